This design comes from an exercise in tuning for small area and a short achievable clock period on the open sky130 flow, not from production work.
The RTL was checked by simulation tests, not by an equivalence proof against the original design.
Order is by start time. A run may have started before the one above it ended, and the first run may already hold edits.
The series may have gaps, and a smaller design here may also do less where the tests do not look.
Power figures rest on the tool's default switching activity, not on a simulated workload.

<file path="flow/run.sh">
#!/bin/bash
# synth_recipe.tcl (not shown) runs the flow's synth.tcl, then flattens the netlist and writes it again
# the make line also repeats each setting of config.mk as NAME=value (left out here)
make -C /OpenROAD-flow-scripts/flow DESIGN_CONFIG=/design/flow/config.mk WORK_HOME=/design/flow/orfs CLKGATE_MAP_FILE= SYNTH_SCRIPT=/design/flow/synth_recipe.tcl finish
</file>
<file path="flow/config.mk">
export PLATFORM = sky130hd
export DESIGN_NAME = UART
export DESIGN_NICKNAME = UART
export VERILOG_FILES = /design/flow/design.v
export SDC_FILE = /design/flow/constraint.sdc
export NUM_CORES = 4
export LEC_CHECK = 0
export CAP_MARGIN = 20
export CORE_MARGIN = 2
export CORE_UTILIZATION = 40
export SLEW_MARGIN = 20
</file>
<file path="flow/constraint.sdc">
create_clock -name core_clock -period 5.0 [get_ports {clk}]
set_input_delay 1.0000 -clock core_clock [delete_from_list [all_inputs] [get_ports {clk}]]
set_output_delay 1.0000 -clock core_clock [all_outputs]
set_load 0.01 [all_outputs]
</file>
<file path="flow/design.v">
package UART_csr_pkg;
parameter  int unsigned NUM_UART_CSR        = 3;
parameter  int unsigned UART_CSR_DATA_WIDTH = 32;
localparam int unsigned UART_CSR_ADDR_WIDTH = $clog2(NUM_UART_CSR);
typedef logic [UART_CSR_ADDR_WIDTH-1:0] uart_csr_addr_t;
typedef logic [UART_CSR_DATA_WIDTH-1:0] uart_csr_data_t;
typedef enum logic {UART_NO_PARITY = 1'b0,   UART_PARITY = 1'b1}     uart_set_parity_e;
typedef enum logic {UART_EVEN_PARITY = 1'b0, UART_ODD_PARITY = 1'b1} uart_parity_e;
typedef enum logic {UART_NO_ERROR = 1'b0,    UART_ERROR = 1'b1}      uart_error_e;
typedef enum logic {UART_FREE = 1'b0,        UART_BUSY = 1'b1}       uart_busy_e;
parameter int unsigned UART_BAUD_RATE_CSR_DONT_CARE_BITS = 0;
parameter int unsigned UART_CONTROL_0_CSR_DONT_CARE_BITS = UART_CSR_DATA_WIDTH - 6;
parameter int unsigned UART_STATUS_0_CSR_DONT_CARE_BITS  = UART_CSR_DATA_WIDTH - 3;
typedef struct packed {
    uart_csr_data_t baud_rate;
} uart_baud_rate_csr_t;
typedef struct packed {
    logic [UART_CONTROL_0_CSR_DONT_CARE_BITS-1:0] dont_care;
    logic [3:0]                                   data_bits;
    uart_parity_e                                 odd_parity;
    uart_set_parity_e                             parity_bit;
} uart_control_0_csr_t;
typedef struct packed {
    logic[UART_STATUS_0_CSR_DONT_CARE_BITS-1:0] dont_care;
    uart_error_e                                data_bits_error;
    uart_error_e                                parity_error;
    uart_busy_e                                 busy;
} uart_status_0_csr_t;
parameter uart_csr_addr_t UART_BAUD_RATE_CSR_ADDR = 'h0;
parameter uart_csr_addr_t UART_CONTROL_0_CSR_ADDR = 'h1;
parameter uart_csr_addr_t UART_STATUS_0_CSR_ADDR  = 'h2;
parameter uart_csr_data_t UART_BAUD_RATE_CSR_RST = 'd5208;       
parameter uart_csr_data_t UART_CONTROL_0_CSR_RST = {{UART_CONTROL_0_CSR_DONT_CARE_BITS{1'b0}}, 4'd8, UART_ODD_PARITY, UART_PARITY}; 
parameter uart_csr_data_t UART_STATUS_0_CSR_RST = {{UART_STATUS_0_CSR_DONT_CARE_BITS{1'b0}}, UART_NO_ERROR, UART_NO_ERROR, UART_FREE};
endpackage
package UART_pkg;
parameter logic UART_START_BIT = 1'b0;
parameter logic UART_STOP_BIT  = 1'b1; 
typedef logic[7:0] uart_data_t;
endpackage
package UART_tx_pkg;
typedef enum logic[1:0] {
    IDLE_S      = 2'd0,
    WAIT_BIT_S  = 2'd1, 
    SHIFT_BIT_S = 2'd2
} tx_state;
endpackage      
package UART_rx_pkg;
typedef enum logic[1:0] {
    IDLE_S      = 2'd0,
    WAIT_BIT_S  = 2'd1, 
    SHIFT_BIT_S = 2'd2,
    DONE_S      = 2'd3
} rx_state;
endpackage      
module shift_register#(
    parameter bit              SHIFT_LEFT  = 1'b1,
    parameter int unsigned     WIDTH       = 8,
    parameter logic[WIDTH-1:0] RST_VAL     = {WIDTH{1'b0}}
)(
    input  logic            clk,
    input  logic            rst_n,
    input  logic[WIDTH-1:0] data_in_p,
    input  logic            data_in_s,
    input  logic            load,
    input  logic            shift,
    output logic[WIDTH-1:0] data_out_p,
    output logic            data_out_s
);
localparam bit SHIFT_RIGHT = ~SHIFT_LEFT;
logic [WIDTH-1:0] shift_reg;
logic [WIDTH-1:0] next_shift_reg;
assign data_out_p = shift_reg;
generate
    if (SHIFT_LEFT) begin : gen_shift_register_left 
        assign next_shift_reg = {shift_reg[WIDTH-2:0], data_in_s};    
        assign data_out_s     = shift_reg[WIDTH-1];
    end else begin : gen_shift_register_right 
        assign next_shift_reg = {data_in_s, shift_reg[WIDTH-1:1]};   
        assign data_out_s     = shift_reg[0];
    end 
endgenerate
always_ff @(posedge clk or negedge rst_n) begin
    if (~rst_n) begin
        shift_reg <= RST_VAL;
    end else begin
        if (load) begin
            shift_reg <= data_in_p;
        end else if (shift) begin
            shift_reg <= next_shift_reg;
        end
    end
end
endmodule   
module timer#(
    parameter bit HALF_PULSE     = 0,
    parameter int unsigned WIDTH = 32
)(
    input  logic            clk,
    input  logic            rst_n,
    input  logic            clr_n,           
    input  logic[WIDTH-1:0] count,
    input  logic            en,
    output logic            half_trigger,    
    output logic            trigger
);
logic[WIDTH-1:0] cntr;
logic[WIDTH-1:0] next_cntr;
assign next_cntr = cntr + 1'b1;
assign trigger = (next_cntr == count);
generate
    if (HALF_PULSE) begin: gen_half_trigger
        assign half_trigger = (next_cntr == (count>>1));
    end else begin: gen_no_half_trigger
        assign half_trigger = 1'b0;
    end
endgenerate
always_ff @(posedge clk or negedge rst_n) begin
    if (~rst_n) begin
        cntr <= {WIDTH{1'b0}};
    end else if (~clr_n) begin
        cntr <= {WIDTH{1'b0}};
    end else if (en) begin
        if (trigger) begin
            cntr <= {WIDTH{1'b0}};
        end else begin
            cntr <= next_cntr;
        end
    end
end
endmodule
module UART_csr (
    input  logic           clk,
    input  logic           rst_n,
    input  UART_csr_pkg::uart_csr_addr_t wr_addr,
    input  UART_csr_pkg::uart_csr_data_t wr_data,
    input  logic           wen,
    input  UART_csr_pkg::uart_csr_addr_t rd_addr,
    output UART_csr_pkg::uart_csr_data_t rd_data,
    input  logic           ren,
    output UART_csr_pkg::uart_baud_rate_csr_t csr_baud_rate,
    output UART_csr_pkg::uart_control_0_csr_t csr_control_0,
    output UART_csr_pkg::uart_status_0_csr_t  csr_status_0,
    input logic           parity_error,
    input UART_csr_pkg::uart_busy_e     busy
);
UART_csr_pkg::uart_baud_rate_csr_t uart_baud_rate_csr;
UART_csr_pkg::uart_control_0_csr_t uart_control_0_csr;
UART_csr_pkg::uart_status_0_csr_t  uart_status_0_csr;
logic write_uart_baud_rate_csr;
logic write_uart_control_0_csr;
logic read_uart_status_0_csr;
logic data_bit_error;
assign csr_baud_rate = uart_baud_rate_csr;
assign csr_control_0 = uart_control_0_csr;
assign csr_status_0  = uart_status_0_csr;
assign write_uart_baud_rate_csr = wen && (wr_addr == UART_csr_pkg::UART_BAUD_RATE_CSR_ADDR);
assign write_uart_control_0_csr = wen && (wr_addr == UART_csr_pkg::UART_CONTROL_0_CSR_ADDR);
assign read_uart_status_0_csr  = ren && (rd_addr == UART_csr_pkg::UART_STATUS_0_CSR_ADDR);
always_ff @(posedge clk or negedge rst_n) begin
    if (~rst_n) begin
        uart_baud_rate_csr <= UART_csr_pkg::UART_BAUD_RATE_CSR_RST;
    end else if (write_uart_baud_rate_csr) begin
        uart_baud_rate_csr <= wr_data;
    end
end
always_ff @(posedge clk or negedge rst_n) begin
    if (~rst_n) begin
        uart_control_0_csr <= UART_csr_pkg::UART_CONTROL_0_CSR_RST;
    end else if (write_uart_control_0_csr) begin
        uart_control_0_csr <= wr_data;
    end
end
assign data_bit_error = (uart_control_0_csr.data_bits < 5) || (uart_control_0_csr.data_bits > 8);
always_ff @(posedge clk or negedge rst_n) begin
    if (~rst_n) begin
        uart_status_0_csr <= UART_csr_pkg::UART_STATUS_0_CSR_RST;
    end else if (read_uart_status_0_csr) begin       
        uart_status_0_csr.data_bits_error <= UART_csr_pkg::UART_NO_ERROR;
        uart_status_0_csr.parity_error    <= UART_csr_pkg::UART_NO_ERROR;
    end else begin
        if (data_bit_error) begin
            uart_status_0_csr.data_bits_error <= UART_csr_pkg::UART_ERROR;
        end
        if (parity_error) begin
            uart_status_0_csr.parity_error    <= UART_csr_pkg::UART_ERROR;
        end
        uart_status_0_csr.busy                <= busy;
    end
end
always_ff @(posedge clk or negedge rst_n) begin
    if (~rst_n) begin
        rd_data <= {UART_csr_pkg::UART_CSR_DATA_WIDTH{1'b0}};
    end else if (ren) begin
        case (rd_addr)
            UART_csr_pkg::UART_BAUD_RATE_CSR_ADDR: begin
                rd_data <= uart_baud_rate_csr;
            end
            UART_csr_pkg::UART_CONTROL_0_CSR_ADDR: begin
                rd_data <= uart_control_0_csr;
            end
            UART_csr_pkg::UART_STATUS_0_CSR_ADDR: begin
                rd_data <= uart_status_0_csr;
            end
            default: begin
                rd_data <= {UART_csr_pkg::UART_CSR_DATA_WIDTH{1'b0}};
            end
        endcase
    end
end
endmodule
module UART_tx_fsm (
    input  logic        clk,
    input  logic        rst_n,
    input  logic        send,
    input  logic        wait_bit_done,
    output logic        tx_data_ready,
    output UART_csr_pkg::uart_busy_e  busy,
    output logic        start_bits,
    output logic        shift_bits,
    output logic        wait_bit_en,
    output logic        wait_bit_rst_n,
    input UART_csr_pkg::uart_baud_rate_csr_t csr_baud_rate,
    input UART_csr_pkg::uart_control_0_csr_t csr_control_0
);
UART_tx_pkg::tx_state state, next_state;
logic[3:0] bits_sent;
logic all_bits_sent;        
logic bits_sent_en;         
logic bits_sent_rst_n;     
logic use_parity_bit;      
always_ff @(posedge clk or negedge rst_n) begin
    if (~rst_n) begin
        state <= UART_tx_pkg::IDLE_S;    
    end else begin
        state <= next_state;
    end    
end
always_comb begin
    case(state)
        UART_tx_pkg::IDLE_S: begin
            next_state = (send) ? UART_tx_pkg::WAIT_BIT_S : UART_tx_pkg::IDLE_S;
        end
        UART_tx_pkg::WAIT_BIT_S: begin
            if (wait_bit_done) begin
                if (~all_bits_sent) begin
                    next_state = UART_tx_pkg::SHIFT_BIT_S;        
                end else begin
                    next_state = UART_tx_pkg::IDLE_S;
                end
            end else begin
                next_state = UART_tx_pkg::WAIT_BIT_S;             
            end
        end
        UART_tx_pkg::SHIFT_BIT_S: begin
            next_state = UART_tx_pkg::WAIT_BIT_S;
        end
        default: begin
            next_state = UART_tx_pkg::IDLE_S;
        end
    endcase
end
always_comb begin
    case(state)
        UART_tx_pkg::IDLE_S: begin
            bits_sent_rst_n   = 1'b0;
            bits_sent_en      = 1'b0;
            tx_data_ready     = 1'b1;
            busy              = UART_csr_pkg::UART_FREE;
            shift_bits        = 1'b0;
            wait_bit_en       = 1'b0;
            wait_bit_rst_n    = 1'b0;
            start_bits        = send;
        end
        UART_tx_pkg::WAIT_BIT_S: begin
            bits_sent_rst_n   = 1'b1;
            bits_sent_en      = 1'b0;
            tx_data_ready     = 1'b0;
            busy              = UART_csr_pkg::UART_BUSY;
            shift_bits        = 1'b0;
            wait_bit_en       = 1'b1;
            wait_bit_rst_n    = 1'b1;
            start_bits        = 1'b0;
        end
        UART_tx_pkg::SHIFT_BIT_S: begin
            bits_sent_rst_n   = 1'b1;
            bits_sent_en      = 1'b1;
            tx_data_ready     = 1'b0;
            busy              = UART_csr_pkg::UART_BUSY;
            shift_bits        = 1'b1;
            wait_bit_en       = 1'b0;
            wait_bit_rst_n    = 1'b0;
            start_bits        = 1'b0;
        end
        default: begin
            bits_sent_rst_n   = 1'b0;
            bits_sent_en      = 1'b0;
            tx_data_ready     = 1'b0;
            busy              = UART_csr_pkg::UART_BUSY;
            shift_bits        = 1'b0;
            wait_bit_en       = 1'b0;
            wait_bit_rst_n    = 1'b0;
            start_bits        = 1'b0;
        end
    endcase
end
always_ff @(posedge clk or negedge rst_n) begin
    if (~rst_n) begin
        bits_sent <= 4'd0;
    end else if (~bits_sent_rst_n) begin
        bits_sent <= 4'd0;
    end else if (bits_sent_en) begin
        bits_sent <= bits_sent + 1'b1;
    end
end
assign use_parity_bit = (csr_control_0.parity_bit == UART_csr_pkg::UART_PARITY);
assign all_bits_sent  = (bits_sent == (csr_control_0.data_bits + use_parity_bit + 1'b1));  
endmodule
module UART_tx_datapath (
    input  logic        clk,
    input  logic        rst_n,
    input  logic        start_bits,
    input  logic        shift_bits,
    input  logic        wait_bit_en,
    input  logic        wait_bit_rst_n,
    input  UART_pkg::uart_data_t  tx_data,
    output logic        wait_bit_done,
    output logic        tx,
    input UART_csr_pkg::uart_baud_rate_csr_t csr_baud_rate,
    input UART_csr_pkg::uart_control_0_csr_t csr_control_0
);
logic[10:0] load_shift_reg_data;
logic parity_bit;
logic parity_bit_stop;
logic odd_parity;
logic even_parity;
shift_register#(
    .SHIFT_LEFT(1'b0),
    .WIDTH(11),           
    .RST_VAL(11'b111_1111_1111)
) shft_reg(
    .clk(clk),
    .rst_n(rst_n),
    .data_in_p(load_shift_reg_data),
    .data_in_s(1'b1),
    .load(start_bits),
    .shift(shift_bits),
    .data_out_s(tx)
);
timer#(
    .HALF_PULSE(1'b0),
    .WIDTH(32)
) wait_bit_timer(
    .clk(clk),
    .rst_n(rst_n),
    .clr_n(wait_bit_rst_n),
    .count(csr_baud_rate),
    .en(wait_bit_en),
    .trigger(wait_bit_done)
);
assign odd_parity = ~even_parity;
assign parity_bit = (csr_control_0.odd_parity) ? odd_parity : even_parity;
assign parity_bit_stop = (csr_control_0.parity_bit) ? parity_bit : UART_pkg::UART_STOP_BIT;
always_comb begin
    case (csr_control_0.data_bits)
        4'd5: begin
            even_parity          = ^tx_data[4:0];
            load_shift_reg_data = {3'b111, UART_pkg::UART_STOP_BIT, parity_bit_stop, tx_data[4:0], UART_pkg::UART_START_BIT};
        end
        4'd6: begin
            even_parity          = ^tx_data[5:0];
            load_shift_reg_data = {2'b1, UART_pkg::UART_STOP_BIT, parity_bit_stop, tx_data[5:0], UART_pkg::UART_START_BIT};
        end
        4'd7: begin
            even_parity          = ^tx_data[6:0];
            load_shift_reg_data = {1'b1, UART_pkg::UART_STOP_BIT, parity_bit_stop, tx_data[6:0], UART_pkg::UART_START_BIT};
        end
        4'd8: begin
            even_parity          = ^tx_data[7:0];
            load_shift_reg_data = {UART_pkg::UART_STOP_BIT, parity_bit_stop, tx_data[7:0], UART_pkg::UART_START_BIT};
        end
        default: begin
            even_parity = 1'b0;
			load_shift_reg_data = 11'b111_1111_1111;
        end
    endcase
end
endmodule
module UART_tx (
    input  logic        clk,
    input  logic        rst_n,
    input  UART_pkg::uart_data_t  tx_data,
    input  logic        send,
    output logic        tx_data_ready,
    output logic        tx,
    input UART_csr_pkg::uart_baud_rate_csr_t csr_baud_rate,
    input UART_csr_pkg::uart_control_0_csr_t csr_control_0,
    output UART_csr_pkg::uart_busy_e  busy
);
logic wait_bit_done;
logic start_bits;
logic shift_bits;
logic wait_bit_en;
logic wait_bit_rst_n;
UART_tx_fsm fsm(
    .clk(clk),
    .rst_n(rst_n),
    .send(send),
    .wait_bit_done(wait_bit_done),
    .tx_data_ready(tx_data_ready),
    .busy(busy),
    .start_bits(start_bits),
    .shift_bits(shift_bits),
    .wait_bit_en(wait_bit_en),
    .wait_bit_rst_n(wait_bit_rst_n),
    .csr_baud_rate(csr_baud_rate),
    .csr_control_0(csr_control_0)
);
UART_tx_datapath datapath(
    .clk(clk),
    .rst_n(rst_n),
    .start_bits(start_bits),
    .shift_bits(shift_bits),
    .wait_bit_en(wait_bit_en),
    .wait_bit_rst_n(wait_bit_rst_n),
    .tx_data(tx_data),
    .wait_bit_done(wait_bit_done),
    .tx(tx),
    .csr_baud_rate(csr_baud_rate),
    .csr_control_0(csr_control_0)
);
endmodule
module UART_rx_fsm (
    input  logic clk,
    input  logic rst_n,
    input  logic rx,
    input  logic wait_bit_done,
    output logic shift_bits,
    output logic wait_bit_en,
    output logic wait_bit_rst_n,
    output logic done,
    input UART_csr_pkg::uart_baud_rate_csr_t csr_baud_rate,
    input UART_csr_pkg::uart_control_0_csr_t csr_control_0
);
UART_rx_pkg::rx_state state, next_state;
logic[3:0] bits_sent;
logic all_bits_sent;        
logic bits_sent_en;         
logic bits_sent_rst_n;     
logic use_parity_bit;      
logic valid_shift;         
always_ff @(posedge clk or negedge rst_n) begin
    if (~rst_n) begin
        state <= UART_rx_pkg::IDLE_S;
    end else begin
        state <= next_state;
    end
end
always_comb begin
    case (state)
        UART_rx_pkg::IDLE_S: begin
            next_state = (~rx) ? UART_rx_pkg::WAIT_BIT_S : UART_rx_pkg::IDLE_S;    
        end
        UART_rx_pkg::WAIT_BIT_S: begin
            if (wait_bit_done) begin
                if (~all_bits_sent) begin
                    next_state = UART_rx_pkg::SHIFT_BIT_S;        
                end else begin
                    next_state = UART_rx_pkg::DONE_S;         
                end
            end else begin
                next_state = UART_rx_pkg::WAIT_BIT_S;             
            end
        end
        UART_rx_pkg::SHIFT_BIT_S: begin
            next_state = UART_rx_pkg::WAIT_BIT_S;
        end
        UART_rx_pkg::DONE_S: begin
            next_state = (~rx) ? UART_rx_pkg::WAIT_BIT_S : UART_rx_pkg::IDLE_S;
        end
        default: begin
            next_state = UART_rx_pkg::IDLE_S;
        end
    endcase
end
always_comb begin
    case(state)
        UART_rx_pkg::IDLE_S: begin
            bits_sent_rst_n   = 1'b0;
            bits_sent_en      = 1'b0;
            shift_bits        = 1'b0;
            wait_bit_en       = 1'b0;
            wait_bit_rst_n    = 1'b0;
            done              = 1'b0;
        end
        UART_rx_pkg::WAIT_BIT_S: begin
            bits_sent_rst_n   = 1'b1;
            bits_sent_en      = 1'b0;
            shift_bits        = 1'b0;
            wait_bit_en       = 1'b1;
            wait_bit_rst_n    = 1'b1;
            done              = 1'b0;
        end
        UART_rx_pkg::SHIFT_BIT_S: begin
            bits_sent_rst_n   = 1'b1;
            bits_sent_en      = 1'b1;
            shift_bits        = valid_shift;
            wait_bit_en       = 1'b0;
            wait_bit_rst_n    = 1'b0;
            done              = 1'b0;
        end
        UART_rx_pkg::DONE_S: begin
            bits_sent_rst_n   = 1'b0;
            bits_sent_en      = 1'b0;
            shift_bits        = 1'b0;
            wait_bit_en       = 1'b0;
            wait_bit_rst_n    = 1'b0;
            done              = 1'b1;
        end
        default: begin
            bits_sent_rst_n   = 1'b0;
            bits_sent_en      = 1'b0;
            shift_bits        = 1'b0;
            wait_bit_en       = 1'b0;
            wait_bit_rst_n    = 1'b0;
            done              = 1'b0;
        end
    endcase
end
always_ff @(posedge clk or negedge rst_n) begin
    if (~rst_n) begin
        bits_sent <= 4'd0;
    end else if (~bits_sent_rst_n) begin
        bits_sent <= 4'd0;
    end else if (bits_sent_en) begin
        bits_sent <= bits_sent + 1'b1;
    end
end
assign use_parity_bit = (csr_control_0.parity_bit == UART_csr_pkg::UART_PARITY);
assign all_bits_sent  = (bits_sent == (csr_control_0.data_bits + use_parity_bit + 1'b1));  
assign valid_shift = (bits_sent <= (csr_control_0.data_bits + use_parity_bit));
endmodule
module UART_rx_datapath (
    input  logic        clk,
    input  logic        rst_n,
    input  logic        rx,
    input  logic        shift_bits,
    input  logic        wait_bit_en,
    input  logic        wait_bit_rst_n,
    input  logic        done,
    input  logic        rx_data_ready,
    output logic        wait_bit_done,
    output UART_pkg::uart_data_t  rx_data,
    output logic        parity_error,
    output logic        rx_data_valid,
    input UART_csr_pkg::uart_baud_rate_csr_t csr_baud_rate,
    input UART_csr_pkg::uart_control_0_csr_t csr_control_0
);
logic sample_rx;
logic [8:0] shift_reg;
logic [7:0] shift_reg_no_parity;
logic rx_sampled;
logic odd_parity;
logic even_parity;
logic parity;
logic check_parity;
logic check_odd;
always_ff @(posedge clk or negedge rst_n) begin
    if (~rst_n) begin
        rx_sampled <= 1'b0;
    end
    else if (sample_rx) begin
        rx_sampled <= rx;    
    end    
end
timer#(
    .HALF_PULSE(1'b1),
    .WIDTH(32)
)wait_bit_timer(
    .clk(clk),
    .rst_n(rst_n),
    .clr_n(wait_bit_rst_n),
    .count(csr_baud_rate),
    .en(wait_bit_en),
    .half_trigger(sample_rx),
    .trigger(wait_bit_done)
);
shift_register#(
    .SHIFT_LEFT(1'b0),
    .WIDTH(9)           
) shft_reg(
    .clk(clk),
    .rst_n(rst_n),
    .data_in_p(9'd0),
    .data_in_s(rx_sampled),
    .load(1'b0),
    .shift(shift_bits),
    .data_out_p(shift_reg)
);
assign shift_reg_no_parity = (csr_control_0.parity_bit) ? shift_reg[7:0] : shift_reg[8:1];
always_ff @(posedge clk or negedge rst_n) begin
    if (~rst_n) begin
        parity       <= 1'b0;
        check_parity <= 1'b0;
        check_odd    <= 1'b0;
        rx_data      <= 8'd0;
    end else if (done) begin
        parity       <= shift_reg[8];
        check_parity <= csr_control_0.parity_bit;
        check_odd    <= csr_control_0.odd_parity;
        case(csr_control_0.data_bits)
            4'd5: begin
                rx_data    <= {3'd0, shift_reg_no_parity[7:3]};
            end
            4'd6: begin
                rx_data    <= {2'd0, shift_reg_no_parity[7:2]};
            end
            4'd7: begin
                rx_data    <= {1'd0, shift_reg_no_parity[7:1]};
            end
            4'd8: begin
                rx_data    <= {shift_reg_no_parity[7:0]};
            end
        endcase
    end 
end
assign even_parity  = ^rx_data;
assign odd_parity  = ~even_parity;
always_comb begin
    if (check_parity) begin
        parity_error = (check_odd) ? (parity != odd_parity) : (parity != even_parity);
    end else begin
	     parity_error = 1'b0;
	 end
end
always_ff @(posedge clk or negedge rst_n) begin
    if (~rst_n) begin
        rx_data_valid <= 1'b0;
    end else if (done) begin
        rx_data_valid <= 1'b1;
    end else if (rx_data_ready) begin
        rx_data_valid <= 1'b0;
    end
end
endmodule
module UART_rx (
    input  logic        clk,
    input  logic        rst_n,
    input  logic        rx_data_ready,
    output UART_pkg::uart_data_t  rx_data,
    output logic        rx_data_valid,
    input  logic        rx,
    output logic        parity_error,
    input UART_csr_pkg::uart_baud_rate_csr_t csr_baud_rate,
    input UART_csr_pkg::uart_control_0_csr_t csr_control_0
);
logic wait_bit_done;
logic start_bits;
logic shift_bits;
logic wait_bit_en;
logic wait_bit_rst_n;
logic done;
UART_rx_fsm fsm(
    .clk(clk),
    .rst_n(rst_n),
    .rx(rx),
    .wait_bit_done(wait_bit_done),
    .shift_bits(shift_bits),
    .wait_bit_en(wait_bit_en),
    .wait_bit_rst_n(wait_bit_rst_n),
    .done(done),
    .csr_baud_rate(csr_baud_rate),
    .csr_control_0(csr_control_0)
);
UART_rx_datapath datapath(
    .clk(clk),
    .rst_n(rst_n),
    .rx(rx),
    .shift_bits(shift_bits),
    .wait_bit_en(wait_bit_en),
    .wait_bit_rst_n(wait_bit_rst_n),
    .done(done),
    .rx_data_ready(rx_data_ready),
    .wait_bit_done(wait_bit_done),
    .rx_data(rx_data),
    .parity_error(parity_error),
    .rx_data_valid(rx_data_valid),
    .csr_baud_rate(csr_baud_rate),
    .csr_control_0(csr_control_0)
);
endmodule
module UART (
    input  logic           clk,
    input  logic           rst_n,
    input  UART_csr_pkg::uart_csr_addr_t csr_wr_addr,
    input  UART_csr_pkg::uart_csr_data_t csr_wr_data,
    input  logic           csr_wen,
    input  UART_csr_pkg::uart_csr_addr_t csr_rd_addr,
    input  logic           csr_ren,
    output UART_csr_pkg::uart_csr_data_t csr_rd_data,
    input  UART_pkg::uart_data_t     tx_data,
    input  logic           tx_send,
    output logic           tx_data_ready,
    output UART_pkg::uart_data_t     rx_data,
    output logic           rx_flag,            
    input  logic           rx_flag_clr,        
    output logic           tx,
    input  logic           rx,
    output logic           parity_error
);
    UART_csr_pkg::uart_baud_rate_csr_t csr_baud_rate;
    UART_csr_pkg::uart_control_0_csr_t csr_control_0;
    UART_csr_pkg::uart_status_0_csr_t  csr_status_0;
    UART_csr_pkg::uart_busy_e uart_busy_f;
    logic uart_parity_error_f;
    assign parity_error = csr_status_0.parity_error;
    UART_csr csr(
        .clk(clk),
        .rst_n(rst_n),
        .wr_addr(csr_wr_addr),
        .wr_data(csr_wr_data),
        .wen(csr_wen),
        .rd_addr(csr_rd_addr),
        .rd_data(csr_rd_data),
        .ren(csr_ren),
        .csr_baud_rate(csr_baud_rate),
        .csr_control_0(csr_control_0),
        .csr_status_0(csr_status_0),
        .parity_error(uart_parity_error_f),
        .busy(uart_busy_f)
    );
    UART_tx tx0(
        .clk(clk),
        .rst_n(rst_n),
        .tx_data(tx_data),
        .send(tx_send),
        .tx_data_ready(tx_data_ready),
        .tx(tx),
        .csr_baud_rate(csr_baud_rate),
        .csr_control_0(csr_control_0),
        .busy(uart_busy_f)
    );
    UART_rx rx0(
        .clk(clk),
        .rst_n(rst_n),
        .rx_data(rx_data),
        .rx_data_valid(rx_flag),
        .rx_data_ready(rx_flag_clr),
        .rx(rx),
        .csr_baud_rate(csr_baud_rate),
        .csr_control_0(csr_control_0),
        .parity_error(uart_parity_error_f)
    );
endmodule
</file>
==> summary.md, run 1 <==
| Metric | Value |
|---|---|
| IO buf count | 94 |
| Fmax | 0.255 GHz |
| Largest family of logic cells by synthesized area | simple AND/OR/NAND/NOR gates |
| Compound-cell area share of the yosys netlist | 11.2% |
| Total routing usage reported by global routing | 22.5% |
| Final period utilization | 78.6% |
| Cell type with the highest aggregate area in the netlist | dfrtp_1 |
| Clock buffer depth | 3 |
| Post-Route Hold Slack | 481 ps |
| Switching power | 1.57 mW |
| Net Count, Synth | 1323 |
| Cts-stage hold buffer count | 0 |
| Wire per inst | 21.5 um |
| Count of buffers added by post-CTS timing repair for setup | 0 |
| Initial DRC count | 746 |
| Share of the synthesized area in the top cell type | 37.9% |
| Part of the power in the clock network | 37.1% |
| Clock H-tree levels | 1 |
| Mapped Cells | 1252 |
| Peak supply drop | 0.000265 V |
| Final total negative setup slack | 0 ps |
| Combinational share of power | 20.9% |
| Remaining routing DRC violations | 0 |
| Final clock skew | 15.1 ps |
| Number of endpoints with negative hold slack in the final report | 0 |
| Area share of and/or/nand/nor cells after synthesis | 16.9% |
| Final estimated routing congestion in global placement | 0.934 |
| Outcome | complete, no violations |
| Clock-pin slew reported for the worst setup and hold paths after clock tree synthesis | 60 ps |
| Final Max Slew Viols | 0 |
| Die Span Y | 181 um |
| Global route overflow | 0 |
| Via count normalized by instance count | 5.71 |
| Starting density of the core | 40.7% |
| R2R depth | 11 |
| Average cell area after synthesis | 9.97 sq um |
| Fraction of the mapped netlist area in adder cells | 2.01% |
| Multiplexer fraction of the synthesized cell area | 11.1% |
| Area of the placeable core | 30700 sq um |
| Number of cell rows | 64 |
| Via count | 9803 |
| Number of distinct library cells after synthesis | 81 |
| Wire length of the first global-routing pass | 57.7 mm |
| WHS Endpoint | rx0.datapath.rx_data_valid |
| EDFF count, synth | 0 |
| Kind of critical path | register to register |
| Via count of the first global-routing pass | 9617 |
| Pin count of the biggest net entering global routing | 113 |
| Parity-gate share of the synthesized area counting xor and xnor cells | 12.0% |
| Commonest register cell after synthesis | dfrtp_1 |
| Count of antenna-violating nets left after detailed routing | 0 |
| Clock tree from TritonCTS | yes |
| Number of gates resized after cts | 0 |
| Number of sinks handled by clock tree synthesis | 208 |
| Share of layout cells above drive strength 1 | 13.5% |
| Length of the first detailed-routing pass in iterations | 5 |
| Setup slack of the worst register-to-register path | 1070 ps |
| Number of buffers inserted during clock tree synthesis | 25 |
| Clock latency reported for the late side of the worst-skew pair | 540 ps |
| Start of the worst register-to-register path | rx0.datapath.wait_bit_timer.cntr[0] |
| Internal Dissipation | 3.61 mW |
| Final antenna diode count | 0 |
| Overall power after layout | 5.18 mW |
| X dimension of the die | 181 um |
| Time the final worst path needs with I/O delays and setup | 3930 ps |
| Crit path DAT | 4320 ps |
| Total length of routed wires | 36.9 mm |
| Hold_sp | rx0.datapath.rx_data_valid |
| Async S/R FF share, synth | 100% |
| Worst Setup End Kind | register |
| Half-perimeter wire length after placement | 27.2 mm |
| DIE AREA | 32600 sq um |
| RSZ-0062 raised after global routing | no |
| Sequential area share after synthesis | 41.9% |
| Synthesis-to-finish area growth | 17.0% |
| Worst endpoint required time | 5390 ps |
| Number of register bits inferred by synthesis | 208 |
| Kind of launch point of the worst setup path | register |
| Switching part of the total power | 30.3% |
| # setup viols final | 0 |
| Normalized max-slew margin | 34.6% |
| Power density over cell area | 355 nW/um^2 |
| Critical path peak fanout | 18 |
| Clock root buffer | clkbuf_16 |
| Mapped Area | 12500 sq um |
| P_leak | 6.04 nW |
| Worst min-delay path class | register to register |
| Reg-to-reg endpoint | rx0.datapath.wait_bit_timer.cntr[17] |
| Net count of the finished layout | 1374 |
| YS warnings | 9 |
| Worst hold path depth | 1 |
| Top-level I/O count | 95 |
| Transition time at the pin with the least slew margin | 980 ps |
| Ranking of synthesized cells by area | dfrtp_1 38%, mux2_2 6.4%, xnor2_1 6.4% |
| Sequential cell fraction of total power | 42.0% |
| Antenna violations before repair | 0 |
| Max-Cap Viols | 0 |
-- layer usage --
metal	vias up	part of all wire [%]	wire (um)	track usage, %
met5	-	0	0	0
met2	286	45	16600	34.4
met3	67	4.9	1820	2.95
li1	4600	-	-	-
met4	0	3.2	1180	7.58
met1	4850	47	17300	32.7
-- final cells by class --
cell class,count,area (sq um)
Inverter,63,236
Clock buffer,39,758
Timing Repair Buffer,114,1100
Multi-Input combinational cell,891,6660
Fill cell,2881,16100
Tap cell,396,495
Clock inverter,7,116
Sequential cell,208,5230
-- placed cells by master (no fill, tap or decap), types with 7 or more instances in the layout --
master,instances
a21oi_1,37
a31oi_1,7
and2_1,9
and3_1,19
and4_1,13
buf_4,19
clkbuf_16,25
clkbuf_8,9
clkdlybuf4s50_1,92
dfrtp_1,189
dfstp_2,19
ha_1,20
inv_1,63
mux2_2,71
mux2i_1,59
nand2_1,69
nand2b_1,9
nand3_1,37
nand4_1,25
nor2_1,105
nor2b_1,8
nor3_1,31
nor4_1,17
o211ai_1,8
o21ai_0,37
o22ai_1,35
or4_1,7
xnor2_1,91
xnor3_1,13
xor2_1,44
-- stage by stage --
step                      utilization [%]  instance area [sq um]  worst slack (ps)  instances
after floorplan                         -                  12500              1620       1252
after global placement               44.7                  13700              1100       1672
after detailed placement             44.7                  13700              1140       1672
after CTS                            47.6                  14600              1100       1718
after global routing                 47.6                  14600               840       1718
final                                47.6                  14600              1070       1718
-- worst max-delay path by stage --
stage / start / endpoint
after global routing: tx0.datapath.wait_bit_timer.cntr[18] / tx0.datapath.wait_bit_timer.cntr[17]
final: rx0.datapath.wait_bit_timer.cntr[0] / rx0.datapath.wait_bit_timer.cntr[17]
after floorplan: tx0.datapath.wait_bit_timer.cntr[13] / tx0.datapath.wait_bit_timer.cntr[1]
after detailed placement: rx0.datapath.wait_bit_timer.cntr[0] / rx0.datapath.wait_bit_timer.cntr[17]
after CTS: rx0.datapath.wait_bit_timer.cntr[0] / rx0.datapath.wait_bit_timer.cntr[17]
after global placement: rx0.datapath.wait_bit_timer.cntr[0] / rx0.datapath.wait_bit_timer.cntr[15]
-- Yosys cell counts (all sizes together) (4+ instances only) --
cell type	n
a2111oi	4
a211o	6
a211oi	5
a21oi	37
a221oi	4
a311oi	4
a31oi	7
a32oi	6
and2	9
and3	20
and4	14
buf	35
clkbuf	55
dfrtp	189
dfstp	19
ha	20
inv	63
mux2	71
mux2i	59
nand2	69
nand2b	9
nand3	37
nand4	28
nor2	105
nor2b	8
nor3	31
nor3b	6
nor4	21
nor4b	5
o2111ai	6
o211ai	8
o21ai	38
o221ai	4
o22ai	35
o41ai	4
or3	5
or4	11
xnor2	91
xnor3	13
xor2	44
-- power groups by stage --
stage                     registers, mW  clock network [mW]  logic, mW
after detailed placement           2.20                   0       1.08
after global routing               2.20                2.05       1.18
after CTS                          2.17                1.96       1.09
after global placement             2.19                   0       1.06
after floorplan                    2.00                   0      0.811
final                              2.18                1.92       1.08
-- cells by family (layout without fill, tap and decap cells) --
group                    Yosys count  in the layout
AO/OA/AOI/OAI                    201            201
adder cells (fa/ha/maj)           20             20
flip-flops                       208            208
multiplexers                     130            130
buffers and inverters            153            223
AND/OR/NAND/NOR                  391            391
XOR/XNOR                         149            149
-- worst max-delay path, stage by stage, from the launching register on --
cell and delay, ps:
dfrtp_1 460, ha_1 380, and2_1 250, nand4_1 110
buf_4 210, nor4_1 390, xnor2_1 250, a211o_1 350
or4b_1 610, o41ai_4 400, buf_4 300, nor2_1 70
==> run 2: changes to the inputs <==
==> flow/design.v (replaced) <==
package UART_csr_pkg;
parameter  int unsigned NUM_UART_CSR        = 3;
parameter  int unsigned UART_CSR_DATA_WIDTH = 32;
localparam int unsigned UART_CSR_ADDR_WIDTH = $clog2(NUM_UART_CSR);
typedef logic [UART_CSR_ADDR_WIDTH-1:0] uart_csr_addr_t;
typedef logic [UART_CSR_DATA_WIDTH-1:0] uart_csr_data_t;
typedef enum logic {UART_NO_PARITY = 1'b0,   UART_PARITY = 1'b1}     uart_set_parity_e;
typedef enum logic {UART_EVEN_PARITY = 1'b0, UART_ODD_PARITY = 1'b1} uart_parity_e;
typedef enum logic {UART_NO_ERROR = 1'b0,    UART_ERROR = 1'b1}      uart_error_e;
typedef enum logic {UART_FREE = 1'b0,        UART_BUSY = 1'b1}       uart_busy_e;
parameter int unsigned UART_BAUD_RATE_CSR_DONT_CARE_BITS = 0;
parameter int unsigned UART_CONTROL_0_CSR_DONT_CARE_BITS = UART_CSR_DATA_WIDTH - 6;
parameter int unsigned UART_STATUS_0_CSR_DONT_CARE_BITS  = UART_CSR_DATA_WIDTH - 3;
typedef struct packed {
    uart_csr_data_t baud_rate;
} uart_baud_rate_csr_t;
typedef struct packed {
    logic [UART_CONTROL_0_CSR_DONT_CARE_BITS-1:0] dont_care;
    logic [3:0]                                   data_bits;
    uart_parity_e                                 odd_parity;
    uart_set_parity_e                             parity_bit;
} uart_control_0_csr_t;
typedef struct packed {
    logic[UART_STATUS_0_CSR_DONT_CARE_BITS-1:0] dont_care;
    uart_error_e                                data_bits_error;
    uart_error_e                                parity_error;
    uart_busy_e                                 busy;
} uart_status_0_csr_t;
parameter uart_csr_addr_t UART_BAUD_RATE_CSR_ADDR = 'h0;
parameter uart_csr_addr_t UART_CONTROL_0_CSR_ADDR = 'h1;
parameter uart_csr_addr_t UART_STATUS_0_CSR_ADDR  = 'h2;
parameter uart_csr_data_t UART_BAUD_RATE_CSR_RST = 'd5208;       
parameter uart_csr_data_t UART_CONTROL_0_CSR_RST = {{UART_CONTROL_0_CSR_DONT_CARE_BITS{1'b0}}, 4'd8, UART_ODD_PARITY, UART_PARITY}; 
parameter uart_csr_data_t UART_STATUS_0_CSR_RST = {{UART_STATUS_0_CSR_DONT_CARE_BITS{1'b0}}, UART_NO_ERROR, UART_NO_ERROR, UART_FREE};
endpackage
package UART_pkg;
parameter logic UART_START_BIT = 1'b0;
parameter logic UART_STOP_BIT  = 1'b1; 
typedef logic[7:0] uart_data_t;
endpackage
package UART_tx_pkg;
typedef enum logic[1:0] {
    IDLE_S      = 2'd0,
    WAIT_BIT_S  = 2'd1, 
    SHIFT_BIT_S = 2'd2
} tx_state;
endpackage      
package UART_rx_pkg;
typedef enum logic[1:0] {
    IDLE_S      = 2'd0,
    WAIT_BIT_S  = 2'd1, 
    SHIFT_BIT_S = 2'd2,
    DONE_S      = 2'd3
} rx_state;
endpackage      
module UART (
    input  logic        clk,
    input  logic        rst_n,
    input  logic [1:0]  csr_wr_addr,
    input  logic [31:0] csr_wr_data,
    input  logic        csr_wen,
    input  logic [1:0]  csr_rd_addr,
    input  logic        csr_ren,
    output logic [31:0] csr_rd_data,
    input  logic [7:0]  tx_data,
    input  logic        tx_send,
    output logic        tx_data_ready,
    output logic [7:0]  rx_data,
    output logic        rx_flag,
    input  logic        rx_flag_clr,
    output logic        tx,
    input  logic        rx,
    output logic        parity_error
);
logic [31:0] baud;
logic [31:0] ctrl;
logic        st_busy, st_perr, st_dberr;
logic        rx_perr;           
logic        tx_idle;
wire       par_en   = ctrl[0];
wire       par_odd  = ctrl[1];
wire [3:0] nbits    = ctrl[5:2];
wire       nbits_ok = (nbits == 4'd5) | (nbits == 4'd6) | (nbits == 4'd7) | (nbits == 4'd8);
wire [3:0] last_bit = nbits + {3'd0, par_en} + 4'd1;
wire rd_status = csr_ren & (csr_rd_addr == 2'd2);
always_ff @(posedge clk or negedge rst_n) begin
    if (~rst_n)
        baud <= 32'd5208;
    else if (csr_wen & (csr_wr_addr == 2'd0))
        baud <= csr_wr_data;
end
always_ff @(posedge clk or negedge rst_n) begin
    if (~rst_n)
        ctrl <= 32'h23;
    else if (csr_wen & (csr_wr_addr == 2'd1))
        ctrl <= csr_wr_data;
end
always_ff @(posedge clk or negedge rst_n) begin
    if (~rst_n) begin
        st_busy  <= 1'b0;
        st_perr  <= 1'b0;
        st_dberr <= 1'b0;
    end else if (rd_status) begin
        st_perr  <= 1'b0;
        st_dberr <= 1'b0;
    end else begin
        st_busy <= ~tx_idle;
        if (rx_perr)   st_perr  <= 1'b1;
        if (~nbits_ok) st_dberr <= 1'b1;
    end
end
always_ff @(posedge clk or negedge rst_n) begin
    if (~rst_n)
        csr_rd_data <= 32'd0;
    else if (csr_ren) begin
        case (csr_rd_addr)
            2'd0:    csr_rd_data <= baud;
            2'd1:    csr_rd_data <= ctrl;
            2'd2:    csr_rd_data <= {29'd0, st_dberr, st_perr, st_busy};
            default: csr_rd_data <= 32'd0;
        endcase
    end
end
assign parity_error = st_perr;
logic        tx_shift;
logic [31:0] tx_cnt;        
logic [3:0]  tx_bits;
logic [10:0] tx_sr;
wire tx_wait = ~tx_idle & ~tx_shift;
wire tx_trig = (tx_cnt == baud);
wire tx_last = (tx_bits == last_bit);
wire tx_load = tx_idle & tx_send;
always_ff @(posedge clk or negedge rst_n) begin
    if (~rst_n) begin
        tx_idle  <= 1'b1;
        tx_shift <= 1'b0;
    end else begin
        tx_idle  <= tx_idle ? ~tx_send : (tx_wait & tx_trig & tx_last);
        tx_shift <= tx_wait & tx_trig & ~tx_last;
    end
end
always_ff @(posedge clk) begin
    if (tx_wait & ~tx_trig)
        tx_cnt <= tx_cnt + 32'd1;
    else
        tx_cnt <= 32'd1;
end
always_ff @(posedge clk) begin
    if (tx_idle)
        tx_bits <= 4'd0;
    else if (tx_shift)
        tx_bits <= tx_bits + 4'd1;
end
logic [10:0] tx_frame;
logic       tx_ps;
always_comb begin
    case (nbits)
        4'd5: begin
            tx_ps    = ~par_en | (par_odd ^ (^tx_data[4:0]));
            tx_frame = {4'b1111, tx_ps, tx_data[4:0], 1'b0};
        end
        4'd6: begin
            tx_ps    = ~par_en | (par_odd ^ (^tx_data[5:0]));
            tx_frame = {3'b011, tx_ps, tx_data[5:0], 1'b0};    
        end
        4'd7: begin
            tx_ps    = ~par_en | (par_odd ^ (^tx_data[6:0]));
            tx_frame = {2'b11, tx_ps, tx_data[6:0], 1'b0};
        end
        4'd8: begin
            tx_ps    = ~par_en | (par_odd ^ (^tx_data[7:0]));
            tx_frame = {1'b1, tx_ps, tx_data[7:0], 1'b0};
        end
        default: begin
            tx_ps    = 1'b1;
            tx_frame = 11'h7FF;
        end
    endcase
end
always_ff @(posedge clk or negedge rst_n) begin
    if (~rst_n)
        tx_sr <= 11'h7FF;
    else if (tx_load)
        tx_sr <= tx_frame;
    else if (tx_shift)
        tx_sr <= {1'b1, tx_sr[10:1]};
end
assign tx            = tx_sr[0];
assign tx_data_ready = tx_idle;
logic        rx_wait, rx_shift, rx_done;
logic [31:0] rx_cnt;        
logic [3:0]  rx_bits;
logic [8:0]  rx_sr;
logic        rx_smp;
wire rx_trig = (rx_cnt == baud);
wire rx_half = (rx_cnt == {1'b0, baud[31:1]});
wire rx_last = (rx_bits == last_bit);
wire rx_take = (rx_bits <= (nbits + {3'd0, par_en}));
wire rx_start = ~rx & ~rx_wait & ~rx_shift;
always_ff @(posedge clk or negedge rst_n) begin
    if (~rst_n) begin
        rx_wait  <= 1'b0;
        rx_shift <= 1'b0;
        rx_done  <= 1'b0;
    end else begin
        rx_wait  <= rx_start | rx_shift | (rx_wait & ~rx_trig);
        rx_shift <= rx_wait & rx_trig & ~rx_last;
        rx_done  <= rx_wait & rx_trig & rx_last;
    end
end
always_ff @(posedge clk) begin
    if (rx_wait & ~rx_trig)
        rx_cnt <= rx_cnt + 32'd1;
    else
        rx_cnt <= 32'd1;
end
always_ff @(posedge clk) begin
    if (~rx_wait & ~rx_shift)
        rx_bits <= 4'd0;
    else if (rx_shift)
        rx_bits <= rx_bits + 4'd1;
end
always_ff @(posedge clk or negedge rst_n) begin
    if (~rst_n)
        rx_smp <= 1'b0;
    else if (rx_half)
        rx_smp <= rx;
end
always_ff @(posedge clk or negedge rst_n) begin
    if (~rst_n)
        rx_sr <= 9'd0;
    else if (rx_shift & rx_take)
        rx_sr <= {rx_smp, rx_sr[8:1]};
end
wire [7:0] rx_np = par_en ? rx_sr[7:0] : rx_sr[8:1];
logic [7:0] rx_new;
always_comb begin
    case (nbits)
        4'd5:    rx_new = {3'd0, rx_np[7:3]};
        4'd6:    rx_new = {2'd0, rx_np[7:2]};
        4'd7:    rx_new = {1'd0, rx_np[7:1]};
        4'd8:    rx_new = rx_np;
        default: rx_new = rx_data;
    endcase
end
always_ff @(posedge clk or negedge rst_n) begin
    if (~rst_n) begin
        rx_data <= 8'd0;
        rx_perr <= 1'b0;
    end else if (rx_done) begin
        rx_data <= rx_new;
        rx_perr <= par_en & (rx_sr[8] ^ par_odd ^ (^rx_new));
    end
end
always_ff @(posedge clk or negedge rst_n) begin
    if (~rst_n)
        rx_flag <= 1'b0;
    else if (rx_done)
        rx_flag <= 1'b1;
    else if (rx_flag_clr)
        rx_flag <= 1'b0;
end
endmodule
==> run 2 against run 1 <==
Net effect:
- final area shrank 15%
- still clean
- register-to-register slack gained 920 ps
- die area shrank 16%
- hold slack got worse by 51 ps
- synthesized cell count fell by 19%
- flip-flop and latch count decreased by 1
- combinational power grew 7%
- critical endpoint is now rx_perr
- total power up 2.5%
- via count fell by 24%
- wire length decreased by 33%
- clock skew up 2.6 ps
==> summary.md, run 2 <==
| Metric | Value |
|---|---|
| RSZ-0062 raised after global routing | no |
| X dimension of the die | 166 um (-8.2%) |
| Clock latency reported for the late side of the worst-skew pair | 520 ps (-20 ps) |
| Setup slack of the worst register-to-register path | 1990 ps (+920 ps) |
| Top-level I/O count | 95 (unchanged) |
| Max-Cap Viols | 0 (unchanged) |
| Worst Setup End Kind | register |
| Outcome | complete, no violations |
| Transition time at the pin with the least slew margin | 800 ps (-181 ps) |
| Length of the first detailed-routing pass in iterations | 5 (unchanged) |
| Reg-to-reg endpoint | rx_perr |
| Net count of the finished layout | 1147 (-17%) |
| Clock-pin slew reported for the worst setup and hold paths after clock tree synthesis | 60 ps (about the same) |
| Number of register bits inferred by synthesis | 207 (-0.48%) |
| Number of buffers inserted during clock tree synthesis | 24 (-4.0%) |
| Via count normalized by instance count | 5.15 (-9.7%) |
| Initial DRC count | 359 (-52%) |
| Kind of launch point of the worst setup path | register |
| Starting density of the core | 40.4% (-0.27 points) |
| # setup viols final | 0 (unchanged) |
| Filler-free cell count of the finished design | 1438 (-16%) |
| Via count of the first global-routing pass | 7372 (-23%) |
| Setup slack after placement | 1910 ps (+772 ps) |
| Worst Setup SP | ctrl[5] |
| Number of gates resized after cts | 0 (unchanged) |
| Global route overflow | 0 (unchanged) |
| Synthesis-to-finish area growth | 19.1% |
| Via count | 7406 (-24%) |
| IO buf count | 94 (unchanged) |
| Leading cell type in the layout, fill and taps excluded | dfrtp_1 |
| Half-perimeter wire length after placement | 17.8 mm (-35%) |
| Share of layout cells above drive strength 1 | 14.4% (+0.95 points) |
| Clock H-tree levels | 1 (unchanged) |
| Worst endpoint required time | 5440 ps (+50 ps) |
| Worst min-delay path class | register to register |
| Final estimated routing congestion in global placement | 0.869 (-6.9%) |
| Area of the placeable core | 25900 sq um (-16%) |
| Count of buffers added by post-CTS timing repair for setup | 0 (unchanged) |
| Wire length of the first global-routing pass | 40.1 mm (-30%) |
| Setup crit end | rx_perr |
| Remaining routing DRC violations | 0 (unchanged) |
| DR WL met2 | 12.1 mm (-27%) |
| Start of the worst register-to-register path | ctrl[5] |
| Pin count of the biggest net entering global routing | 63 (-44%) |
| Final Max Slew Viols | 0 (unchanged) |
| Peak supply drop | 0.000229 V (-13%) |
| Final antenna diode count | 0 (unchanged) |
| Post-Route Hold Slack | 430 ps (-51.0 ps) |
| Most common library cells after synthesis | 115 x dfrtp_1, 99 x nor2_1, 99 x xnor2_1, 80 x xor2_1, 76 x mux2_2 |
| Crit path DAT | 3450 ps (-870 ps) |
| Mapped Cells | 1012 (-19%) |
| Overall power after layout | 5.31 mW (+2.5%) |
| Total routing usage reported by global routing | 17.9% (-4.6 points) |
| Die Span Y | 166 um (-8.2%) |
| Share of the synthesized area in the top cell type | 27.5% (-10 points) |
| Count of antenna-violating nets left after detailed routing | 0 (unchanged) |
| Net Count, Synth | 1074 (-19%) |
| Time the final worst path needs with I/O delays and setup | 3010 ps (-917 ps) |
| Met1 WL | 11.4 mm (-34%) |
| Sequential area share after synthesis | 46.2% (+4.4 points) |
| Kind of critical path | register to register |
| R2R depth | 7 (-4) |
| Final total negative setup slack | 0 ps (unchanged) |
| Final worst-path setup slack | 1990 ps (+917 ps) |
| Normalized max-slew margin | 46.7% (+12 points) |
| DIE AREA | 27500 sq um (-16%) |
| Wire per inst | 17.3 um (-19%) |
| Area after detailed placement | 11600 sq um (-15%) |
| Final clock skew | 17.7 ps (+2.60 ps) |
| Clock tree from TritonCTS | yes |
| Number of cell rows | 59 (-7.8%) |
| Fmax | 0.332 GHz (+30%) |
| Cell with the most instances after synthesis | dfrtp_1 |
| Area of all placed cells without fillers | 12500 sq um (-15%) |
| Utilization after layout | 48.2% (+0.56 points) |
| Cts-stage hold buffer count | 0 (unchanged) |
| Cell type with the highest aggregate area in the netlist | dfrtp_1 |
| P_leak | 5.01 nW (-17%) |
| Clock buffer depth | 3 (unchanged) |
| Clock root buffer | clkbuf_16 |
| YS warnings | 1 (-8) |
| Power density over cell area | 426 nW/um^2 (+20%) |
| Total length of routed wires | 24.9 mm (-33%) |
| Ranking of synthesized cells by area | dfrtp_1 27%, dfxtp_1 14%, xnor2_1 8.3% |
| Placed cell count | 1393 (-17%) |
| Final period utilization | 60.2% (-18 points) |
| Number of distinct library cells after synthesis | 55 (-32%) |
| EDFF count, synth | 0 (unchanged) |
| Number of endpoints with negative hold slack in the final report | 0 (unchanged) |
| Average cell area after synthesis | 10.4 sq um (+3.8%) |
| Commonest non-fill, non-tap cells in the layout | 115 x dfrtp_1, 99 x xnor2_1, 99 x nor2_1 |
| Mapped Area | 10500 sq um (-16%) |
| Antenna violations before repair | 0 (unchanged) |
| Uppermost layer routed | met4 |
| Met3 Wirelength | 982 um (-46%) |
| Critical path peak fanout | 15 (-3) |
| Number of sinks handled by clock tree synthesis | 207 (-0.48%) |
| Async S/R FF share, synth | 65.2% (-35 points) |
| Commonest register cell after synthesis | dfrtp_1 |
[run 2: layout make-up]
class	count	area, sq um
fill	2411	13400
multi-input combinational	698	5170
sequential	207	4840
timing repair buffer	105	1030
clock buffer	35	723
tap	335	419
inverter	49	184
clock inverter	9	108
[run 2: layer usage]
metal  vias to the layer above  track usage (%)
met3                        25             3.00
met4                         0             3.63
met1                      3604             23.8
met5                         -                0
li1                       3617                -
met2                       160             30.9
[run 2: cells by family (layout without fill, tap and decap cells)]
group	after synthesis	count (layout)	synth area share, %
AO/OA/AOI/OAI	104	104	6.31
XOR/XNOR	182	182	15.6
adder cells (fa/ha/maj)	11	11	1.31
buffers and inverters	107	198	4.47
flip-flops	207	207	46.2
multiplexers	128	128	13.1
AND/OR/NAND/NOR	273	273	12.9
[run 2: critical path, stage by stage (launching register included)]
cell      delay [ps]
dfstp_2          610
or4b_4           590
o21a_1           330
a211oi_1         430
xnor2_1          190
xnor3_1          350
or3_1            350
nand3_1           90
[run 2: worst min path at each step]
stage	slack (ps)	endpoint	cells past startpoint	from
after global routing	450	tx_cnt[0]	1	tx_cnt[0]
final	430	tx_cnt[0]	1	tx_cnt[0]
after floorplan	390	tx_cnt[0]	1	tx_cnt[0]
after CTS	430	tx_cnt[0]	1	tx_cnt[0]
after global placement	420	tx_cnt[0]	1	tx_cnt[0]
after detailed placement	410	tx_cnt[0]	1	tx_cnt[0]
[run 2: power breakdown]
group | total, mW | internal (mW) | switching (mW)
Combinational | 1.16 | 0.636 | 0.519
Clock | 1.81 | 1.11 | 0.704
Sequential | 2.34 | 1.95 | 0.395
Total | 5.31 | 3.69 | 1.62
==> run 3: changes to the inputs <==
--- a/flow/design.v
+++ b/flow/design.v
@@ -72,28 +72,47 @@
     input  logic        rx,
     output logic        parity_error
 );
-logic [31:0] baud;
-logic [31:0] ctrl;
+localparam logic [31:0] BAUD_RST = 32'd5208;
+localparam logic [31:0] CTRL_RST = 32'h23;
+logic [31:0] baud_q, ctrl_q;
+wire  [31:0] baud = baud_q ^ BAUD_RST;
+wire  [31:0] ctrl = ctrl_q ^ CTRL_RST;
+wire         wr_ctrl = csr_wen & (csr_wr_addr == 2'd1);
+wire  [31:0] ctrl_d  = wr_ctrl ? csr_wr_data : ctrl;
 logic        st_busy, st_perr, st_dberr;
 logic        rx_perr;           
-logic        tx_idle;
+logic        rx_pchk;           
+logic        rx_pbit;           
+logic        tx_busy;
 wire       par_en   = ctrl[0];
 wire       par_odd  = ctrl[1];
 wire [3:0] nbits    = ctrl[5:2];
 wire       nbits_ok = (nbits == 4'd5) | (nbits == 4'd6) | (nbits == 4'd7) | (nbits == 4'd8);
-wire [3:0] last_bit = nbits + {3'd0, par_en} + 4'd1;
+logic [3:0] frame_last;
+always_ff @(posedge clk or negedge rst_n) begin
+    if (~rst_n)
+        frame_last <= 4'd9;
+    else
+        frame_last <= ctrl_d[5:2] + {3'd0, ctrl_d[0]};
+end
+function automatic logic lt4(input logic [3:0] a, input logic [3:0] b);
+    lt4 = (~a[3] & b[3]) |
+          (~(a[3] ^ b[3]) & ~a[2] & b[2]) |
+          (~(a[3] ^ b[3]) & ~(a[2] ^ b[2]) & ~a[1] & b[1]) |
+          (~(a[3] ^ b[3]) & ~(a[2] ^ b[2]) & ~(a[1] ^ b[1]) & ~a[0] & b[0]);
+endfunction
 wire rd_status = csr_ren & (csr_rd_addr == 2'd2);
 always_ff @(posedge clk or negedge rst_n) begin
     if (~rst_n)
-        baud <= 32'd5208;
+        baud_q <= 32'd0;
     else if (csr_wen & (csr_wr_addr == 2'd0))
-        baud <= csr_wr_data;
-end
-always_ff @(posedge clk or negedge rst_n) begin
-    if (~rst_n)
-        ctrl <= 32'h23;
-    else if (csr_wen & (csr_wr_addr == 2'd1))
-        ctrl <= csr_wr_data;
+        baud_q <= csr_wr_data ^ BAUD_RST;
+end
+always_ff @(posedge clk or negedge rst_n) begin
+    if (~rst_n)
+        ctrl_q <= 32'd0;
+    else if (wr_ctrl)
+        ctrl_q <= csr_wr_data ^ CTRL_RST;
 end
 always_ff @(posedge clk or negedge rst_n) begin
     if (~rst_n) begin
@@ -104,7 +123,7 @@
         st_perr  <= 1'b0;
         st_dberr <= 1'b0;
     end else begin
-        st_busy <= ~tx_idle;
+        st_busy <= tx_busy;
         if (rx_perr)   st_perr  <= 1'b1;
         if (~nbits_ok) st_dberr <= 1'b1;
     end
@@ -124,18 +143,18 @@
 assign parity_error = st_perr;
 logic        tx_shift;
 logic [31:0] tx_cnt;        
-logic [3:0]  tx_bits;
-logic [10:0] tx_sr;
-wire tx_wait = ~tx_idle & ~tx_shift;
+logic [3:0]  tx_bits;       
+logic [10:0] tx_srn;        
+wire tx_wait = tx_busy & ~tx_shift;
 wire tx_trig = (tx_cnt == baud);
-wire tx_last = (tx_bits == last_bit);
-wire tx_load = tx_idle & tx_send;
-always_ff @(posedge clk or negedge rst_n) begin
-    if (~rst_n) begin
-        tx_idle  <= 1'b1;
+wire tx_last = (tx_bits == frame_last);
+wire tx_load = ~tx_busy & tx_send;
+always_ff @(posedge clk or negedge rst_n) begin
+    if (~rst_n) begin
+        tx_busy  <= 1'b0;
         tx_shift <= 1'b0;
     end else begin
-        tx_idle  <= tx_idle ? ~tx_send : (tx_wait & tx_trig & tx_last);
+        tx_busy  <= tx_busy ? ~(tx_wait & tx_trig & tx_last) : tx_send;
         tx_shift <= tx_wait & tx_trig & ~tx_last;
     end
 end
@@ -146,8 +165,8 @@
         tx_cnt <= 32'd1;
 end
 always_ff @(posedge clk) begin
-    if (tx_idle)
-        tx_bits <= 4'd0;
+    if (~tx_busy)
+        tx_bits <= 4'hF;
     else if (tx_shift)
         tx_bits <= tx_bits + 4'd1;
 end
@@ -179,23 +198,23 @@
 end
 always_ff @(posedge clk or negedge rst_n) begin
     if (~rst_n)
-        tx_sr <= 11'h7FF;
+        tx_srn <= 11'h000;
     else if (tx_load)
-        tx_sr <= tx_frame;
+        tx_srn <= ~tx_frame;
     else if (tx_shift)
-        tx_sr <= {1'b1, tx_sr[10:1]};
-end
-assign tx            = tx_sr[0];
-assign tx_data_ready = tx_idle;
+        tx_srn <= {1'b0, tx_srn[10:1]};
+end
+assign tx            = ~tx_srn[0];
+assign tx_data_ready = ~tx_busy;
 logic        rx_wait, rx_shift, rx_done;
 logic [31:0] rx_cnt;        
-logic [3:0]  rx_bits;
+logic [3:0]  rx_bits;       
 logic [8:0]  rx_sr;
 logic        rx_smp;
 wire rx_trig = (rx_cnt == baud);
 wire rx_half = (rx_cnt == {1'b0, baud[31:1]});
-wire rx_last = (rx_bits == last_bit);
-wire rx_take = (rx_bits <= (nbits + {3'd0, par_en}));
+wire rx_last = (rx_bits == frame_last);
+wire rx_take = (rx_bits == 4'hF) | lt4(rx_bits, frame_last);
 wire rx_start = ~rx & ~rx_wait & ~rx_shift;
 always_ff @(posedge clk or negedge rst_n) begin
     if (~rst_n) begin
@@ -216,7 +235,7 @@
 end
 always_ff @(posedge clk) begin
     if (~rx_wait & ~rx_shift)
-        rx_bits <= 4'd0;
+        rx_bits <= 4'hF;
     else if (rx_shift)
         rx_bits <= rx_bits + 4'd1;
 end
@@ -246,12 +265,15 @@
 always_ff @(posedge clk or negedge rst_n) begin
     if (~rst_n) begin
         rx_data <= 8'd0;
-        rx_perr <= 1'b0;
+        rx_pchk <= 1'b0;
+        rx_pbit <= 1'b0;
     end else if (rx_done) begin
         rx_data <= rx_new;
-        rx_perr <= par_en & (rx_sr[8] ^ par_odd ^ (^rx_new));
-    end
-end
+        rx_pchk <= par_en;
+        rx_pbit <= rx_sr[8] ^ par_odd;
+    end
+end
+assign rx_perr = rx_pchk & (rx_pbit ^ (^rx_data));
 always_ff @(posedge clk or negedge rst_n) begin
     if (~rst_n)
         rx_flag <= 1'b0;
==> flow/flow/run.sh (new file) <==
#!/bin/bash
# Layout flow: the standard ORFS flow (standard.sh) with these changes:
#  - synthesis leaves adders and comparators as plain gates for abc
#    (ADDER_MAP_FILE empty: no half/full adder cell extraction);
#  - every input and output port gets a buf_2 port buffer;
set -o pipefail
bash standard.sh \
    ADDER_MAP_FILE= \
    "BUFFER_PORTS_ARGS=-buffer_cell sky130_fd_sc_hd__buf_2" \
    "CTS_ARGS=-sink_clustering_enable -repair_clock_nets -dont_use_dummy_load -buf_list sky130_fd_sc_hd__clkbuf_16 -sink_clustering_size 30 -sink_clustering_max_diameter 80" \
    finish > flow.log 2>&1
==> flow/standard.sh (new file) <==
#!/bin/bash
# synth_recipe.tcl (not shown) runs the flow's synth.tcl, then flattens the netlist and writes it again
# the make line also repeats each setting of config.mk as NAME=value (left out here)
make -C /OpenROAD-flow-scripts/flow DESIGN_CONFIG=/design/flow/config.mk WORK_HOME=/design/flow/orfs CLKGATE_MAP_FILE= SYNTH_SCRIPT=/design/flow/synth_recipe.tcl "${@:-finish}"
--- a/flow/config.mk
+++ b/flow/config.mk
@@ -7,5 +7,6 @@
 export LEC_CHECK = 0
 export CAP_MARGIN = 20
 export CORE_MARGIN = 2
-export CORE_UTILIZATION = 40
+export CORE_UTILIZATION = 60
+export SETUP_SLACK_MARGIN = 2.8
 export SLEW_MARGIN = 20
removed: flow/run.sh
==> run 3 against run 2 <==
Net effect:
- clock power shrank 47%
- largest cell class unchanged
- via count grew 1.3%
- highest routed layer unchanged
- still clean on timing, DRC and antenna
- cell count shrank 9.6%
- non-clock buffer count is the same
- area after synthesis grew 0.39%
- fmax grew 41%
- flip-flop and latch count grew 5
- hold slack gained 4.1 ps
==> summary.md, run 3 <==
| Metric | Value |
|---|---|
| Clock tree from TritonCTS | yes |
| Net Count, Synth | 1080 (+0.56%) |
| Area of the placeable core | 17200 sq um (-33%) |
| Leading cell type in the layout, fill and taps excluded | dfrtp_1 |
| Number of endpoints with negative hold slack in the final report | 0 (unchanged) |
| Total routing usage reported by global routing | 27.1% (+9.2 points) |
| Final total negative setup slack | 0 ps (unchanged) |
| Outcome | complete, no violations |
| Kind of critical path | register to output port |
| Overall power after layout | 4.01 mW (-25%) |
| CP top delay family | flip-flops |
| RSZ-0062 raised after global routing | no |
| Top-level I/O count | 95 (unchanged) |
| Mapped Area | 10500 sq um (+0.39%) |
| Clock H-tree levels | 1 (unchanged) |
| Worst Setup End Kind | output port |
| Final period utilization | 42.6% (-18 points) |
| Clock buffer depth | 3 (unchanged) |
| Sequential area share after synthesis | 47.0% (+0.79 points) |
| Placed cell count | 1283 (-7.9%) |
| Worst min-delay path class | input port to asynchronous set/reset pin |
| Filler-free cell count of the finished design | 1300 (-9.6%) |
| Count of antenna-violating nets left after detailed routing | 0 (unchanged) |
| Average cell area after synthesis | 10.2 sq um (-1.3%) |
| Mapped Cells | 1029 (+1.7%) |
| Most common library cells after synthesis | 138 x dfrtp_1, 91 x xnor2_1, 80 x xor2_1, 73 x mux2_2, 72 x dfxtp_1 |
| Critical path peak fanout | 2 (-13) |
| Cts-stage hold buffer count | 0 (unchanged) |
| Number of sinks handled by clock tree synthesis | 212 (+2.4%) |
| Wire per inst | 19.0 um (+10%) |
| Antenna violations before repair | 0 (unchanged) |
| Cell with the most instances after synthesis | dfrtp_1 |
| R2R depth | 6 (-1) |
| Crit-path max cell delay | 450 ps (-160 ps) |
| Peak supply drop | 0.000272 V (+18%) |
| Clock-pin slew reported for the worst setup and hold paths after clock tree synthesis | 110 ps (+50 ps) |
| Worst endpoint required time | 4000 ps (-1440 ps) |
| Power density over cell area | 350 nW/um^2 (-18%) |
| Length of the first detailed-routing pass in iterations | 5 (unchanged) |
| Normalized max-slew margin | 32.4% (-14 points) |
| X dimension of the die | 136 um (-18%) |
| Final estimated routing congestion in global placement | 0.931 (+7.1%) |
| IO buf count | 94 (unchanged) |
| Total length of routed wires | 24.8 mm (-0.41%) |
| Via count | 7502 (+1.3%) |
| Setup slack of the worst register-to-register path | 2910 ps (+920 ps) |
| Transition time at the pin with the least slew margin | 1010 ps (+214 ps) |
| Share of layout cells above drive strength 1 | 19.8% (+5.4 points) |
| Final antenna diode count | 0 (unchanged) |
| Async S/R FF share, synth | 66.0% (+0.82 points) |
| Number of distinct library cells after synthesis | 64 (+16%) |
| Global route overflow | 0 (unchanged) |
| Share of the synthesized area in the top cell type | 32.8% (+5.4 points) |
| Area of all placed cells without fillers | 11400 sq um (-8.2%) |
| P_leak | 4.87 nW (-2.8%) |
| # setup viols final | 0 (unchanged) |
| Critical Path Stages | 2 (-5) |
| Number of register bits inferred by synthesis | 212 (+2.4%) |
| Critical path buffer and inverter count | 2 (+2) |
| Slowest-stage cell, CP | dfrtp_2 |
| Wire length of the first global-routing pass | 38.9 mm (-3.1%) |
| Via count normalized by instance count | 5.77 (+12%) |
| Synthesis-to-finish area growth | 8.88% |
| Starting density of the core | 61.0% (+21 points) |
| Fmax | 0.469 GHz (+41%) |
| Final Max Slew Viols | 0 (unchanged) |
| Final clock skew | 54.8 ps (+37.1 ps) |
| Ranking of synthesized cells by area | dfrtp_1 33%, dfxtp_1 14%, mux2_2 7.8% |
| Via count of the first global-routing pass | 7118 (-3.4%) |
| YS warnings | 1 (unchanged) |
| DIE AREA | 18600 sq um (-32%) |
| Pin count of the biggest net entering global routing | 113 (+79%) |
| Clock root buffer | clkbuf_16 |
| Initial DRC count | 513 (+43%) |
| Remaining routing DRC violations | 0 (unchanged) |
| Area after detailed placement | 11000 sq um (-5.1%) |
| Net count of the finished layout | 1128 (-1.7%) |
| Cell type with the highest aggregate area in the netlist | dfrtp_1 |
| Crit path DAT | 1130 ps (-2320 ps) |
| Kind of launch point of the worst setup path | register |
| Time the final worst path needs with I/O delays and setup | 2130 ps (-879 ps) |
| Number of buffers inserted during clock tree synthesis | 12 (-50%) |
| Half-perimeter wire length after placement | 17.8 mm (-0.30%) |
| Die Span Y | 136 um (-18%) |
| Commonest register cell after synthesis | dfrtp_1 |
| Clock latency reported for the late side of the worst-skew pair | 490 ps (-30 ps) |
| EDFF count, synth | 0 (unchanged) |
| Commonest non-fill, non-tap cells in the layout | 134 x dfrtp_1, 93 x buf_2, 91 x xnor2_1 |
| Number of cell rows | 48 (-19%) |
| Chain of cells forming the critical path | inv_1, buf_2 |
| Max-Cap Viols | 0 (unchanged) |
==> run 3: layout make-up <==
| type | count | area (sq um) |
|---|---|---|
| clock buffer | 12 | 300 |
| inverter | 47 | 176 |
| tap | 225 | 282 |
| sequential | 212 | 4950 |
| fill | 1413 | 5790 |
| multi-input combinational | 699 | 5160 |
| timing repair buffer | 105 | 583 |
==> run 3: where the power goes <==
group,total [mW],leakage (nW),internal (mW),switching (mW)
Combinational,0.781,2.41,0.415,0.366
Sequential,2.27,2.32,1.92,0.345
Clock,0.960,0.148,0.432,0.527
Total,4.01,4.87,2.77,1.24
==> run 3: through the flow <==
stage          setup slack (ps)  util (%)  hold slack (ps)
2_1_floorplan              2800         -              425
3_3_place_gp               2160      64.0              460
3_5_place_dp               2470      64.1              456
4_1_cts                    2830      65.9              483
5_1_grt                    2810      66.4              448
6_report                   2870      66.4              434
==> run 3: layer usage <==
layer | part of all wire (%) | GRT usage, %
met5 | 0 | 0
met4 | 2.3 | 7.47
met3 | 4.8 | 3.62
met2 | 47 | 43.5
met1 | 46 | 38.6
==> run 3: cells by family (layout without fill, tap and decap cells) <==
| group | after synthesis | after routing | share of synthesized area, % |
|---|---|---|---|
| compound gates | 137 | 137 | 8.33 |
| mux | 114 | 114 | 11.7 |
| buf+inv | 118 | 164 | 4.44 |
| fa+ha+maj | 1 | 1 | 0.0952 |
| flops | 212 | 212 | 47.0 |
| simple gates | 274 | 274 | 13.7 |
| xor+xnor | 173 | 173 | 14.7 |
==> run 3: repair_timing <==
action                                  CTS  global route
endpoints found under the hold margin     0             0
pin swaps                                 0             2
resized for setup                         5            10
buffers inserted                          1             3
endpoints found under the setup margin    9            68
==> run 3: worst paths after layout <==
kind,from,endpoint
worst max register to register,baud_q[1],rx_cnt[21]
worst min register to register,tx_cnt[0],tx_cnt[0]
worst max-delay path,tx_busy,tx_data_ready
worst min-delay path,rst_n,baud_q[26]
max in group asynchronous,rst_n,ctrl_q[9]
min in group core_clock,tx_cnt[0],tx_cnt[0]
==> run 4: changes to the inputs <==
--- a/flow/design.v
+++ b/flow/design.v
@@ -89,12 +89,8 @@
 wire [3:0] nbits    = ctrl[5:2];
 wire       nbits_ok = (nbits == 4'd5) | (nbits == 4'd6) | (nbits == 4'd7) | (nbits == 4'd8);
 logic [3:0] frame_last;
-always_ff @(posedge clk or negedge rst_n) begin
-    if (~rst_n)
-        frame_last <= 4'd9;
-    else
-        frame_last <= ctrl_d[5:2] + {3'd0, ctrl_d[0]};
-end
+always_ff @(posedge clk)
+    frame_last <= ctrl_d[5:2] + {3'd0, ctrl_d[0]};
 function automatic logic lt4(input logic [3:0] a, input logic [3:0] b);
     lt4 = (~a[3] & b[3]) |
           (~(a[3] ^ b[3]) & ~a[2] & b[2]) |
@@ -159,7 +155,7 @@
     end
 end
 always_ff @(posedge clk) begin
-    if (tx_wait & ~tx_trig)
+    if (tx_wait)
         tx_cnt <= tx_cnt + 32'd1;
     else
         tx_cnt <= 32'd1;
@@ -266,13 +262,14 @@
     if (~rst_n) begin
         rx_data <= 8'd0;
         rx_pchk <= 1'b0;
-        rx_pbit <= 1'b0;
     end else if (rx_done) begin
         rx_data <= rx_new;
         rx_pchk <= par_en;
+    end
+end
+always_ff @(posedge clk)
+    if (rx_done)
         rx_pbit <= rx_sr[8] ^ par_odd;
-    end
-end
 assign rx_perr = rx_pchk & (rx_pbit ^ (^rx_data));
 always_ff @(posedge clk or negedge rst_n) begin
     if (~rst_n)
==> flow/flow/run.sh (replaced) <==
#!/bin/bash
# Layout flow: the standard ORFS flow (standard.sh) with these changes:
#  - synthesis leaves adders and comparators as plain gates for abc
#    (ADDER_MAP_FILE empty: no half/full adder cell extraction);
#  - every input and output port gets a buf_1 port buffer;
set -o pipefail
bash standard.sh \
    ADDER_MAP_FILE= \
    "BUFFER_PORTS_ARGS=-buffer_cell sky130_fd_sc_hd__buf_1" \
    "CTS_ARGS=-sink_clustering_enable -repair_clock_nets -dont_use_dummy_load -buf_list sky130_fd_sc_hd__clkbuf_16 -sink_clustering_size 30 -sink_clustering_max_diameter 80" \
    finish > flow.log 2>&1
--- a/flow/config.mk
+++ b/flow/config.mk
@@ -8,5 +8,5 @@
 export CAP_MARGIN = 20
 export CORE_MARGIN = 2
 export CORE_UTILIZATION = 60
-export SETUP_SLACK_MARGIN = 2.8
+export SETUP_SLACK_MARGIN = 2.9
 export SLEW_MARGIN = 20
==> run 4 against run 3 <==
Net effect:
- worst setup slack gained 68 ps
- fmax grew 3.3%
- wire length shrank 0.19%
- core utilization shrank 0.17 points
- synthesized cell count is essentially flat
- highest routed layer unchanged
- first-iteration DRC count shrank 0.78%
- sequential power is essentially flat
- hold slack gained 27 ps
- clock-buffer cell count grew 1
==> summary.md, run 4 <==
| Metric | Value |
|---|---|
| Outcome | complete, no violations |
| Die Span Y | 136 um (-0.32%) |
| Ranking of synthesized cells by area | dfrtp_1 32%, dfxtp_1 15%, xor2_1 8.6% |
| Wire per inst | 18.9 um (-0.65%) |
| Synthesis-to-finish area growth | 8.93% (about the same) |
| P_leak | 4.71 nW (-3.3%) |
| Critical path peak fanout | 3 (+1) |
| Transition time at the pin with the least slew margin | 804 ps (-210 ps) |
| Total routing usage reported by global routing | 27.2% (+0.095 points) |
| R2R depth | 6 (unchanged) |
| Kind of critical path | register to output port |
| Area of the placeable core | 17200 sq um (-0.35%) |
| Via count of the first global-routing pass | 6970 (-2.1%) |
| Count of antenna-violating nets left after detailed routing | 0 (unchanged) |
| Power density over cell area | 363 nW/um^2 (+3.7%) |
| DIE AREA | 18500 sq um (-0.64%) |
| Most common library cells after synthesis | 135 x dfrtp_1, 103 x nor2_1, 103 x xor2_1, 78 x xnor2_1, 76 x dfxtp_1 |
| Top-level I/O count | 95 (unchanged) |
| Final total negative setup slack | 0 ps (unchanged) |
| Number of cell rows | 48 (unchanged) |
| Share of the synthesized area in the top cell type | 32.3% (-0.50 points) |
| RSZ-0062 raised after global routing | yes |
| IO buf count | 94 (unchanged) |
| Worst Setup SP | tx_busy |
| Cell type with the highest aggregate area in the netlist | dfrtp_1 |
| Number of endpoints with negative hold slack in the final report | 0 (unchanged) |
| Share of layout cells above drive strength 1 | 13.2% (-6.6 points) |
| Starting density of the core | 60.8% (-0.19 points) |
| Global route overflow | 0 (unchanged) |
| Final Max Slew Viols | 0 (unchanged) |
| EDFF count, synth | 1 (+1) |
| Total length of routed wires | 24.7 mm (-0.19%) |
| Clock-pin slew reported for the worst setup and hold paths after clock tree synthesis | 70 ps (-40 ps) |
| Normalized max-slew margin | 46.4% (+14 points) |
| Switching part of the total power | 31.6% (+0.69 points) |
| Post-Route Hold Slack | 461 ps (+26.7 ps) |
| Commonest non-fill, non-tap cells in the layout | 129 x dfrtp_1, 103 x nor2_1, 103 x xor2_1 |
| Commonest register cell after synthesis | dfrtp_1 |
| Remaining routing DRC violations | 0 (unchanged) |
| Setup crit end | tx_data_ready |
| Half-perimeter wire length after placement | 18.0 mm (+1.3%) |
| Peak supply drop | 0.000258 V (-4.9%) |
| Combinational share of power | 20.1% (+0.6 points) |
| Number of buffers inserted during clock tree synthesis | 13 (+1) |
| X dimension of the die | 136 um (-0.32%) |
| Net count of the finished layout | 1133 (+0.44%) |
| Clock tree from TritonCTS | yes |
| Sequential area share after synthesis | 47.2% (+0.14 points) |
| Setup slack of the worst register-to-register path | 2970 ps (+60 ps) |
| Mapped Cells | 1028 (-0.097%) |
| Count of fill cells added during filler insertion | 1447 (+2.4%) |
| Time the final worst path needs with I/O delays and setup | 2060 ps (-68.3 ps) |
| Switching power | 1.30 mW (+5.4%) |
| Via count normalized by instance count | 5.69 (-1.3%) |
| Placed cell count | 1285 (+0.16%) |
| Clock latency reported for the late side of the worst-skew pair | 480 ps (about the same) |
| Start of the worst register-to-register path | baud_q[23] |
| Number of distinct library cells after synthesis | 59 (-7.8%) |
| Part of the power in the clock network | 24.4% (+0.5 points) |
| Initial DRC count | 509 (-0.78%) |
| Leading cell type in the layout, fill and taps excluded | dfrtp_1 |
| Number of sinks handled by clock tree synthesis | 212 (unchanged) |
| Wire length of the first global-routing pass | 38.8 mm (-0.14%) |
| Length of the first detailed-routing pass in iterations | 5 (unchanged) |
| Kind of launch point of the worst setup path | register |
| Sequential cell fraction of total power | 55.5% (-1.1 points) |
| Net Count, Synth | 1079 (-0.093%) |
| Antenna violations before repair | 0 (unchanged) |
| Async S/R FF share, synth | 63.7% (-2.4 points) |
| Final period utilization | 41.3% (-1.4 points) |
| Reg-to-reg endpoint | rx_cnt[26] |
| Clock root buffer | clkbuf_16 |
| Clock H-tree levels | 1 (unchanged) |
| Filler-free cell count of the finished design | 1306 (+0.46%) |
| Final clock skew | 44.2 ps (-10.6 ps) |
| Internal Dissipation | 2.83 mW (+2.1%) |
| Cell with the most instances after synthesis | dfrtp_1 |
| Fmax | 0.485 GHz (+3.3%) |
| Pin count of the biggest net entering global routing | 49 (-57%) |
| YS warnings | 1 (unchanged) |
| # setup viols final | 0 (unchanged) |
| Worst Setup End Kind | output port |
| Crit path DAT | 1060 ps (-70 ps) |
| Worst endpoint required time | 4000 ps (about the same) |
| Number of register bits inferred by synthesis | 212 (unchanged) |
| Clock buffer depth | 3 (unchanged) |
| Worst min-delay path class | register to register |
| Mapped Area | 10400 sq um (-0.65%) |
| Via count | 7437 (-0.87%) |
| Final estimated routing congestion in global placement | 0.937 (+0.60%) |
| Average cell area after synthesis | 10.2 sq um (-0.56%) |
| Max-Cap Viols | 0 (unchanged) |
[run 4: repair_timing]
action	CTS	global route
pin swaps	2	4
gates cloned	1	0
buffers inserted	2	4
hold buffers	0	0
gates resized for setup	13	20
endpoints found under the setup margin	66	49
[run 4: worst max-delay path: stages (launching register included)]
cell	delay, ps
dfrtp_2	420
inv_2	80
buf_6	120
[run 4: metal layers]
| layer | share of wire (%) | up-vias | track usage (%) |
|---|---|---|---|
| met5 | 0 | - | 0 |
| met4 | 2.2 | 0 | 6.60 |
| met1 | 47 | 3600 | 39.6 |
| li1 | - | 3612 | - |
| met2 | 46 | 195 | 43.0 |
| met3 | 5.1 | 30 | 3.99 |
[run 4: how the worst min path moves through the flow]
stage	startpoint	slack (ps)	depth (start not counted)	to
6_report	tx_cnt[0]	460	1	tx_cnt[0]
5_1_grt	tx_cnt[0]	500	1	tx_cnt[0]
4_1_cts	tx_cnt[0]	460	1	tx_cnt[0]
2_1_floorplan	tx_cnt[0]	420	1	tx_cnt[0]
3_5_place_dp	tx_cnt[0]	450	1	tx_cnt[0]
3_3_place_gp	tx_cnt[0]	450	1	tx_cnt[0]
[run 4: area by class of cell]
| class | instances | area [sq um] | share of cell area [%] |
|---|---|---|---|
| Inverter | 43 | 161 | 1.42 |
| Tap cell | 225 | 282 | 2.47 |
| Multi-Input combinational cell | 703 | 5180 | 45.5 |
| Sequential cell | 212 | 4940 | 43.4 |
| Timing Repair Buffer | 109 | 490 | 4.31 |
| Antenna cell | 1 | 2.50 | 0.0220 |
| Clock buffer | 13 | 325 | 2.86 |
[run 4: per-stage QoR]
step	instance area, sq um	utilization [%]	setup slack (ps)	total power, mW
2_1_floorplan	10500	-	2810	2.84
3_3_place_gp	10900	63.4	2240	3.12
3_5_place_dp	10900	63.4	2220	3.13
4_1_cts	11300	65.7	2910	4.14
5_1_grt	11400	66.2	2890	4.33
6_report	11400	66.3	2940	4.13
[run 4: cells by family after synthesis]
logic type,count (synthesis),share of synthesized area (%)
and+or+nand+nor,288,14.0
DFF,212,47.2
xor gates and xnor gates,183,15.6
muxes,116,12.0
AOI/OAI and AO/OA,114,6.83
buffers and inverters,114,4.37
adders and majority gates,1,0.0958
[run 4: power groups by stage]
stage               clock [mW]  combinational, mW  sequential [mW]
floorplan                    0              0.670             2.17
global placement             0              0.801             2.32
detailed placement           0              0.813             2.32
CTS                       1.03              0.822             2.29
global route              1.09              0.921             2.33
finish                    1.01              0.830             2.30

-- afterwards: timing with drivers on the ports --
Ports are ideal in the flow. The routed layouts listed here were re-timed in OpenROAD.
Step 1 (the two cells are an assumption about what drives the block):
set clk [get_ports {clk}]
set_driving_cell -lib_cell sky130_fd_sc_hd__clkbuf_16 $clk
set_driving_cell -lib_cell sky130_fd_sc_hd__buf_2 [delete_from_list [all_inputs] $clk]
Step 2 adds t to the input delays and takes it off the output delays; t is the mean of the earliest and latest rising clock arrival at the registers after step 1. Input paths then give back, and output paths get back, about the clock's delay inside the block.
a / b / c = no drivers / after step 1 / after step 2; a / b = the first two.
| run | t, ns | setup slack, ns | hold WS [ns] | slew at the worst register clock pin (ns) |
|---|---|---|---|---|
| run 1 | 0.577 | 1.072 / 1.072 / 1.072 | 0.481 / 0.481 / 0.481 | 0.07 / 0.07 |
| run 2 | 0.553 | 1.989 / 1.989 / 1.903 | 0.430 / 0.430 / 0.430 | 0.06 / 0.06 |
| run 3 | 0.506 | 2.869 / 2.821 / 2.473 | 0.434 / 0.425 / 0.495 | 0.11 / 0.11 |
| run 4 | 0.503 | 2.937 / 2.892 / 2.567 | 0.461 / 0.461 / 0.461 | 0.11 / 0.11 |
After both steps setup and hold are still met in every run listed. For run 3, which loses most, drivers alone change the setup slack by -0.048 ns; drivers and shift together by -0.396 ns.
